This design comes from an exercise in tuning for small area, a short achievable clock period and few clock cycles on the open sky130 flow, not from production work. Function was checked by simulation only, so behaviour that the tests miss may differ from the original. Runs are listed by start time; runs that overlapped did not see each other's results, and the first one shown may already differ from the original design. Not every run is shown, and edits may drop behaviour that the tests do not exercise. Power figures rest on the tool's default switching activity, not on a simulated workload.

<file path="flow/design.v">
module fullAdder #(
    parameter WIDTH = 32
) (
    input logic[WIDTH-1:0] operand1, operand2,
    input logic cin,
    output logic[WIDTH-1:0] result,
    output logic cout
);
    assign {cout, result} = operand1 + operand2 + cin;
endmodule
module zeroExtender (
    input logic inbit,
    output logic[31:0] extended
);
    assign extended = {31'b0, inbit};
endmodule
module mux2 #(
    parameter WIDTH = 32
) (
    input logic[WIDTH-1:0] data1, data2,
    input logic s,
    output logic[WIDTH-1:0] dout
);
    assign dout = s ? data2 : data1;
endmodule
module mux3 #(
    parameter WIDTH = 32
) (
    input logic[WIDTH - 1:0] data0, data1, data2,
    input logic[1:0] s,
    output logic[WIDTH - 1:0] dout
);
    always_comb begin
        case (s)
            2'b00: dout = data0;
            2'b01: dout = data1;
            2'b10: dout = data2;
            default: dout = 'bx;        
        endcase
    end
endmodule
module mux4 #(
    parameter WIDTH = 32
) (
    input logic[WIDTH - 1:0] data0, data1, data2, data3,
    input logic[1:0] s,
    output logic[WIDTH - 1:0] dout
);
    always_comb begin
        case (s)
            2'b00: dout = data0;
            2'b01: dout = data1;
            2'b10: dout = data2;
            2'b11: dout = data3;
            default: dout = 'bx;        
        endcase
    end
endmodule
module mux10 (
    input logic[9:0][31:0] data,
    input logic[3:0] s,
    output logic[31:0] dout
);
    always_comb begin
        if(s < 10) begin
            dout = data[s];
        end
        else begin
            dout = 32'bx;
        end
    end 
endmodule
module FlipFlop #(
    parameter WIDTH = 32
) (
    input logic clk, en, srst, arst,
    input logic[WIDTH - 1:0] d,
    output logic[WIDTH - 1:0] q
);
    always_ff @(posedge clk or negedge arst) begin 
        if(~arst) q <= 0;      
		else if(~srst) q <= 0;  
        else if(en) q <= d;   
    end   
endmodule
module FlipFlop2 #(
    parameter WIDTH = 32
) (
    input logic clk, en, srst, arst,
    input logic[WIDTH - 1:0] d0, d1,
    output logic[WIDTH - 1:0] q0, q1
);
    always_ff @(posedge clk or negedge arst) begin 
        if(~arst) begin  
            q0 <= 0; 
            q1 <= 0;
        end 
		  else if(~srst) begin  
				q0 <= 0;
				q1 <= 0;
		  end
        else if(en) begin  
            q0 <= d0;
            q1 <= d1;
        end
    end
endmodule
module ALU(
    input logic[31:0] operand1, operand2,
    input logic[3:0] control,
    output logic[31:0] result,
    output logic[3:0] flags
);
    logic[31:0] muxedOperand2, sum, ored, anded, xored, slt, sll, srl, sra, sltu;
    logic cout, sltnonext, sltunonext;
    mux2 substractionmux(operand2, ~operand2, control[0], muxedOperand2);
    fullAdder adder(operand1, muxedOperand2, control[0], sum, cout);
    assign ored = operand1 | operand2;
    assign anded = operand1 & operand2;
    assign xored = operand1 ^ operand2;
    assign sll = operand1 << operand2[4:0];
    assign srl = operand1 >> operand2[4:0];
    assign sra = $signed(operand1) >>> operand2[4:0];
    assign sltnonext = sum[31] ^ flags[3];
    zeroExtender zero(sltnonext, slt);
    assign sltunonext = ~flags[2];
    zeroExtender zero_u(sltunonext, sltu);
    assign flags[0] = &(~result);
    assign flags[1] = result[31];
    assign flags[2] = cout & ~control[1];
    assign flags[3] = ~(control[0] ^ operand1[31] ^ operand2[31]) &
        (operand1[31] ^ sum[31]) & ~control[1];
	mux10 resultmux({sltu, sra, srl, sll, slt, xored, ored, anded, sum, sum}, control, result);
endmodule
module ALUControl(
    input logic[1:0] ALUOp,
    input logic[4:0] func,  
    output logic[3:0] ALUCtrl
);
    always_comb begin
        case (ALUOp)
            2'b00: begin
                casez (func[4:1])
                    4'b000?: begin
                        if(func[0] === 1) begin
                            if(func[1] === 0) ALUCtrl = 4'd0;  
                            else ALUCtrl = 4'd1;  
                        end
                        else ALUCtrl = 4'd0;  
                    end                            
                    4'b0010: ALUCtrl = 4'd6;  
                    4'b010?: ALUCtrl = 4'd5;  
                    4'b011?: ALUCtrl = 4'd9;  
                    4'b100?: ALUCtrl = 4'd4;  
                    4'b1010: ALUCtrl = 4'd7;  
                    4'b1011: ALUCtrl = 4'd8;  
                    4'b110?: ALUCtrl = 4'd3;  
                    4'b111?: ALUCtrl = 4'd2;  
                    default: ALUCtrl = 4'bx;
                endcase
                end
            2'b01: ALUCtrl = 4'd1;
            2'b10: ALUCtrl = 4'd0;
            default: ALUCtrl = 4'bx;
        endcase
    end 
endmodule
module BranchLogic(
    input logic[2:0] funct3,
    input logic[3:0] flags,
    output logic branch
);
    always_comb begin
        case (funct3)
            3'b000: branch = flags[0];  
            3'b001: branch = ~flags[0];  
            3'b100: branch = flags[1] ^ flags[3];  
            3'b101: branch = ~(flags[1] ^ flags[3]);  
            3'b110: branch = ~flags[2];  
            3'b111: branch = flags[2];  
            default: branch = 0;
        endcase
    end
endmodule
module ImmediateGenerator(
    input logic[31:0] instruction,
    output logic[31:0] immediate
);
    always_comb begin
        case (instruction[6:0])  
            7'b0000011, 7'b0010011, 7'b1100111: immediate = {{21{instruction[31]}}, instruction[30:20]};  
            7'b0100011: immediate = {{21{instruction[31]}}, instruction[30:25], instruction[11:7]};  
            7'b1100011: immediate = {{20{instruction[31]}}, instruction[7], instruction[30:25], instruction[11:8], 1'b0};  
            7'b0010111, 7'b0110111: immediate = {instruction[31:12], 12'b0};  
            7'b1101111: immediate = {{12{instruction[31]}}, instruction[19:12], instruction[20], instruction[30:21], 1'b0};  
            default: immediate = 32'dx;
        endcase
    end
endmodule
module RegisterFile(
    input logic clk, we, rst,
    input logic[4:0] reg1, reg2, reg3,
    input logic[31:0] dataIn,
    output logic[31:0] regData1, regData2
);
    logic[31:0] registers[31:1];
    assign regData1 = (reg1 != 0) ? registers[reg1] : 32'b0;
    assign regData2 = (reg2 != 0) ? registers[reg2] : 32'b0;
    always_ff @(posedge clk) begin
        if (we && reg3 != 0) registers[reg3] <= dataIn;
    end
endmodule
module Control(
    input logic clk, arst, en, branch,
    input logic[6:0] opCode,
    output logic PCRegEN, FetchRegEN, RFRegEN, ALUOutRegEN, DataRegEN, PCRegRST, FetchRegRST, RFRegRST,
        ALUOutRegRST, memWE, Regwe, InstructionRead,
    output logic[1:0] ALUIn1Src, ALUIn2Src, ResultSrc, ALUOp
);
    typedef enum logic [3:0] {Fetch, Decode, ExecuteR, ExecuteI, 
        ExecuteLui, ExecuteAuipc, PCUpdateI, PCUpdateJ,
        RdCalculation, Comparison, RegisterWrite, PCUpdateB,
        memoryAddr, memoryRead, memoryWrite, memoryWriteBack
        } statetype;
    statetype state, nextstate;
    always_ff @(posedge clk or negedge arst) begin
        if(~arst) state <= Fetch;
        else if(en) state <= nextstate;
    end
    always_comb begin
        case(state) 
            Fetch: nextstate = Decode;
            Decode: 
                case(opCode)
                    7'b0000011, 7'b0100011: nextstate = memoryAddr;
                    7'b0010011: nextstate = ExecuteI;
                    7'b0110011: nextstate = ExecuteR;
                    7'b0010111: nextstate = ExecuteAuipc;
                    7'b0110111: nextstate = ExecuteLui;
                    7'b1100111: nextstate = PCUpdateI;
                    7'b1101111: nextstate = PCUpdateJ;
                    7'b1100011: nextstate = Comparison;
                    default: nextstate = Fetch;
                endcase
            memoryAddr: 
                if(opCode[5]) nextstate = memoryWrite;
                else nextstate = memoryRead;
            memoryWrite: nextstate = Fetch;
            memoryRead: nextstate = memoryWriteBack;
            memoryWriteBack: nextstate = Fetch;
            ExecuteR: nextstate = RegisterWrite;
            ExecuteI: nextstate = RegisterWrite;
            ExecuteAuipc: nextstate = RegisterWrite;
            ExecuteLui: nextstate = RegisterWrite;
            PCUpdateI: nextstate = RdCalculation;
            PCUpdateJ: nextstate = RdCalculation;
            RdCalculation: nextstate = RegisterWrite;
            RegisterWrite: nextstate = Fetch;
            Comparison: 
                if(branch) nextstate = PCUpdateB;
                else nextstate = Fetch;
            PCUpdateB: nextstate = Fetch;
            default: nextstate = Fetch;
        endcase
    end
    always_comb begin
        case(state)
            Fetch: begin
                PCRegEN = 1'b1;
                FetchRegEN = 1'b1;
                InstructionRead = 1'b1;
                RFRegEN = 1'b0;
                ALUOutRegEN = 1'b0;
                DataRegEN = 1'b0;
                PCRegRST = 1'b1;
                FetchRegRST = 1'b1;
                RFRegRST = 1'b1;
                ALUOutRegRST = 1'b1;
                ALUIn1Src = 2'b11;
                ALUIn2Src = 2'b10;
                ResultSrc = 2'b01;
                memWE = 1'b0;
                Regwe = 1'b0;
                ALUOp = 2'b10;
            end
            Decode: begin
                PCRegEN = 1'b0;
                FetchRegEN = 1'b0;
                InstructionRead = 1'b0;
                RFRegEN = 1'b1;
                ALUOutRegEN = 1'b0;
                DataRegEN = 1'b0;
                PCRegRST = 1'b1;
                FetchRegRST = 1'b1;
                RFRegRST = 1'b1;
                ALUOutRegRST = 1'b1;
                ALUIn1Src = 2'b00;
                ALUIn2Src = 2'b00;
                ResultSrc = 2'b00;
                memWE = 1'b0;
                Regwe = 1'b0;
                ALUOp = 2'b00;
            end
            memoryAddr: begin
                PCRegEN = 1'b0;
                FetchRegEN = 1'b0;
                InstructionRead = 1'b0;
                RFRegEN = 1'b0;
                ALUOutRegEN = 1'b1;
                DataRegEN = 1'b0;
                PCRegRST = 1'b1;
                FetchRegRST = 1'b1;
                RFRegRST = 1'b1;
                ALUOutRegRST = 1'b1;
                ALUIn1Src = 2'b00;
                ALUIn2Src = 2'b00;
                ResultSrc = 2'b00;
                memWE = 1'b0;
                Regwe = 1'b0;
                ALUOp = 2'b10;
            end
            memoryRead: begin
                PCRegEN = 1'b0;
                FetchRegEN = 1'b0;
                InstructionRead = 1'b0;
                RFRegEN = 1'b0;
                ALUOutRegEN = 1'b0;
                DataRegEN = 1'b1;
                PCRegRST = 1'b1;
                FetchRegRST = 1'b1;
                RFRegRST = 1'b1;
                ALUOutRegRST = 1'b1;
                ALUIn1Src = 2'b00;
                ALUIn2Src = 2'b00;
                ResultSrc = 2'b00;
                memWE = 1'b0;
                Regwe = 1'b0;
                ALUOp = 2'b00;
            end
            memoryWriteBack: begin
                PCRegEN = 1'b0;
                FetchRegEN = 1'b0;
                InstructionRead = 1'b0;
                RFRegEN = 1'b0;
                ALUOutRegEN = 1'b0;
                DataRegEN = 1'b0;
                PCRegRST = 1'b1;
                FetchRegRST = 1'b1;
                RFRegRST = 1'b1;
                ALUOutRegRST = 1'b1;
                ALUIn1Src = 2'b00;
                ALUIn2Src = 2'b00;
                ResultSrc = 2'b10;
                memWE = 1'b0;
                Regwe = 1'b1;
                ALUOp = 2'b00;
            end
            memoryWrite: begin
                PCRegEN = 1'b0;
                FetchRegEN = 1'b0;
                InstructionRead = 1'b0;
                RFRegEN = 1'b0;
                ALUOutRegEN = 1'b0;
                DataRegEN = 1'b0;
                PCRegRST = 1'b1;
                FetchRegRST = 1'b1;
                RFRegRST = 1'b1;
                ALUOutRegRST = 1'b1;
                ALUIn1Src = 2'b00;
                ALUIn2Src = 2'b00;
                ResultSrc = 2'b00;
                memWE = 1'b1;
                Regwe = 1'b0;
                ALUOp = 2'b00;
            end
            ExecuteR: begin
                PCRegEN = 1'b0;
                FetchRegEN = 1'b0;
                InstructionRead = 1'b0;
                RFRegEN = 1'b0;
                ALUOutRegEN = 1'b1;
                DataRegEN = 1'b0;
                PCRegRST = 1'b1;
                FetchRegRST = 1'b1;
                RFRegRST = 1'b1;
                ALUOutRegRST = 1'b1;
                ALUIn1Src = 2'b00;
                ALUIn2Src = 2'b01;
                ResultSrc = 2'b00;
                memWE = 1'b0;
                Regwe = 1'b0;
                ALUOp = 2'b00;
            end
            ExecuteI: begin
                PCRegEN = 1'b0;
                FetchRegEN = 1'b0;
                InstructionRead = 1'b0;
                RFRegEN = 1'b0;
                ALUOutRegEN = 1'b1;
                DataRegEN = 1'b0;
                PCRegRST = 1'b1;
                FetchRegRST = 1'b1;
                RFRegRST = 1'b1;
                ALUOutRegRST = 1'b1;
                ALUIn1Src = 2'b00;
                ALUIn2Src = 2'b00;
                ResultSrc = 2'b00;
                memWE = 1'b0;
                Regwe = 1'b0;
                ALUOp = 2'b00;
            end
            ExecuteAuipc: begin
                PCRegEN = 1'b0;
                FetchRegEN = 1'b0;
                InstructionRead = 1'b0;
                RFRegEN = 1'b0;
                ALUOutRegEN = 1'b1;
                DataRegEN = 1'b0;
                PCRegRST = 1'b1;
                FetchRegRST = 1'b1;
                RFRegRST = 1'b1;
                ALUOutRegRST = 1'b1;
                ALUIn1Src = 2'b10;
                ALUIn2Src = 2'b00;
                ResultSrc = 2'b00;
                memWE = 1'b0;
                Regwe = 1'b0;
                ALUOp = 2'b10;
            end
            ExecuteLui: begin
                PCRegEN = 1'b0;
                FetchRegEN = 1'b0;
                InstructionRead = 1'b0;
                RFRegEN = 1'b0;
                ALUOutRegEN = 1'b1;
                DataRegEN = 1'b0;
                PCRegRST = 1'b1;
                FetchRegRST = 1'b1;
                RFRegRST = 1'b1;
                ALUOutRegRST = 1'b1;
                ALUIn1Src = 2'b01;
                ALUIn2Src = 2'b00;
                ResultSrc = 2'b00;
                memWE = 1'b0;
                Regwe = 1'b0;
                ALUOp = 2'b10;
            end
            PCUpdateI: begin
                PCRegEN = 1'b1;
                FetchRegEN = 1'b0;
                InstructionRead = 1'b0;
                RFRegEN = 1'b0;
                ALUOutRegEN = 1'b0;
                DataRegEN = 1'b0;
                PCRegRST = 1'b1;
                FetchRegRST = 1'b1;
                RFRegRST = 1'b1;
                ALUOutRegRST = 1'b1;
                ALUIn1Src = 2'b00;
                ALUIn2Src = 2'b00;
                ResultSrc = 2'b01;
                memWE = 1'b0;
                Regwe = 1'b0;
                ALUOp = 2'b10;
            end
            PCUpdateJ: begin
                PCRegEN = 1'b1;
                FetchRegEN = 1'b0;
                InstructionRead = 1'b0;
                RFRegEN = 1'b0;
                ALUOutRegEN = 1'b0;
                DataRegEN = 1'b0;
                PCRegRST = 1'b1;
                FetchRegRST = 1'b1;
                RFRegRST = 1'b1;
                ALUOutRegRST = 1'b1;
                ALUIn1Src = 2'b10;
                ALUIn2Src = 2'b00;
                ResultSrc = 2'b01;
                memWE = 1'b0;
                Regwe = 1'b0;
                ALUOp = 2'b10;
            end
            RdCalculation: begin
                PCRegEN = 1'b0;
                FetchRegEN = 1'b0;
                InstructionRead = 1'b0;
                RFRegEN = 1'b0;
                ALUOutRegEN = 1'b1;
                DataRegEN = 1'b0;
                PCRegRST = 1'b1;
                FetchRegRST = 1'b1;
                RFRegRST = 1'b1;
                ALUOutRegRST = 1'b1;
                ALUIn1Src = 2'b10;
                ALUIn2Src = 2'b10;
                ResultSrc = 2'b00;
                memWE = 1'b0;
                Regwe = 1'b0;
                ALUOp = 2'b10;
            end
            Comparison: begin
                PCRegEN = 1'b0;
                FetchRegEN = 1'b0;
                InstructionRead = 1'b0;
                RFRegEN = 1'b0;
                ALUOutRegEN = 1'b0;
                DataRegEN = 1'b0;
                PCRegRST = 1'b1;
                FetchRegRST = 1'b1;
                RFRegRST = 1'b1;
                ALUOutRegRST = 1'b1;
                ALUIn1Src = 2'b00;
                ALUIn2Src = 2'b01;
                ResultSrc = 2'b00;
                memWE = 1'b0;
                Regwe = 1'b0;
                ALUOp = 2'b01;
            end
            PCUpdateB: begin
                PCRegEN = 1'b1;
                FetchRegEN = 1'b0;
                InstructionRead = 1'b0;
                RFRegEN = 1'b0;
                ALUOutRegEN = 1'b0;
                DataRegEN = 1'b0;
                PCRegRST = 1'b1;
                FetchRegRST = 1'b1;
                RFRegRST = 1'b1;
                ALUOutRegRST = 1'b1;
                ALUIn1Src = 2'b10;
                ALUIn2Src = 2'b00;
                ResultSrc = 2'b01;
                memWE = 1'b0;
                Regwe = 1'b0;
                ALUOp = 2'b10;
            end
            RegisterWrite: begin
                PCRegEN = 1'b0;
                FetchRegEN = 1'b0;
                InstructionRead = 1'b0;
                RFRegEN = 1'b0;
                ALUOutRegEN = 1'b0;
                DataRegEN = 1'b0;
                PCRegRST = 1'b1;
                FetchRegRST = 1'b1;
                RFRegRST = 1'b1;
                ALUOutRegRST = 1'b1;
                ALUIn1Src = 2'b00;
                ALUIn2Src = 2'b00;
                ResultSrc = 2'b00;
                memWE = 1'b0;
                Regwe = 1'b1;
                ALUOp = 2'b00;
            end
        endcase
        if(~en) begin
            PCRegEN = 1'b0;
            FetchRegEN = 1'b0;
            RFRegEN = 1'b0;
            ALUOutRegEN = 1'b0;
            DataRegEN = 1'b0;
            memWE = 1'b0;
            Regwe = 1'b0;
            InstructionRead = 1'b0;
        end
    end
endmodule
module RV32I_Multicycle(
    input logic clk, arst, en,
    input logic[31:0] data, instruction,
    output memWE, InstructionRead, DataRegEN,
    output[31:0] memAddr, memIn, pcOut
);
    logic [31:2] pcF, pcD;
    logic Dv, Ev, Wv;
    logic [31:0] A, B, I;
    logic [4:0] rdE, rdW;
    logic e_wr, e_ld, e_st, e_br, e_jalr, e_link, e_useI, e_sub, e_alt;
    logic [2:0] e_f3;
    logic [4:0] opc;
    logic [4:0] rs1, rs2, rd;
    logic [2:0] f3;
    assign opc = instruction[6:2];
    assign rs1 = instruction[19:15];
    assign rs2 = instruction[24:20];
    assign rd  = instruction[11:7];
    assign f3  = instruction[14:12];
    logic isLUI, isAUIPC, isJAL, isJALR, isBR, isLD, isST, isOPI, isOP;
    assign isLUI   = opc == 5'b01101;
    assign isAUIPC = opc == 5'b00101;
    assign isJAL   = opc == 5'b11011;
    assign isJALR  = opc == 5'b11001;
    assign isBR    = opc == 5'b11000;
    assign isLD    = opc == 5'b00000;
    assign isST    = opc == 5'b01000;
    assign isOPI   = opc == 5'b00100;
    assign isOP    = opc == 5'b01100;
    logic [31:0] immI, immS, immB, immU, immJ;
    assign immI = {{20{instruction[31]}}, instruction[31:20]};
    assign immS = {{20{instruction[31]}}, instruction[31:25], instruction[11:7]};
    assign immB = {{19{instruction[31]}}, instruction[31], instruction[7], instruction[30:25], instruction[11:8], 1'b0};
    assign immU = {instruction[31:12], 12'b0};
    assign immJ = {{11{instruction[31]}}, instruction[31], instruction[19:12], instruction[20], instruction[30:21], 1'b0};
    logic [31:2] pcImmSel, pcImm;
    assign pcImmSel = isJAL ? immJ[31:2] : isBR ? immB[31:2] : immU[31:2];
    assign pcImm = pcD + pcImmSel;
    logic [31:0] rf1, rf2, wdata, eres;
    logic [4:0] waddr;
    logic we;
    RegisterFile RV_Registerfile(
        .clk(clk),
        .we(we),
        .rst(arst),
        .reg1(rs1),
        .reg2(rs2),
        .reg3(waddr),
        .dataIn(wdata),
        .regData1(rf1),
        .regData2(rf2)
    );
    logic fE1, fE2, fW1, fW2;
    assign fE1 = Ev & e_wr & (rdE == rs1);
    assign fE2 = Ev & e_wr & (rdE == rs2);
    assign fW1 = Wv & (rdW == rs1);
    assign fW2 = Wv & (rdW == rs2);
    logic [31:0] aVal, bVal, Anext, Bnext, Inext;
    assign aVal = fE1 ? eres : fW1 ? data : rf1;
    assign bVal = fE2 ? eres : fW2 ? data : rf2;
    assign Anext = (isLUI | isAUIPC) ? 32'b0 : aVal;
    assign Bnext = (isJAL | isJALR) ? {pcF, 2'b00} : bVal;
    assign Inext = (isBR | isAUIPC) ? {pcImm, 2'b00} :
                   isLUI ? immU :
                   isST ? immS : immI;
    logic [31:0] op2, op2x, sum, addr, shOut, alu;
    logic cout, lt, ltu, eq, taken;
    assign op2 = e_useI ? I : B;
    assign op2x = e_sub ? ~op2 : op2;
    assign {cout, sum} = {1'b0, A} + {1'b0, op2x} + {32'b0, e_sub};
    assign ltu = ~cout;
    assign lt = (A[31] ^ op2[31]) ? A[31] : sum[31];
    assign eq = A == B;
    logic shl;
    logic [31:0] shIn, shR;
    assign shl = ~e_f3[2];
    always_comb for (int i = 0; i < 32; i++) shIn[i] = shl ? A[31 - i] : A[i];
    assign shR = 32'($signed({e_alt & A[31] & ~shl, shIn}) >>> op2[4:0]);
    always_comb for (int i = 0; i < 32; i++) shOut[i] = shl ? shR[31 - i] : shR[i];
    always_comb begin
        case (e_f3)
            3'b000: alu = sum;
            3'b001: alu = shOut;
            3'b010: alu = {31'b0, lt};
            3'b011: alu = {31'b0, ltu};
            3'b100: alu = A ^ op2;
            3'b101: alu = shOut;
            3'b110: alu = A | op2;
            default: alu = A & op2;
        endcase
    end
    assign eres = e_link ? B : alu;
    always_comb begin
        case (e_f3)
            3'b000: taken = eq;
            3'b001: taken = ~eq;
            3'b100: taken = lt;
            3'b101: taken = ~lt;
            3'b110: taken = ltu;
            3'b111: taken = ~ltu;
            default: taken = 1'b0;
        endcase
    end
    assign addr = A + I;
    logic stall, redirE, dJal, Dgo;
    logic [31:2] tgtE;
    assign stall  = Ev & e_ld & Dv;
    assign redirE = Ev & ((e_br & taken) | e_jalr);
    assign tgtE   = e_jalr ? addr[31:2] : I[31:2];
    assign dJal   = Dv & isJAL & ~redirE & ~stall;
    assign Dgo    = Dv & ~redirE & ~stall;
    assign we    = en & ((Ev & e_wr) | Wv);
    assign wdata = Wv ? data : eres;
    assign waddr = Wv ? rdW : rdE;
    always_ff @(posedge clk or negedge arst) begin
        if (~arst) begin
            pcF <= '0;
            Dv <= 1'b0;
            Ev <= 1'b0;
            Wv <= 1'b0;
        end else if (en) begin
            if (redirE) pcF <= tgtE;
            else if (dJal) pcF <= pcImm;
            else if (~stall) pcF <= pcF + 30'd1;
            if (~stall) Dv <= ~(redirE | dJal);
            Ev <= Dgo;
            Wv <= Ev & e_ld & (rdE != 5'd0);
        end
    end
    always_ff @(posedge clk) begin
        if (en) begin
            if (~stall) pcD <= pcF;
            rdW <= rdE;
            A <= Anext;
            B <= Bnext;
            I <= Inext;
            rdE <= rd;
            e_wr <= (isLUI | isAUIPC | isJAL | isJALR | isOPI | isOP) & (rd != 5'd0);
            e_ld <= isLD;
            e_st <= isST;
            e_br <= isBR;
            e_jalr <= isJALR;
            e_link <= isJAL | isJALR;
            e_useI <= ~(isOP | isBR);
            e_sub <= isBR | ((isOP | isOPI) & (f3 == 3'b010 | f3 == 3'b011)) |
                     (isOP & f3 == 3'b000 & instruction[30]);
            e_alt <= instruction[30];
            e_f3 <= (isOP | isOPI | isBR) ? f3 : 3'b000;
        end
    end
    assign InstructionRead = en & ~stall;
    assign pcOut = {pcF, 2'b00};
    assign DataRegEN = en & Ev & e_ld;
    assign memWE = arst & en & Ev & e_st;
    assign memAddr = addr;
    assign memIn = B;
endmodule
</file>
<file path="flow/run.sh">
#!/bin/bash
# synth_recipe.tcl (not shown) runs the flow's synth.tcl, then flattens the netlist and writes it again
# the make line also repeats each setting of config.mk as NAME=value (left out here)
make -C /OpenROAD-flow-scripts/flow DESIGN_CONFIG=/design/flow/config.mk WORK_HOME=/design/flow/orfs CLKGATE_MAP_FILE= SYNTH_SCRIPT=/design/flow/synth_recipe.tcl finish
</file>
<file path="flow/config.mk">
export PLATFORM = sky130hd
export DESIGN_NAME = RV32I_Multicycle
export DESIGN_NICKNAME = RV32I_Multicycle
export VERILOG_FILES = /design/flow/design.v
export SDC_FILE = /design/flow/constraint.sdc
export NUM_CORES = 4
export LEC_CHECK = 0
export CAP_MARGIN = 20
export CORE_MARGIN = 2
export CORE_UTILIZATION = 45
export PLACE_DENSITY = 0.6
export SLEW_MARGIN = 20
</file>
<file path="flow/constraint.sdc">
create_clock -name core_clock -period 8.0 [get_ports {clk}]
set_input_delay 1.6000 -clock core_clock [delete_from_list [all_inputs] [get_ports {clk}]]
set_output_delay 1.6000 -clock core_clock [all_outputs]
set_load 0.01 [all_outputs]
</file>
==> results of run 1 <==
## power by group
group	switching, W	internal, W
sequential	0.000471	0.00733
clock	0.00263	0.00354
combinational	0.00275	0.00166
total	0.00585	0.0125
## layout make-up
| class | count | area, um^2 | area share |
|---|---|---|---|
| Clock buffer | 152 | 3400 | 0.0451 |
| Antenna cell | 8 | 20.0 | 0.000266 |
| Sequential cell | 1173 | 35100 | 0.465 |
| Tap cell | 1930 | 2410 | 0.0320 |
| Timing Repair Buffer | 328 | 2960 | 0.0392 |
| Inverter | 104 | 393 | 0.00521 |
| Clock inverter | 92 | 967 | 0.0128 |
| Multi-Input combinational cell | 3015 | 30200 | 0.400 |
## layout by cell type (no fill, tap or decap), types with 43 or more instances in the layout
| cell | count |
|---|---|
| clkdlybuf4s50_1 | 149 |
| nor2_1 | 264 |
| a21o_1 | 72 |
| edfxtp_1 | 1140 |
| a21oi_1 | 277 |
| o211ai_1 | 43 |
| o21ai_0 | 173 |
| a211oi_1 | 76 |
| buf_4 | 164 |
| inv_1 | 99 |
| nand3_1 | 72 |
| xnor2_1 | 103 |
| clkbuf_16 | 133 |
| mux4_2 | 555 |
| nand2_1 | 208 |
| mux2i_1 | 312 |
| xor2_1 | 84 |
| ha_1 | 156 |
## worst min-delay path by stage
stage / start / to / slack, ns / depth (start not counted)
finish: pcF[29]$_DFFE_PN0P_ / pcD[29]$_DFFE_PP_ / 0.63 / 0
global route: pcF[18]$_DFFE_PN0P_ / pcD[18]$_DFFE_PP_ / 0.65 / 0
CTS: pcF[18]$_DFFE_PN0P_ / pcD[18]$_DFFE_PP_ / 0.64 / 0
detailed placement: pcF[18]$_DFFE_PN0P_ / pcD[18]$_DFFE_PP_ / 0.62 / 0
global placement: rdE[2]$_DFFE_PP_ / rdW[2]$_DFFE_PP_ / 0.63 / 0
floorplan: rdE[0]$_DFFE_PP_ / rdW[0]$_DFFE_PP_ / 0.42 / 0
## kinds of logic (layout without fill, tap and decap cells)
family                     Yosys count  in the layout  share of synthesized area
buffers and inverters              435            676                     0.0272
xor gates and xnor gates           188            188                     0.0248
AOI/OAI and AO/OA                  970            970                     0.0960
muxes                              908            908                      0.242
adders and majority gates          159            159                     0.0302
other                                1             10                  0.0000563
and+or+nand+nor                    788            788                     0.0537
DFF                               1173           1173                      0.526
## sequential cells by signal (all words and copies together) (netlist names), 3 cells and up
signal,count
pcF,30
I,32
A,32
rdE,5
rdW,5
B,32
pcD,30
e_f3,3
RV_Registerfile.registers,992
## through the flow
stage	util	total power, W	std cells	hold WS [ns]	setup WS, ns
final	0.512	0.0184	6802	0.635	0.941
after global routing	0.512	0.0189	6797	0.651	0.766
after floorplan	-	0.0103	4623	0.424	1.89
after detailed placement	0.481	0.0122	6548	0.625	0.838
after global placement	0.481	0.0122	6548	0.627	0.887
after CTS	0.511	0.0183	6792	0.645	1.07
## routing by layer
layer,wire [um],vias to the layer above
met2,113000,2850
met3,24200,680
met5,71,-
met1,91600,24000
li1,-,19000
met4,16000,10
## critical path, cell delays in order, from the launching register on
cell,delay (ns)
edfxtp_1,0.33
buf_4,0.22
ha_1,0.22
inv_1,0.06
fa_1,0.41
nor2b_1,0.19
o2111ai_1,0.18
nand3_1,0.20
nand3b_1,0.14
a311oi_1,0.62
o21ai_0,0.32
o31ai_1,0.47
a31oi_1,0.17
xnor2_1,0.48
clkdlybuf4s50_1,0.65
## Yosys cell counts, types with 23 or more instances
cell type | instances | share of area
mux2i_1 | 315 | 0.047
nor2_1 | 297 | 0.017
edfxtp_1 | 1140 | 0.51
buf_2 | 74 | 0.0056
nand2b_1 | 25 | 0.0023
xnor2_1 | 103 | 0.014
a21oi_1 | 282 | 0.021
o22ai_1 | 29 | 0.0027
a211oi_1 | 76 | 0.0086
xor2_1 | 84 | 0.011
nor2b_1 | 30 | 0.0028
mux4_2 | 555 | 0.19
nor3_1 | 32 | 0.0024
o211ai_1 | 43 | 0.0048
clkbuf_1 | 189 | 0.011
dfrtp_1 | 33 | 0.012
a221o_1 | 27 | 0.0041
mux2_2 | 34 | 0.0057
o21ai_0 | 181 | 0.014
nand4_1 | 23 | 0.0022
and3_1 | 24 | 0.0023
nand3_1 | 73 | 0.0055
a31oi_1 | 34 | 0.0032
a21o_1 | 72 | 0.0081
nand2_1 | 209 | 0.012
inv_1 | 100 | 0.0056
ha_1 | 156 | 0.029
buf_1 | 52 | 0.0029
==> impl_metrics.ini, run 1 <==
[sta]
rsz0062_at_grt = no
tightestPinTransition_ns = 1.26
skew_ns = 0.0279
setup_violations = 0
layout_min_cycle_time_ns = 7.06
finalCritPeriodShare = 0.882
finalSetupTns_ns = 0
hold_viol_final = 0
relSlewSlack = 0.155
maxSlewViolCount = 0
max_freq_ghz = 0.142

[cts]
cts.sinks = 1173
h-tree-depth = 4
cts_buffers = 132
cts_resized = 0
clockRootBuffer = clkbuf_16
cts_tree = built
max-clock-path-buffers = 3
clkLatencyLatePin_ns = 0.79
clkTransAtPathRegs_ns = 0.06
post_cts_buffers = 0
cts_hold_buf = 0

[routing]
drc = 0
routedWlPerCell_um = 36.1
firstDrtPassIters = 5
dr_total_vias = 46500
vias_per_cell = 6.84
drt_wl_total_um = 245000
drt_iter0_drc = 6436
ant_nets = 0

[yosys]
yosysUniqueCellTypes = 97
syn_avg_cell_area_um2 = 14.4
seq_area_frac_synth = 0.526
syn_area_um2 = 66600
synth-async-reset-ratio = 0.0281
synthCells = 4622
ys_seq_elements = 1173
ys.flop_type = edfxtp_1
synth_edf_count = 1140
yosys_warnings = 2

[status]
status = finished clean

[placed_design]
gp_congestion = 1.05
dpl.hpwl_um = 160000
post_dp_cell_area_um2 = 70900
io_buffer_count = 161

[worst_setup_path]
cp_max_fo = 8
endpoint_kind = output pin
r2r_cells = 13
critPathArrivalTime_ns = 5.46
r2r-end = RV_Registerfile.registers[7][26]$_DFFE_PP_
startpoint_type = flip-flop
crit_start = A[0]$_SDFFCE_PP0P_
worstPathRequired_ns = 6.40
reg2reg_setup_slack_ns = 1.77
critPathKind = reg2out
crit_path_end = memAddr[30]
r2r_start = e_useI$_DFFE_PP_

[floorplan]
fp.dieArea_um2 = 151000
design.core.area_um2 = 147000
rows = 141
io_pins = 166
initial_core_util = 0.452
die_x_um = 389
die_h_um = 389

[global_routing]
antenna_found_initial = 15
grtUsageMet3 = 0.0675
use_met1 = 0.422
grt_first_pass_wirelength_um = 343000
grt_usage = 0.323
grt_overflow = 0
grt_use_met2 = 0.504
grt_max_degree = 98
grt_pass1_vias = 44900
grt.busiest_layer = met2

[min_path]
hold_class = reg2reg

[pwr]
p_leak_nw = 25.9
power_per_cell_area_nw_per_um2 = 244
peakVddDrop_uv = 210

[final_layout]
fin_nets = 4980
fillers = 12200
drive_above_1_share = 0.222
area_growth_syn_to_layout_pct = 13.2
final_area_um2 = 75400

[job]
maxCapViolations = 0
Testbench counts, summed over its fixed seeds: cycles 15,743.
==> run 2, diff against run 1 <==
--- a/flow/design.v
+++ b/flow/design.v
@@ -205,7 +205,22 @@
 );
-    logic[31:0] registers[31:1];
-    assign regData1 = (reg1 != 0) ? registers[reg1] : 32'b0;
-    assign regData2 = (reg2 != 0) ? registers[reg2] : 32'b0;
+    logic [31:1][31:0] registers;
+    logic [31:1] sel1, sel2, wsel;
+    always_comb begin
+        for (int i = 1; i < 32; i++) begin
+            sel1[i] = reg1 == 5'(i);
+            sel2[i] = reg2 == 5'(i);
+            wsel[i] = we & (reg3 == 5'(i));
+        end
+    end
+    always_comb begin
+        regData1 = 32'b0;
+        regData2 = 32'b0;
+        for (int i = 1; i < 32; i++) begin
+            regData1 = regData1 | ({32{sel1[i]}} & registers[i]);
+            regData2 = regData2 | ({32{sel2[i]}} & registers[i]);
+        end
+    end
     always_ff @(posedge clk) begin
-        if (we && reg3 != 0) registers[reg3] <= dataIn;
+        for (int i = 1; i < 32; i++)
+            if (wsel[i]) registers[i] <= dataIn;
     end
@@ -673,9 +688,13 @@
     assign addr = A + I;
-    logic stall, redirE, dJal, Dgo;
+    logic stall, replay, redirE, dJal, Dgo;
     logic [31:2] tgtE;
-    assign stall  = Ev & e_ld & Dv;
+    logic [31:0] maddr, mdata;
+    logic Mld, Mst;
+    logic [4:0] rdM;
+    assign stall  = Mld & Dv;
+    assign replay = Ev & e_ld & Dv & (rdE != 5'd0) & ((rdE == rs1) | (rdE == rs2));
     assign redirE = Ev & ((e_br & taken) | e_jalr);
     assign tgtE   = e_jalr ? addr[31:2] : I[31:2];
-    assign dJal   = Dv & isJAL & ~redirE & ~stall;
-    assign Dgo    = Dv & ~redirE & ~stall;
+    assign dJal   = Dv & isJAL & ~redirE & ~stall & ~replay;
+    assign Dgo    = Dv & ~redirE & ~stall & ~replay;
     assign we    = en & ((Ev & e_wr) | Wv);
@@ -688,2 +707,4 @@
             Ev <= 1'b0;
+            Mld <= 1'b0;
+            Mst <= 1'b0;
             Wv <= 1'b0;
@@ -691,7 +712,11 @@
             if (redirE) pcF <= tgtE;
+            else if (replay) pcF <= pcD;
             else if (dJal) pcF <= pcImm;
             else if (~stall) pcF <= pcF + 30'd1;
-            if (~stall) Dv <= ~(redirE | dJal);
+            if (redirE | replay) Dv <= 1'b0;
+            else if (~stall) Dv <= ~dJal;
             Ev <= Dgo;
-            Wv <= Ev & e_ld & (rdE != 5'd0);
+            Mld <= Ev & e_ld;
+            Mst <= Ev & e_st;
+            Wv <= Mld & (rdM != 5'd0) & ~(Ev & e_wr & (rdE == rdM));
         end
@@ -701,3 +726,6 @@
             if (~stall) pcD <= pcF;
-            rdW <= rdE;
+            maddr <= addr;
+            mdata <= B;
+            rdM <= rdE;
+            rdW <= rdM;
             A <= Anext;
@@ -721,6 +749,6 @@
     assign pcOut = {pcF, 2'b00};
-    assign DataRegEN = en & Ev & e_ld;
-    assign memWE = arst & en & Ev & e_st;
-    assign memAddr = addr;
-    assign memIn = B;
+    assign DataRegEN = en & Mld;
+    assign memWE = arst & en & Mst;
+    assign memAddr = maddr;
+    assign memIn = mdata;
 endmodule
--- a/flow/config.mk
+++ b/flow/config.mk
@@ -11,2 +11,3 @@
 export PLACE_DENSITY = 0.6
+export SETUP_SLACK_MARGIN = 4.3
 export SLEW_MARGIN = 20
==> run 2 against run 1 <==
Effect of this change: clock power is 3% higher; global-route usage is 14 points higher; die area is 4.3% lower; critical path depth is 6 higher; sequential cell count is 71 higher; sequential share of layout area is 2.4 points lower; sequential power is 8.6% higher; hold slack worse by 0.13 ns; synthesized cell count is 11% higher; combinational power is 46% higher; synthesized area is 4.3% lower; routed wire length is 43% higher; highest routed layer unchanged.
==> impl_metrics.ini, run 2 <==
[final_layout]
largest_register_ffs = 992
layout_common_cells = edfxtp_1, buf_4, a22oi_1
regMostFlops = RV_Registerfile.registers
final_cells = 7877
layout_commonest_cell = edfxtp_1
register_area_um2 = 37200
final_core_util = 0.597
drive_above_1_share = 0.285
fillers = 11000
fin_nets = 6100
area_growth_syn_to_layout_pct = 32.2
multi_input_area_um2 = 30300

[routing]
firstDrtPassIters = 13
drt_iter0_drc = 13200
dr_total_vias = 61500
drc = 0
drt_wl_total_um = 351000
routedWlPerCell_um = 44.5
ant_nets = 0
vias_per_cell = 7.80

[floorplan]
fp.dieArea_um2 = 145000
rows = 138
die_h_um = 380
io_pins = 166
design.core.area_um2 = 141000
die_x_um = 380
initial_core_util = 0.452

[global_routing]
grt_pass1_vias = 56300
antenna_found_initial = 21
grt_max_degree = 67
grt_usage = 0.465
grt_first_pass_wirelength_um = 465000
grt_overflow = 0

[pwr]
p_leak_nw = 29.4
peakVddDrop_uv = 181
power_per_cell_area_nw_per_um2 = 253

[yosys]
synthCells = 5134
synth.top_cell.area_share = 0.570
yosysUniqueCellTypes = 90
syn_area_um2 = 63700
synthTopCellsByArea = edfxtp_1, a22oi_1, a22o_1
syn_avg_cell_area_um2 = 12.4
synth_largest_area_cell = edfxtp_1
synthTopCellsByCount = edfxtp_1, a22oi_1, nor2_1
yosysMostFrequentCell = edfxtp_1
ys_seq_elements = 1244
seq_area_frac_synth = 0.583
yosys_warnings = 2
ys.flop_type = edfxtp_1
synth_edf_count = 1209
synth-async-reset-ratio = 0.0281

[sta]
layout_min_cycle_time_ns = 4.90
finalCritPeriodShare = 0.612
finalSetupTns_ns = 0
hold_viol_final = 0
relSlewSlack = 0.133
maxSlewViolCount = 0
max_freq_ghz = 0.204
layout_setup_ws_ns = 3.10
skew_ns = 0.0545
tightestPinTransition_ns = 1.30
rsz0062_at_grt = yes
setup_violations = 0

[placed_design]
placed_cells = 7047
gp_congestion = 1.02
io_buffer_count = 161
place_ws_ns = 1.65
dpl.hpwl_um = 201000

[worst_setup_path]
critPathKind = reg2reg
worstPathRequired_ns = 8.54
startpoint_type = flip-flop
critPathArrivalTime_ns = 5.44
cp_max_fo = 8
reg2reg_setup_slack_ns = 3.10
endpoint_kind = flip-flop

[job]
maxCapViolations = 0

[cts]
cts_buffers = 137
h-tree-depth = 4
cts_hold_buf = 0
cts_tree = built
max-clock-path-buffers = 3
cts.sinks = 1244
clkLatencyLatePin_ns = 0.83
clockRootBuffer = clkbuf_16
clkTransAtPathRegs_ns = 0.06

[min_path]
hold_class = reg2reg

[status]
status = finished clean
==> run 2: changes by cell type in the layout (fill, tap and decap cells not counted), moves of 125 or more <==
cell      delta
mux4_2     -520
a22oi_1    +411
buf_4      +290
mux2i_1    -245
a22o_1     +234
a221oi_1   +226
a21oi_1    -138
nand4_1    +125
==> run 2: metrics by stage <==
| stage | total power, W | hold WS, ns | area (um^2) |
|---|---|---|---|
| floorplan | 0.0107 | 0.424 | 64500 |
| global placement | 0.0126 | 0.483 | 69300 |
| detailed placement | 0.0126 | 0.483 | 69400 |
| CTS | 0.0202 | 0.500 | 80900 |
| global route | 0.0217 | 0.515 | 84200 |
| finish | 0.0213 | 0.503 | 84300 |
==> run 2: final timing paths <==
path                                       start                                  endpoint  cells past startpoint
max in group asynchronous                   arst                            Wv$_DFFE_PN0P_                      4
worst min-delay path            rdM[1]$_DFFE_PP_                          rdW[1]$_DFFE_PP_                      0
min in group asynchronous                   arst                       pcF[28]$_DFFE_PN0P_                      3
worst max register to register  e_useI$_DFFE_PP_  RV_Registerfile.registers[219]$_DFFE_PP_                     20
worst min register to register  rdM[1]$_DFFE_PP_                          rdW[1]$_DFFE_PP_                      0
worst max-delay path            e_useI$_DFFE_PP_  RV_Registerfile.registers[219]$_DFFE_PP_                     20
==> run 2: area by class of cell <==
class,count,area share
Timing Repair inverter,1,0.0000891
Antenna cell,12,0.000356
Sequential cell,1244,0.441
Tap cell,1890,0.0281
Inverter,108,0.00520
Clock inverter,71,0.00811
Timing Repair Buffer,887,0.114
Multi-Input combinational cell,3495,0.359
Clock buffer,169,0.0437
==> run 2: routing by layer <==
metal  global-route usage  up-vias  part of all wire  routed length (um)
met2                0.646     6982              0.39              138000
met3                0.222     2473              0.17               60800
met4                0.388       40              0.12               41500
met5               0.0284        -            0.0027                 959
li1                     -    22700                 -                   -
met1                0.537    29200              0.31              109000
==> run 2: logic make-up after synthesis <==
family	share of synthesized area
AOI/OAI and AO/OA	0.212
DFF	0.583
and+or+nand+nor	0.0820
buffers and inverters	0.0286
xor gates and xnor gates	0.0261
muxes	0.0367
adders and majority gates	0.0316
other	0.0000588
==> run 2: critical path, cell delays in order, from the launching register on <==
cell	delay, ns
edfxtp_1	0.42
buf_12	0.18
buf_16	0.14
buf_12	0.15
mux2i_4	0.20
xnor2_1	0.24
ha_1	0.30
a21o_1	0.18
a21o_1	0.20
a21oi_2	0.27
o211ai_4	0.19
buf_12	0.17
buf_6	0.10
buf_6	0.11
a31oi_4	0.21
o21ai_2	0.11
xor2_2	0.17
a221oi_4	0.58
o31ai_4	0.17
buf_6	0.19
mux2_4	0.32
==> run 2: what timing repair did <==
item	in CTS	in global routing
resized for setup	648	340
setup endpoints to repair	1252	1245
pin swaps	219	188
setup buffers	338	138
cloned	74	28
==> run 2: power breakdown <==
| group | switching (W) | internal (W) |
|---|---|---|
| logic | 0.00368 | 0.00278 |
| registers | 0.000601 | 0.00787 |
| clock network | 0.00274 | 0.00363 |
| total | 0.00702 | 0.0143 |
Testbench counts for the RTL of run 2, summed over its fixed seeds: cycles 15,793.
==> run 3, diff against run 2 <==
--- a/flow/design.v
+++ b/flow/design.v
@@ -590,9 +590,9 @@
     logic [31:2] pcF, pcD;
-    logic Dv, Ev, Wv;
-    logic [31:0] A, B, I;
-    logic [4:0] rdE, rdW;
-    logic e_wr, e_ld, e_st, e_br, e_jalr, e_link, e_useI, e_sub, e_alt;
-    logic [2:0] e_f3;
-    logic [4:0] opc;
-    logic [4:0] rs1, rs2, rd;
+    logic Dv, Ev, Mld, Mst, Wv;
+    logic [31:0] A, X, B, maddr, mdata;
+    logic [4:0] rdE, rdM, rdW, shamt;
+    logic e_wr, e_ld, e_st, e_br, e_jalr, e_sub, e_sra;
+    logic s_add, s_sh, s_shl, s_slt, s_sltu, s_xor, s_or, s_and, s_b;
+    logic b_eq, b_ne, b_lt, b_ge, b_ltu, b_geu;
+    logic [4:0] opc, rs1, rs2, rd;
     logic [2:0] f3;
@@ -619,6 +619,7 @@
     assign immJ = {{11{instruction[31]}}, instruction[31], instruction[19:12], instruction[20], instruction[30:21], 1'b0};
-    logic [31:2] pcImmSel, pcImm;
-    assign pcImmSel = isJAL ? immJ[31:2] : isBR ? immB[31:2] : immU[31:2];
-    assign pcImm = pcD + pcImmSel;
-    logic [31:0] rf1, rf2, wdata, eres;
+    logic [31:2] pcB, pcU, pcJ;
+    assign pcB = pcD + immB[31:2];
+    assign pcU = {pcD[31:12] + immU[31:12], pcD[11:2]};
+    assign pcJ = pcD + immJ[31:2];
+    logic [31:0] rf1, rf2, wdata;
     logic [4:0] waddr;
@@ -636,59 +637,63 @@
     );
-    logic fE1, fE2, fW1, fW2;
-    assign fE1 = Ev & e_wr & (rdE == rs1);
-    assign fE2 = Ev & e_wr & (rdE == rs2);
+    logic fE1, fE2, fW1, fW2, eAdd, eOth;
+    assign eAdd = Ev & e_wr & s_add;
+    assign eOth = Ev & e_wr & ~s_add;
+    assign fE1 = rdE == rs1;
+    assign fE2 = rdE == rs2;
     assign fW1 = Wv & (rdW == rs1);
     assign fW2 = Wv & (rdW == rs2);
-    logic [31:0] aVal, bVal, Anext, Bnext, Inext;
-    assign aVal = fE1 ? eres : fW1 ? data : rf1;
-    assign bVal = fE2 ? eres : fW2 ? data : rf2;
-    assign Anext = (isLUI | isAUIPC) ? 32'b0 : aVal;
-    assign Bnext = (isJAL | isJALR) ? {pcF, 2'b00} : bVal;
-    assign Inext = (isBR | isAUIPC) ? {pcImm, 2'b00} :
+    logic [31:0] aVal, bVal, Xnext, Bnext, eOther;
+    assign aVal = (eAdd & fE1) ? sum : (eOth & fE1) ? eOther : fW1 ? data : rf1;
+    assign bVal = (eAdd & fE2) ? sum : (eOth & fE2) ? eOther : fW2 ? data : rf2;
+    logic useImm, dSub;
+    assign useImm = ~(isOP | isBR);
+    assign dSub = isBR | ((isOP | isOPI) & (f3 == 3'b010 | f3 == 3'b011)) |
+                  (isOP & f3 == 3'b000 & instruction[30]);
+    assign Xnext = (useImm ? (isST ? immS : immI) : bVal) ^ {32{dSub}};
+    assign Bnext = (isJAL | isJALR) ? {pcF, 2'b00} :
                    isLUI ? immU :
-                   isST ? immS : immI;
-    logic [31:0] op2, op2x, sum, addr, shOut, alu;
-    logic cout, lt, ltu, eq, taken;
-    assign op2 = e_useI ? I : B;
-    assign op2x = e_sub ? ~op2 : op2;
-    assign {cout, sum} = {1'b0, A} + {1'b0, op2x} + {32'b0, e_sub};
-    assign ltu = ~cout;
-    assign lt = (A[31] ^ op2[31]) ? A[31] : sum[31];
-    assign eq = A == B;
-    logic shl;
-    logic [31:0] shIn, shR;
-    assign shl = ~e_f3[2];
-    always_comb for (int i = 0; i < 32; i++) shIn[i] = shl ? A[31 - i] : A[i];
-    assign shR = 32'($signed({e_alt & A[31] & ~shl, shIn}) >>> op2[4:0]);
-    always_comb for (int i = 0; i < 32; i++) shOut[i] = shl ? shR[31 - i] : shR[i];
-    always_comb begin
-        case (e_f3)
-            3'b000: alu = sum;
-            3'b001: alu = shOut;
-            3'b010: alu = {31'b0, lt};
-            3'b011: alu = {31'b0, ltu};
-            3'b100: alu = A ^ op2;
-            3'b101: alu = shOut;
-            3'b110: alu = A | op2;
-            default: alu = A & op2;
-        endcase
-    end
-    assign eres = e_link ? B : alu;
+                   isAUIPC ? {pcU, 2'b00} :
+                   isBR ? {pcB, 2'b00} : bVal;
+    logic [31:0] sum, shOut;
+    logic lt, ltu, eq, taken;
+    assign sum = A + X + {31'b0, e_sub};
+    logic [31:0] cg [0:5];
+    logic [31:0] cp [0:5];
+    logic lowC;
     always_comb begin
-        case (e_f3)
-            3'b000: taken = eq;
-            3'b001: taken = ~eq;
-            3'b100: taken = lt;
-            3'b101: taken = ~lt;
-            3'b110: taken = ltu;
-            3'b111: taken = ~ltu;
-            default: taken = 1'b0;
-        endcase
+        for (int i = 0; i < 31; i++) begin
+            cg[0][i] = A[i] & X[i];
+            cp[0][i] = A[i] | X[i];
+        end
+        cg[0][31] = 1'b0;
+        cp[0][31] = 1'b1;
+        for (int l = 0; l < 5; l++)
+            for (int i = 0; i < (32 >> (l + 1)); i++) begin
+                cg[l + 1][i] = cg[l][2 * i + 1] | (cp[l][2 * i + 1] & cg[l][2 * i]);
+                cp[l + 1][i] = cp[l][2 * i + 1] & cp[l][2 * i];
+            end
+        for (int l = 1; l < 6; l++)
+            for (int i = (32 >> l); i < 32; i++) begin
+                cg[l][i] = 1'b0;
+                cp[l][i] = 1'b0;
+            end
+        lowC = cg[5][0] | cp[5][0];
     end
-    assign addr = A + I;
+    assign ltu = (A[31] == X[31]) ? ~A[31] : ~lowC;
+    assign lt  = (A[31] == X[31]) ?  A[31] : ~lowC;
+    assign eq = &(A ^ X);
+    logic [31:0] shIn, shR;
+    always_comb for (int i = 0; i < 32; i++) shIn[i] = s_shl ? A[31 - i] : A[i];
+    assign shR = 32'($signed({e_sra & A[31], shIn}) >>> shamt);
+    always_comb for (int i = 0; i < 32; i++) shOut[i] = s_shl ? shR[31 - i] : shR[i];
+    assign eOther = ({32{s_sh}} & shOut) |
+                    ({32{s_xor}} & (A ^ X)) |
+                    ({32{s_or}} & (A | X)) |
+                    ({32{s_and}} & (A & X)) |
+                    ({32{s_b}} & B) |
+                    {31'b0, (s_slt & lt) | (s_sltu & ltu)};
+    assign taken = (b_eq & eq) | (b_ne & ~eq) | (b_lt & lt) | (b_ge & ~lt) |
+                   (b_ltu & ltu) | (b_geu & ~ltu);
     logic stall, replay, redirE, dJal, Dgo;
     logic [31:2] tgtE;
-    logic [31:0] maddr, mdata;
-    logic Mld, Mst;
-    logic [4:0] rdM;
     assign stall  = Mld & Dv;
@@ -696,7 +701,10 @@
     assign redirE = Ev & ((e_br & taken) | e_jalr);
-    assign tgtE   = e_jalr ? addr[31:2] : I[31:2];
+    assign tgtE   = e_jalr ? sum[31:2] : B[31:2];
     assign dJal   = Dv & isJAL & ~redirE & ~stall & ~replay;
     assign Dgo    = Dv & ~redirE & ~stall & ~replay;
+    logic [31:2] pcSeq, pcNext;
+    assign pcSeq  = replay ? pcD : stall ? pcF : pcF + 30'd1;
+    assign pcNext = dJal ? pcJ : redirE ? tgtE : pcSeq;
     assign we    = en & ((Ev & e_wr) | Wv);
-    assign wdata = Wv ? data : eres;
+    assign wdata = Wv ? data : s_add ? sum : eOther;
     assign waddr = Wv ? rdW : rdE;
@@ -711,6 +719,3 @@
         end else if (en) begin
-            if (redirE) pcF <= tgtE;
-            else if (replay) pcF <= pcD;
-            else if (dJal) pcF <= pcImm;
-            else if (~stall) pcF <= pcF + 30'd1;
+            pcF <= pcNext;
             if (redirE | replay) Dv <= 1'b0;
@@ -726,3 +731,3 @@
             if (~stall) pcD <= pcF;
-            maddr <= addr;
+            maddr <= sum;
             mdata <= B;
@@ -730,5 +735,6 @@
             rdW <= rdM;
-            A <= Anext;
+            A <= aVal;
+            X <= Xnext;
+            shamt <= useImm ? instruction[24:20] : bVal[4:0];
             B <= Bnext;
-            I <= Inext;
             rdE <= rd;
@@ -739,8 +745,19 @@
             e_jalr <= isJALR;
-            e_link <= isJAL | isJALR;
-            e_useI <= ~(isOP | isBR);
-            e_sub <= isBR | ((isOP | isOPI) & (f3 == 3'b010 | f3 == 3'b011)) |
-                     (isOP & f3 == 3'b000 & instruction[30]);
-            e_alt <= instruction[30];
-            e_f3 <= (isOP | isOPI | isBR) ? f3 : 3'b000;
+            e_sub <= dSub;
+            e_sra <= instruction[30] & f3[2];
+            s_add <= (isOP | isOPI) & (f3 == 3'b000);
+            s_sh <= (isOP | isOPI) & (f3 == 3'b001 | f3 == 3'b101);
+            s_shl <= ~f3[2];
+            s_slt <= (isOP | isOPI) & (f3 == 3'b010);
+            s_sltu <= (isOP | isOPI) & (f3 == 3'b011);
+            s_xor <= (isOP | isOPI) & (f3 == 3'b100);
+            s_or <= (isOP | isOPI) & (f3 == 3'b110);
+            s_and <= (isOP | isOPI) & (f3 == 3'b111);
+            s_b <= isJAL | isJALR | isLUI | isAUIPC;
+            b_eq <= f3 == 3'b000;
+            b_ne <= f3 == 3'b001;
+            b_lt <= f3 == 3'b100;
+            b_ge <= f3 == 3'b101;
+            b_ltu <= f3 == 3'b110;
+            b_geu <= f3 == 3'b111;
         end
--- a/flow/config.mk
+++ b/flow/config.mk
@@ -9,5 +9,7 @@
 export CORE_MARGIN = 2
-export CORE_UTILIZATION = 45
-export PLACE_DENSITY = 0.6
-export SETUP_SLACK_MARGIN = 4.3
+export CORE_UTILIZATION = 40
+export CTS_CLUSTER_DIAMETER = 80
+export CTS_CLUSTER_SIZE = 30
+export PLACE_DENSITY = 0.55
+export SETUP_SLACK_MARGIN = 4.1
 export SLEW_MARGIN = 20
==> run 3 against run 2 <==
Effect of this change: clock power shrank about 20%; maximum frequency grew 21%; hold slack gained 0.0023 ns; critical endpoint is now B[25]$_DFFE_PP_; largest cell class unchanged.
==> impl_metrics.ini, run 3 <==
[status]
status = finished clean

[sta]
layout_min_cycle_time_ns = 4.04
hold_viol_final = 0
maxSlewViolCount = 0
relSlewSlack = 0.124
layout_setup_ws_ns = 3.96
setup_violations = 0
skew_ns = 0.112
finalSetupTns_ns = 0
finalCritPeriodShare = 0.505
rsz0062_at_grt = yes
max_freq_ghz = 0.247
tightestPinTransition_ns = 1.31

[min_path]
min_to = rdW[0]$_DFFE_PP_
hold_start = rdM[0]$_DFFE_PP_
hold_class = reg2reg
hold_depth = 0

[cts]
clkLatencyLatePin_ns = 0.79
cts_tree = built
cts_buffers = 83
h-tree-depth = 3
clkTransAtPathRegs_ns = 0.11
clockRootBuffer = clkbuf_16
max-clock-path-buffers = 3
cts.sinks = 1259

[routing]
routedWlPerCell_um = 43.9
dr_total_vias = 60400
drt_iter0_drc = 12200
firstDrtPassIters = 12
drc = 0
drt_wl_total_um = 358000
vias_per_cell = 7.40
ant_nets = 0

[yosys]
syn_area_um2 = 65600
ys.flop_type = edfxtp_1
synthTopCellsByCount = edfxtp_1, a22oi_1, nand2_1
synthTopCellsByArea = edfxtp_1, a22oi_1, nand2_1
synth_largest_area_cell = edfxtp_1
seq_area_frac_synth = 0.574
yosysUniqueCellTypes = 92
synth_edf_count = 1224
synth-async-reset-ratio = 0.0278
yosys_warnings = 4
ys_seq_elements = 1259
synthCells = 5493
synth.top_cell.area_share = 0.560
yosysMostFrequentCell = edfxtp_1
syn_avg_cell_area_um2 = 11.9

[global_routing]
grt_first_pass_wirelength_um = 473000
grt_overflow = 0
grt_max_degree = 73
grt_pass1_vias = 55700
grt_usage = 0.410
antenna_found_initial = 23

[worst_setup_path]
r2r_start = X[12]$_DFFE_PP_
r2r_cells = 16
cp_max_fo = 10
worstPathRequired_ns = 8.54
critPathArrivalTime_ns = 4.58
startpoint_type = input pin
critPathKind = in2reg
endpoint_kind = flip-flop
reg2reg_setup_slack_ns = 3.97
r2r-end = pcF[11]$_DFFE_PN0P_
crit_start = instruction[23]

[pwr]
power_per_cell_area_nw_per_um2 = 246
p_total_w = 0.0199
peakVddDrop_uv = 240
p_leak_nw = 27.4

[final_layout]
drive_above_1_share = 0.230
final_area_um2 = 80900
fillers = 14100
regMostFlops = RV_Registerfile.registers
largest_register_ffs = 992
layout_commonest_cell = edfxtp_1
area_growth_syn_to_layout_pct = 23.4
fin_nets = 6098
layout_common_cells = edfxtp_1, a22oi_1, buf_4

[floorplan]
die_h_um = 409
fp.dieArea_um2 = 167000
design.core.area_um2 = 163000
rows = 148
io_pins = 166
initial_core_util = 0.403
die_x_um = 409

[placed_design]
post_dp_cell_area_um2 = 71300
io_buffer_count = 161
place_ws_ns = 1.32
dpl.hpwl_um = 219000
gp_congestion = 0.997

[job]
maxCapViolations = 0
-- run 3: cell types whose count changed after synthesis, sizes merged, moves of 23 or more --
cell / delta
a22oi: +195
nand2: +190
a22o: -110
a221oi: -94
o21ai: +84
o211ai: +53
clkbuf: +43
nor3: +40
ha: -39
inv: +38
mux4: +34
nand4: -26
o22ai: -26
a21o: -23
-- run 3: worst max-delay path, cell delays in order --
cell	delay, ns
buf_6	0.18
nand2b_4	0.17
buf_12	0.17
nor2_4	0.05
buf_4	0.25
buf_4	0.26
a22oi_1	0.26
nand2_1	0.09
nor4_1	0.29
nand3_1	0.30
o211ai_1	0.36
o21ai_0	0.22
o32a_1	0.34
-- run 3: stage by stage --
stage	std cells	hold slack, ns	utilization
6_report	8159	0.505	0.497
5_1_grt	8152	0.507	0.497
4_1_cts	8053	0.505	0.484
3_5_place_dp	7655	0.483	0.438
3_3_place_gp	7652	0.480	0.438
2_1_floorplan	5494	0.424	-
-- run 3: worst max path at each step --
stage	slack [ns]	to	depth (start not counted)
global placement	1.30	B[2]$_DFFE_PP_	12
global route	3.87	pcF[11]$_DFFE_PN0P_	18
detailed placement	1.32	B[2]$_DFFE_PP_	11
floorplan	3.74	InstructionRead	3
finish	3.96	B[25]$_DFFE_PP_	13
CTS	3.85	RV_Registerfile.registers[940]$_DFFE_PP_	6
-- run 3: logic make-up (layout without fill, tap and decap cells) --
kind of cell	count (synthesis)	after routing	share of synthesized area
muxes	206	206	0.0452
and+or+nand+nor	1324	1327	0.0953
xor gates and xnor gates	176	176	0.0235
DFF	1259	1259	0.574
buffers and inverters	552	1018	0.0328
other	1	11	0.0000572
adders and majority gates	122	122	0.0238
AOI/OAI and AO/OA	1853	1865	0.205
-- run 3: area by class of cell --
cell class | count | area [um^2] | share of cell area
Sequential cell | 1259 | 37600 | 0.465
Tap cell | 2175 | 2720 | 0.0336
Inverter | 143 | 569 | 0.00704
Antenna cell | 9 | 22.5 | 0.000278
Timing Repair inverter | 1 | 5.00 | 0.0000619
Multi-Input combinational cell | 3698 | 29500 | 0.365
Clock buffer | 85 | 2110 | 0.0260
Timing Repair Buffer | 723 | 7290 | 0.0901
Clock inverter | 66 | 1040 | 0.0129
-- run 3: routing by layer --
layer / track usage / vias up / wire, um
li1: - / 23000 / -
met2: 0.605 / 6014 / 149000
met1: 0.492 / 29500 / 118000
met3: 0.149 / 1857 / 53700
met5: 0.00690 / - / 526
met4: 0.295 / 43 / 36100
-- run 3: power by group --
| part | total, W | switching, W | internal (W) |
|---|---|---|---|
| registers | 0.00864 | 0.000500 | 0.00814 |
| clock network | 0.00512 | 0.00290 | 0.00222 |
| logic | 0.00613 | 0.00385 | 0.00228 |
-- run 3: timing repair --
item | 4_1_cts | 5_1_grt
endpoints found under the setup margin | 1134 | 813
pin swaps | 114 | 104
setup buffers | 232 | 80
gates cloned | 15 | 15
hold buffers | 0 | 0
resized for setup | 501 | 260
endpoints found under the hold margin | 0 | 0
Testbench counts for the RTL of run 3, summed over its fixed seeds: cycles 15,793.
==> run 4, diff against run 3 <==
--- a/flow/design.v
+++ b/flow/design.v
@@ -623,2 +623,6 @@
     assign pcJ = pcD + immJ[31:2];
+    logic [31:2] pcR;
+    logic jrFast;
+    assign pcR = B[31:2] + immI[31:2];
+    assign jrFast = isJALR & Ev & e_wr & s_b & (rdE == rs1);
     logic [31:0] rf1, rf2, wdata;
@@ -702,3 +706,3 @@
     assign tgtE   = e_jalr ? sum[31:2] : B[31:2];
-    assign dJal   = Dv & isJAL & ~redirE & ~stall & ~replay;
+    assign dJal   = Dv & (isJAL | jrFast) & ~redirE & ~stall & ~replay;
     assign Dgo    = Dv & ~redirE & ~stall & ~replay;
@@ -706,5 +710,8 @@
     assign pcSeq  = replay ? pcD : stall ? pcF : pcF + 30'd1;
-    assign pcNext = dJal ? pcJ : redirE ? tgtE : pcSeq;
+    assign pcNext = dJal ? (isJAL ? pcJ : pcR) : redirE ? tgtE : pcSeq;
     assign we    = en & ((Ev & e_wr) | Wv);
-    assign wdata = Wv ? data : s_add ? sum : eOther;
+    logic wSum, wOth;
+    assign wSum = ~Wv & s_add;
+    assign wOth = ~Wv & ~s_add;
+    assign wdata = ({32{wSum}} & sum) | ({32{wOth}} & eOther) | ({32{Wv}} & data);
     assign waddr = Wv ? rdW : rdE;
@@ -744,3 +751,3 @@
             e_br <= isBR;
-            e_jalr <= isJALR;
+            e_jalr <= isJALR & ~jrFast;
             e_sub <= dSub;
--- a/flow/config.mk
+++ b/flow/config.mk
@@ -10,4 +10,4 @@
 export CORE_UTILIZATION = 40
-export CTS_CLUSTER_DIAMETER = 80
-export CTS_CLUSTER_SIZE = 30
+export CTS_CLUSTER_DIAMETER = 70
+export CTS_CLUSTER_SIZE = 24
 export PLACE_DENSITY = 0.55
==> run 4 against run 3 <==
Effect of this change: cell area rose by 3.2%; hold slack lost 0.015 ns; sequential power barely moved; count of clock-buffer cells in the layout is 14 higher; synthesized cell count is 3.7% higher; critical endpoint is now A[3]$_DFFE_PP_; largest power group unchanged.
==> impl_metrics.ini, run 4 <==
[floorplan]
die_x_um = 413
fp.dieArea_um2 = 171000
io_pins = 166
design.core.area_um2 = 167000
rows = 150
die_h_um = 413
initial_core_util = 0.402

[yosys]
synth-async-reset-ratio = 0.0278
yosys_warnings = 4
synthTopCellsByCount = edfxtp_1, a22oi_1, nand2_1
ys_seq_elements = 1259
synth.top_cell.area_share = 0.548
seq_area_frac_synth = 0.561
yosysUniqueCellTypes = 86
synth_edf_count = 1224
ys.flop_type = edfxtp_1
synthCells = 5697
syn_avg_cell_area_um2 = 11.8
syn_area_um2 = 67000
synthTopCellsByArea = edfxtp_1, a22oi_1, ha_1
yosysMostFrequentCell = edfxtp_1
synth_largest_area_cell = edfxtp_1

[placed_design]
dpl.hpwl_um = 227000
post_dp_cell_area_um2 = 73000
io_buffer_count = 161
gp_congestion = 1.01

[worst_setup_path]
startpoint_type = input pin
critPathArrivalTime_ns = 4.64
cp_max_fo = 27
critPathKind = in2reg
endpoint_kind = flip-flop
reg2reg_setup_slack_ns = 3.98
worstPathRequired_ns = 8.50

[cts]
h-tree-depth = 3
clockRootBuffer = clkbuf_16
cts_buffers = 94
max-clock-path-buffers = 3
cts.sinks = 1259
cts_tree = built
clkTransAtPathRegs_ns = 0.10
clkLatencyLatePin_ns = 0.80

[routing]
vias_per_cell = 7.50
drc = 0
routedWlPerCell_um = 43.8
dr_total_vias = 63800
ant_nets = 0
drt_wl_total_um = 372000
drt_iter0_drc = 13000
route.met3.wl_um = 61900
route.top_layer_used = met5
wl_met2_um = 149000
drt-met1-wl_um = 122000
firstDrtPassIters = 13

[pwr]
seqPwrFrac = 0.426
peakVddDrop_uv = 184
p_int_w = 0.0129
pwr-share-clk = 0.269
p_leak_nw = 29.0
power_per_cell_area_nw_per_um2 = 242
p_total_w = 0.0202
p_sw_w = 0.00734
switching_share = 0.363
pwr-share-comb = 0.304

[final_layout]
largest_register_ffs = 992
fillers = 14400
area_growth_syn_to_layout_pct = 24.6
layout_common_cells = edfxtp_1, a22oi_1, buf_4
regMostFlops = RV_Registerfile.registers
layout_commonest_cell = edfxtp_1
final_area_um2 = 83500
drive_above_1_share = 0.238
fin_nets = 6422

[sta]
finalSetupTns_ns = 0
max_freq_ghz = 0.242
relSlewSlack = 0.0994
layout_min_cycle_time_ns = 4.13
skew_ns = 0.0879
finalCritPeriodShare = 0.517
maxSlewViolCount = 0
hold_viol_final = 0
tightestPinTransition_ns = 1.35
setup_violations = 0
rsz0062_at_grt = yes

[global_routing]
grt_pass1_vias = 57300
grt_max_degree = 78
grt_first_pass_wirelength_um = 489000
antenna_found_initial = 20
grt_usage = 0.418
grt_overflow = 0

[job]
maxCapViolations = 0

[status]
status = finished clean

[min_path]
hold_class = reg2reg
run 4: changes by cell type after synthesis, moves of 21 or more:
| cell | change |
|---|---|
| nor3_1 | -21 |
| a22oi_1 | +23 |
| a221oi_1 | -21 |
| nor2_1 | +35 |
| xor2_1 | +23 |
| ha_1 | +29 |
run 4: cell type report:
cell class | instances | area (um^2) | area share
antenna | 20 | 50.0 | 0.000599
clock buffer | 99 | 2390 | 0.0286
clock inverter | 74 | 1050 | 0.0126
inverter | 144 | 564 | 0.00676
multi-input combinational | 3902 | 31100 | 0.372
sequential | 1259 | 37600 | 0.451
tap | 2204 | 2760 | 0.0330
timing repair buffer | 801 | 8000 | 0.0958
timing repair inverter | 1 | 7.51 | 0.0000899
run 4: critical path, cell delays in order:
cell	delay, ns
buf_2	0.32
nand3_2	0.29
nor2_4	0.38
buf_4	0.76
a22oi_1	0.22
nand3_1	0.14
nor2_1	0.08
nand4_1	0.11
o22ai_1	0.09
mux2i_1	0.59
run 4: cells by family after synthesis:
kind of cell / synth area share
AO/OA/AOI/OAI: 0.206
AND/OR/NAND/NOR: 0.0995
flip-flops: 0.561
buffers and inverters: 0.0323
multiplexers: 0.0454
XOR/XNOR: 0.0264
adder cells (fa/ha/maj): 0.0290
other: 0.0000559
run 4: final timing paths:
kind | to | start | depth (start not counted)
worst max-delay path | A[3]$_DFFE_PP_ | instruction[17] | 10
worst min-delay path | Mld$_DFFE_PN0P_ | e_ld$_DFFE_PP_ | 2
worst max register to register | B[16]$_DFFE_PP_ | A[28]$_DFFE_PP_ | 12
worst min register to register | Mld$_DFFE_PN0P_ | e_ld$_DFFE_PP_ | 2
max in group asynchronous | Wv$_DFFE_PN0P_ | arst | 3
min in group asynchronous | pcF[21]$_DFFE_PN0P_ | arst | 2
run 4: repair_timing:
action                      CTS  global route
gates resized for setup     543           285
setup endpoints to repair  1137           851
buffers inserted            228           128
cloned                       22            14
pin swaps                   114           120
hold buffers                  0             0
run 4: stage by stage:
step                      worst slack, ns  hold slack, ns  utilization  cells
after global routing                 4.01           0.511        0.500   8486
after global placement               1.46           0.480        0.437   7913
after floorplan                      3.85           0.424            -   5698
after detailed placement             1.45           0.489        0.437   7916
after CTS                            4.02           0.501        0.484   8339
final                                3.87           0.490        0.501   8504
run 4: layer usage:
layer | vias up | GRT usage
met5 | - | 0.00594
met4 | 28 | 0.327
li1 | 24000 | -
met1 | 30800 | 0.506
met3 | 2091 | 0.168
met2 | 6840 | 0.592
run 4: power groups by stage:
stage / logic (W) / clock network [W] / registers, W
finish: 0.00615 / 0.00545 / 0.00862
global route: 0.00633 / 0.00566 / 0.00862
CTS: 0.00548 / 0.00541 / 0.00859
detailed placement: 0.00477 / 0 / 0.00880
global placement: 0.00474 / 0 / 0.00880
floorplan: 0.00269 / 0 / 0.00853
Testbench counts for the RTL of run 4, summed over its fixed seeds: cycles 15,515.
==> run 5, diff against run 4 <==
--- a/flow/config.mk
+++ b/flow/config.mk
@@ -9,7 +9,7 @@
 export CORE_MARGIN = 2
-export CORE_UTILIZATION = 40
+export CORE_UTILIZATION = 45
 export CTS_CLUSTER_DIAMETER = 70
 export CTS_CLUSTER_SIZE = 24
-export PLACE_DENSITY = 0.55
-export SETUP_SLACK_MARGIN = 4.1
+export PLACE_DENSITY = 0.6
+export SETUP_SLACK_MARGIN = 4.2
 export SLEW_MARGIN = 20
==> run 5 against run 4 <==
Effect of this change: setup slack lost 0.12 ns; clock skew shrank 0.028 ns; maximum frequency shrank 2.7%; still clean; cell count down 1.4%; first-iteration DRC count is 16% higher; synthesized cell count unchanged; critical path type unchanged.
==> impl_metrics.ini, run 5 <==
[sta]
finalCritPeriodShare = 0.531
hold_viol_final = 0
finalSetupTns_ns = 0
max_freq_ghz = 0.235
rsz0062_at_grt = yes
holdWs_ns = 0.512
relSlewSlack = 0.204
setup_violations = 0
layout_min_cycle_time_ns = 4.25
maxSlewViolCount = 0
tightestPinTransition_ns = 1.19
skew_ns = 0.0604

[worst_setup_path]
startpoint_type = input pin
endpoint_kind = flip-flop
crit_start = instruction[22]
r2r_start = A[3]$_DFFE_PP_
worstPathRequired_ns = 8.49
critPathArrivalTime_ns = 4.73
cp_max_fo = 10
critPathKind = in2reg

[yosys]
yosysUniqueCellTypes = 86
syn_avg_cell_area_um2 = 11.8
synthTopCellsByArea = edfxtp_1, a22oi_1, ha_1
yosysMostFrequentCell = edfxtp_1
synthCells = 5697
seq_area_frac_synth = 0.561
syn_area_um2 = 67000
synth.top_cell.area_share = 0.548
synth-async-reset-ratio = 0.0278
synth_edf_count = 1224
yosys_warnings = 4
ys_seq_elements = 1259
synth_largest_area_cell = edfxtp_1
ys.flop_type = edfxtp_1
synthTopCellsByCount = edfxtp_1, a22oi_1, nand2_1

[global_routing]
grt_first_pass_wirelength_um = 498000
grt_use_met2 = 0.656
use_met1 = 0.554
antenna_found_initial = 22
grtUsageMet3 = 0.229
grt_usage = 0.478
grt.busiest_layer = met2
grt_pass1_vias = 59500
grt_max_degree = 64
grt_overflow = 0

[final_layout]
final_cells = 8385
largest_register_ffs = 992
multi_input_area_um2 = 32300
fin_nets = 6566
layout_common_cells = edfxtp_1, a22oi_1, buf_4
area_growth_syn_to_layout_pct = 28.4
fillers = 11800
regMostFlops = RV_Registerfile.registers
layout_commonest_cell = edfxtp_1
drive_above_1_share = 0.279
register_area_um2 = 37600

[placed_design]
dpl.hpwl_um = 223000
gp_congestion = 1.01
placed_cells = 7648
io_buffer_count = 161

[cts]
max-clock-path-buffers = 3
clkLatencyLatePin_ns = 0.80
clockRootBuffer = clkbuf_16
cts.sinks = 1259
cts_buffers = 93
clkTransAtPathRegs_ns = 0.08
cts_tree = built
h-tree-depth = 3
cts_hold_buf = 0

[pwr]
peakVddDrop_uv = 169
power_per_cell_area_nw_per_um2 = 238
p_leak_nw = 30.1

[routing]
vias_per_cell = 7.87
drt_wl_total_um = 380000
ant_nets = 0
dr_total_vias = 66000
drt_iter0_drc = 15100
routedWlPerCell_um = 45.3
firstDrtPassIters = 20
drc = 0

[floorplan]
die_h_um = 390
design.core.area_um2 = 148000
io_pins = 166
fp.dieArea_um2 = 152000
initial_core_util = 0.453
die_x_um = 390
rows = 141

[min_path]
hold_class = reg2reg
hold_start = rdM[0]$_DFFE_PP_

[status]
status = finished clean

[job]
maxCapViolations = 0
-- run 5: timing repair --
item / in CTS / in global routing
setup buffers: 355 / 141
cloned: 27 / 11
pin swaps: 201 / 256
setup endpoints to repair: 1140 / 1128
gates resized for setup: 676 / 448
-- run 5: worst paths after layout --
path	cells after the start	to	slack, ns
hold reg to reg	0	rdW[0]$_DFFE_PP_	0.51
hold / removal	0	rdW[0]$_DFFE_PP_	0.51
max in group asynchronous	3	Wv$_DFFE_PN0P_	6.66
setup / recovery	16	B[16]$_DFFE_PP_	3.75
min in group asynchronous	2	pcF[16]$_DFFE_PN0P_	0.99
setup reg to reg	13	X[9]$_DFFE_PP_	4.04
-- run 5: logic make-up after synthesis --
family	after synthesis	synth area share
simple gates	1410	0.0995
other cells	1	0.0000559
flops	1259	0.561
mux	208	0.0454
compound gates	1910	0.206
xor+xnor	202	0.0264
fa+ha+maj	152	0.0290
buf+inv	555	0.0323
-- run 5: worst max-delay path, cell delays in order --
cell	delay (ns)
buf_12	0.12
buf_12	0.13
buf_12	0.13
buf_16	0.12
nand3b_1	0.10
buf_6	0.15
nor3_4	0.07
buf_12	0.17
a22oi_1	0.20
nand2_1	0.09
nor4_2	0.23
nand4_1	0.56
o211ai_1	0.33
o21ai_2	0.18
o211ai_1	0.33
o211ai_1	0.17
-- run 5: final cells by class --
cell class / count / area share
inverters: 144 / 0.00659
repair buffers: 940 / 0.112
diodes: 33 / 0.000960
well taps: 1930 / 0.0281
clock inverters: 71 / 0.0111
clock buffers: 99 / 0.0277
multi-input cells: 3909 / 0.376
flip-flops and latches: 1259 / 0.437
-- run 5: per-layer routing --
layer / part of all wire / vias up
li1: - / 24300
met3: 0.17 / 2610
met1: 0.31 / 31400
met5: 0.0021 / -
met2: 0.39 / 7689
met4: 0.12 / 27
-- run 5: per-stage QoR --
| step | instance area, um^2 | util | worst slack [ns] | total power, W |
|---|---|---|---|---|
| 2_1_floorplan | 67800 | - | 3.95 | 0.0113 |
| 3_3_place_gp | 72800 | 0.492 | 1.50 | 0.0135 |
| 3_5_place_dp | 72800 | 0.492 | 1.46 | 0.0136 |
| 4_1_cts | 82400 | 0.557 | 4.00 | 0.0195 |
| 5_1_grt | 86000 | 0.582 | 3.86 | 0.0208 |
| 6_report | 86100 | 0.582 | 3.75 | 0.0205 |
-- run 5: power breakdown --
part / internal (W) / switching, W / total, W
clock network: 0.00247 / 0.00284 / 0.00531
logic: 0.00249 / 0.00407 / 0.00656
registers: 0.00808 / 0.000521 / 0.00860

port drivers added, routing unchanged:
In the flow no input, the clock included, has a driving cell. The finished layouts below were timed again as built, in two steps. Step 1 sets driving cells, clkbuf_16 on the clock port and buf_2 on the other inputs (assumed; they add their load-dependent delay and slew). Step 2 times the ports against the registers' clock, not the clock port: input delays grow and output delays shrink by t, the midpoint of the rising clock arrivals with the driver on. Slacks: ideal ports / drivers / drivers and shift; pairs: ideal ports / drivers.
| run | t, ns | setup WS [ns] | worst setup path after step 2 | latest minus earliest clock arrival (ns) |
|---|---|---|---|---|
| run 1 | 0.855 | 0.941 / 0.860 / 0.734 | input to register | 0.028 / 0.027 |
| run 2 | 0.883 | 3.103 / 3.103 / 2.658 | input to register | 0.057 / 0.057 |
| run 3 | 0.816 | 3.957 / 3.782 / 3.112 | input to register | 0.116 / 0.116 |
| run 4 | 0.842 | 3.867 / 3.776 / 3.083 | input to register | 0.092 / 0.092 |
| run 5 | 0.853 | 3.751 / 3.713 / 2.927 | input to register | 0.063 / 0.063 |
After both steps setup and hold are still met in every run listed. For run 3, which loses most, drivers alone change the setup slack by -0.175 ns; drivers and shift together by -0.845 ns.
